This is an optimization exercise on Yosys and OpenROAD, whose aim is small area, not a production implementation.
At most, simulation tests tie the RTL to the original design; equivalence was not proved.
The runs stand in the order in which they began. Some may have run side by side, so a run need not build on the results above it, and the first need not be the original design.
Not every run is shown, and edits may drop behaviour that the tests do not exercise.
For runs 4 and 5, only the layout was checked, not whether the RTL still works.
The clock port is modelled as an ideal driver; clocking choices that lean on that would not hold on a real chip.
Power figures rest on the tool's default switching activity, not on a simulated workload.

==> design/flow/run.sh <==
#!/bin/bash
# synth_recipe.tcl (not shown) runs the flow's synth.tcl, then flattens the netlist and writes it again
# the make line also repeats each setting of config.mk as NAME=value (left out here)
make -C /OpenROAD-flow-scripts/flow DESIGN_CONFIG=/design/flow/config.mk WORK_HOME=/design/flow/orfs CLKGATE_MAP_FILE= SYNTH_SCRIPT=/design/flow/synth_recipe.tcl finish
==> design/flow/config.mk <==
export PLATFORM = sky130hd
export DESIGN_NAME = pong_top
export DESIGN_NICKNAME = pong_top
export VERILOG_FILES = /design/flow/design.v
export SDC_FILE = /design/flow/constraint.sdc
export NUM_CORES = 4
export LEC_CHECK = 0
export CAP_MARGIN = 20
export CORE_MARGIN = 2
export CORE_UTILIZATION = 40
export PLACE_DENSITY = 0.6
export SLEW_MARGIN = 20
==> design/flow/constraint.sdc <==
create_clock -name core_clock -period 10.0 [get_ports {clk}]
set_input_delay 2.0000 -clock core_clock [delete_from_list [all_inputs] [get_ports {clk}]]
set_output_delay 2.0000 -clock core_clock [all_outputs]
set_load 0.01 [all_outputs]
==> design/flow/design.v <==
module debounce(
    input clk, rst,
    input in,
	output reg out
    );
parameter delay_max = 20'd5000;
reg [31:0] delay_cnt;
reg        key_reg;
always @(posedge clk,posedge rst) begin 
    if (rst) begin 
        key_reg   <= 1'b0;
        delay_cnt <= 20'd0;
    end
    else begin
        key_reg <= in;
        if(key_reg != in)
            delay_cnt <= 20'd0; 
        else if(key_reg == in) begin
                 if(delay_cnt < delay_max)
                     delay_cnt <= delay_cnt + 1'b1;
                 else
                     delay_cnt <= delay_cnt;
             end           
    end   
end
always @(posedge clk, posedge rst) begin 
    if (rst) begin 
        out <= 1'b0;          
    end
    else begin
        if(delay_cnt == delay_max - 1'b1) begin
            out <= in;
        end
        else begin
            out <= out; 
        end  
    end   
end
endmodule 
module vga_drive(
    input vga_clk, rst,
    input [2:0] rgb_data,
    output hsync, vsync,
    output [2:0] vga_rgb,
    output [9:0] posx,
    output [9:0] posy
);                             
wire in_disp_area;
reg  [9:0] h_cnt;
reg  [9:0] v_cnt;
always @(posedge vga_clk, posedge rst) begin         
    if (rst)
        h_cnt <= 10'd0;                                  
    else begin
        if(h_cnt < 799)                                               
            h_cnt <= h_cnt + 1'b1;                               
        else 
            h_cnt <= 10'd0;  
    end
end
always @(posedge vga_clk, posedge rst) begin         
    if (rst)
        v_cnt <= 10'd0;                                  
    else if(h_cnt == 799) begin
        if(v_cnt < 524)                                               
            v_cnt <= v_cnt + 1'b1;                               
        else 
            v_cnt <= 10'd0;  
    end
end                                 
assign hsync  = (h_cnt <= 10'd95)? 1'b0 : 1'b1;
assign vsync  = (v_cnt <= 10'd1)? 1'b0 : 1'b1;
assign in_disp_area = (((h_cnt >= 10'd144) && (h_cnt < 10'd784)) && ((v_cnt >= 10'd35) && (v_cnt < 10'd525)))? 1'b1 : 1'b0;
assign vga_rgb = in_disp_area? rgb_data : 3'd0;
assign posx = in_disp_area? (h_cnt - 10'd143) : 10'd0;
assign posy = in_disp_area? (v_cnt -10'd34) : 10'd0;
endmodule 
module pong(
    input vga_clk, rst,
    input [9:0] posx, posy,
    input btn_up, btn_down,
    output reg [2:0] rgb_data
);    
parameter paddle_width  = 10'd20;
parameter paddle_length = 10'd120;
parameter ball_width = 10'd20;
reg [9:0] ball_x;
reg [9:0] ball_y;
reg [21:0] div_cnt;
reg x_direction;
reg y_direction;
reg [9:0] paddle_y;
reg [7:0] score;
wire [1:0] key_state;
debounce key_debounce_up(   .clk(vga_clk),
                                .rst(rst),
                                .in(btn_up),
                                .out(key_state[0]));
debounce key_debounce_down( .clk(vga_clk),
                                .rst(rst),
                                .in(btn_down),
                                .out(key_state[1]));
wire updatable;
assign updatable = (div_cnt == 22'd2500 - 1'b1) ? 1'b1: 1'b0;
always @(posedge vga_clk ,posedge rst) begin         
    if (rst)
        div_cnt <= 22'd0;
    else begin
        if(div_cnt < 22'd2500 - 1'b1) 
            div_cnt <= div_cnt + 1'b1;
        else
            div_cnt <= 22'd0;
    end
end
always @(posedge vga_clk ,posedge rst) begin         
    if (rst) begin
        x_direction <= 1'b1;
        y_direction <= 1'b1;
        score <= 8'd0;
    end
    else begin
        if (((ball_x == paddle_width) || (ball_x == 10'd640 - paddle_width - ball_width)) &&
            ((ball_y > paddle_y + paddle_length) || (ball_y + ball_width < paddle_y)))
            score <= 8'd0;
        else if (ball_x == paddle_width)begin
            x_direction <= 1'b1;
            score <= score + 1'b1;
        end               
        else if (ball_x == 10'd640 - paddle_width - ball_width) begin
            x_direction <= 1'b0;
            score <= score + 1'b1;
            end              
        else
            x_direction <= x_direction;
        if (ball_y == 1'b0)
            y_direction <= 1'b1;                
        else
        if (ball_y + ball_width == 10'd480)
            y_direction <= 1'b0;               
        else
            y_direction <= y_direction;
    end
end
always @(posedge vga_clk, posedge rst) begin         
    if (rst) begin
        ball_x <= 22'd320;
        ball_y <= 22'd240;
    end
    else if(updatable) begin
        if(x_direction) 
            ball_x <= ball_x + 1'b1;
        else
            ball_x <= ball_x - 1'b1;
        if(y_direction) 
            ball_y <= ball_y + 1'b1;
        else
            ball_y <= ball_y - 1'b1;
    end
    else begin
        ball_x <= ball_x;
        ball_y <= ball_y;
    end
end
always @(posedge vga_clk, posedge rst) begin         
    if (rst) begin
        paddle_y <= 10'd100;
    end
    else if(updatable) begin
        case (key_state)
            2'b00: paddle_y <= paddle_y;
            2'b01: begin
                if (paddle_y == 1'b0)
                    paddle_y <= paddle_y;
                else
                    paddle_y <= paddle_y - 1'b1;
            end
            2'b10: begin
                if (paddle_y + paddle_length == 10'd480)
                    paddle_y <= paddle_y;
                else
                    paddle_y <= paddle_y + 1'b1; 
            end
            2'b11: paddle_y <= paddle_y;
            default: paddle_y <= paddle_y;
        endcase
    end
    else begin
        paddle_y <= paddle_y;
    end
end
always @(posedge vga_clk, posedge rst) begin         
    if (rst) 
        rgb_data <= 3'b000;
    else begin
        if((posx >= ball_x) && (posx < ball_x + ball_width) &&
           (posy >= ball_y) && (posy < ball_y + ball_width))
            rgb_data <= 3'b111;
        else if (posx < paddle_width && posy >= paddle_y && posy <= paddle_y + paddle_length ||
                 posx >= 10'd640 - paddle_width && posy >= paddle_y && posy <= paddle_y + paddle_length) begin
            rgb_data <= 3'b111;
        end
        else
            rgb_data <= 3'b000;
    end
end
endmodule 
module pong_top(
    input clk, rst,
    input btn_up, btn_down,
    output hsync, vsync,
    output [2:0] vga_rgb
    );
wire [2:0] rgb_data_w;
wire [9:0] posx_w;
wire [9:0] posy_w;
vga_drive vga_driver_u( .vga_clk (clk),
                        .rst (rst),
                        .hsync (hsync),
                        .vsync (vsync),
                        .vga_rgb (vga_rgb),
                        .rgb_data (rgb_data_w),
                        .posx (posx_w),
                        .posy (posy_w));
pong pong_u(.vga_clk (clk),
            .rst (rst),
            .btn_up(btn_up),
            .btn_down(btn_down),
            .posx (posx_w),
            .posy (posy_w),
            .rgb_data (rgb_data_w));
endmodule
==> impl_metrics.ini, run 1 <==
[final_layout]
layout_commonest_cell = dfrtp_1
drive_above_1_share = 0.0600
nets = 1139
post-route-util = 0.447
largest_registers = pong_u.key_debounce_down.delay_cnt x32, pong_u.key_debounce_up.delay_cnt x32, pong_u.div_cnt x22
layout_common_cells = dfrtp_1, nor2_1, ha_1, nand2_1, o21ai_0
antenna_cells = 0
areaGrowthSynthToFinish_pct = 10.6

[grt]
track_usage = 0.161
antenna_found_initial = 0
grt.overflow.total = 0
grt_pass1_vias = 6797
grt_pass1_wl_um = 32300
grt_max_degree = 84

[die]
die_y_um = 157
core_region_area_mm2 = 0.0233
ios = 9
rows = 56
die_area_mm2 = 0.0247
start_util = 0.404
dieWidth_um = 157

[routing]
met3WireLength_um = 449
dr.pass1.iters = 7
via_count = 6875
wl_met2_um = 8550
post-route-drc-count = 0
wl_met1_um = 9450
dr.max_layer_used = met4
wl_um = 18800
drt-vias-per-instance = 5.08
drtIter0Drc = 370
wire_per_inst_um = 13.9
ant_nets = 0

[place]
gp_congestion = 0.855
portBuffers = 8
post-dp-hpwl_um = 13300

[cts]
clk_latency_ps = 430
clk_pin_slew_worst_paths_ps = 70
cts_max_level = 4
cts_setup_buffers = 0
clock_path_buffers = 2
hold_buffers = 0
cts_resized = 0
root_buffer = clkbuf_16
cts_buffers = 17
clock_sinks = 143
cts_tree = done

[timing]
fmax_mhz = 209
slew_violations = 0
rsz0062_at_grt = false
finalCritPeriodShare = 0.479
min_period_ps = 4790
relSlewSlack = 0.365
hold_viol = 0
fin_setup_tns_ps = 0
tightestPinTransition_ps = 949
skew_ps = 9.68
setup_viol = 0

[synth]
synth-seq-cells = 143
yosys.area.top_type = dfrtp_1
ys_warn_count = 3
ys_seq_area_frac = 0.383
muxShareOfSynthArea = 0.00613
syn_inst = 1010
synthAdderAreaFrac = 0.157
synth_flop_cell = dfrtp_1
synth_top_family_by_area = simple AND/OR/NAND/NOR gates
synth_top_area_share = 0.352
ys_async_sr_fraction = 1.00
synth_area_mm2 = 0.00939
synthSimpleGateAreaFrac = 0.186
synth_cell_type_count = 67
synth-edff-count = 0
syn_avg_cell_area_um2 = 9.30
synth.area.top_cells = dfrtp_1, ha_1, xnor2_1
synth-compound-area-share = 0.136
synth_xor_area_frac = 0.0932

[critical_path]
cp.required_ps = 8000
crit_fanout = 22
crit_type = flip-flop to output pin
crit_arrival_ps = 2790
worst_setup_path_start_kind = flip-flop
crit_path_start = vga_driver_u.v_cnt[1]
worst_r2r_startpoint = vga_driver_u.v_cnt[1]
cp-end-kind = output pin

[power]
ir_worst_vdd_mv = 0.0902
p_leak_nw = 4.82
p_per_area_mw_per_mm2 = 120

[hold_path]
min_from = pong_u.key_debounce_down.delay_cnt[13]
hp-class = flip-flop to flip-flop

[run]
maxCapViolCount = 0

[run_status]
status = complete, no violations
-- Yosys cell counts, types with 20 or more instances --
cell / number
and2_1: 31
ha_1: 110
a21o_1: 24
nor4_1: 20
inv_1: 60
xor2_1: 43
xnor2_1: 55
nor2_1: 113
nand3_1: 32
dfrtp_1: 132
nor3_1: 20
a21oi_1: 47
o21ai_0: 60
nand2_1: 68
-- kinds of logic (layout without fill, tap and decap cells) --
kind of cell | after synthesis | after routing
and+or+nand+nor | 356 | 356
AOI/OAI and AO/OA | 202 | 202
DFF | 143 | 143
adders and majority gates | 117 | 117
xor gates and xnor gates | 99 | 99
buffers and inverters | 87 | 102
muxes | 5 | 5
other | 1 | 10
-- final cells by class --
cell class	count	area [um^2]
fillers	2321	12900
multi-input cells	789	5480
flip-flops and latches	143	3590
clock buffers	17	425
well taps	319	399
inverters	60	230
clock inverters	14	153
repair buffers	11	106
-- stage by stage --
stage               cell area, um^2  instances  hold slack, ps  worst slack (ps)  total power, mW
floorplan                      9420       1019             445              4180            0.623
global placement               9800       1322             464              5720            0.634
detailed placement             9800       1322             463              5660            0.635
CTS                           10400       1353             484              5210             1.27
global route                  10400       1353             506              5030             1.30
finish                        10400       1353             480              5210             1.25
-- metal layers --
layer | vias to the layer above | global-route usage
li1 | 3563 | -
met1 | 3212 | 0.221
met2 | 79 | 0.257
met3 | 21 | 0.0286
met4 | 0 | 0.0537
met5 | - | 0
-- power by group --
| part | switching, mW | total [mW] | internal, mW |
|---|---|---|---|
| clock | 0.277 | 0.627 | 0.350 |
| sequential | 0.00544 | 0.591 | 0.585 |
| combinational | 0.0239 | 0.0322 | 0.00827 |
-- critical path, cell delays in order (launching register included) --
cell and delay (ps):
dfrtp_1 440, ha_1 250, o41ai_1 250, a21o_1 200
a21o_1 560, nor2_1 150, clkdlybuf4s50_1 520
-- final timing paths --
path / end / slack, ps / cells past startpoint
min: pong_u.key_debounce_down.delay_cnt[13] / 480 / 1
max: vga_rgb[1] / 5210 / 6
max reg2reg: pong_u.rgb_data[1] / 6300 / 13
max in group asynchronous: pong_u.key_debounce_up.delay_cnt[24] / 6820 / 3
min reg2reg: pong_u.key_debounce_down.delay_cnt[13] / 480 / 1
min in group asynchronous: pong_u.key_debounce_down.delay_cnt[9] / 2020 / 2
==> run 2, diff against run 1 <==
==> design/flow/design.v (replaced) <==
module debounce(
    input clk, rst,
    input in,
    output reg out
    );
localparam [12:0] CNT0 = 13'd3184;    
reg [12:0] cnt;
reg        key_reg;
wire low_zero = ~|cnt[11:0];
wire fb       = (cnt[12] ^ cnt[3] ^ cnt[2] ^ cnt[0]) & ~low_zero;
wire at_4999  = cnt[12] & low_zero;
always @(posedge clk, posedge rst) begin
    if (rst) begin
        key_reg <= 1'b0;
        cnt     <= CNT0;
    end else begin
        key_reg <= in;
        if (key_reg != in)
            cnt <= CNT0;
        else
            cnt <= {cnt[11:0], fb};
    end
end
always @(posedge clk, posedge rst) begin
    if (rst)
        out <= 1'b0;
    else if (at_4999)
        out <= in;
end
endmodule
module vga_drive(
    input clk, rst,
    input rgb_data,
    output hsync, vsync,
    output [2:0] vga_rgb,
    output [9:0] hpos,
    output [9:0] vpos,
    output line_end
);
reg [9:0] h;
reg [9:0] v;
reg [9:0] h_inc, v_inc;
reg       hc, vc;
integer   i;
always @* begin
    hc = 1'b1;
    vc = 1'b1;
    for (i = 0; i < 10; i = i + 1) begin
        h_inc[i] = h[i] ^ hc;
        hc       = hc & h[i];
        v_inc[i] = v[i] ^ vc;
        vc       = vc & v[i];
    end
end
assign line_end = hc;    
wire v_wrap = ~v[9] & (&v[8:5]) & v[3] & v[1];
always @(posedge clk, posedge rst) begin
    if (rst)
        h <= 10'd224;
    else
        h <= h_inc | {2'b00, {3{line_end}}, 5'b00000};
end
always @(posedge clk, posedge rst) begin
    if (rst)
        v <= 10'd990;
    else if (line_end)
        v <= v_wrap ? 10'd990 : v_inc;
end
assign hsync = h[9] | (h[8] & (h[7] | h[6]));
assign vsync = ~(&v[9:6] & ~v[5] & (&v[4:1]));
wire disp = (h[9] | (h[8] & (h[7] | (h[6] & h[5] & h[4])))) & ~(&h[9:4]) &
            ~v[9] & (|v[8:0]);
assign vga_rgb = {3{disp & rgb_data}};
assign hpos = h;
assign vpos = v;
endmodule
module pong(
    input clk, rst,
    input [9:0] hpos, vpos,
    input line_end,
    input btn_up, btn_down,
    output reg rgb_data
);
reg [9:0] bx;        
reg [8:0] by;        
reg [8:0] py;        
reg       x_dir, y_dir;
reg [1:0] lines;     
reg [2:0] tick_n;    
wire up, down;
debounce deb_up  (.clk(clk), .rst(rst), .in(btn_up),   .out(up));
debounce deb_down(.clk(clk), .rst(rst), .in(btn_down), .out(down));
function [10:0] sub10;
    input [9:0] a, b;
    integer k;
    reg c;
    begin
        c = 1'b1;
        for (k = 0; k < 10; k = k + 1) begin
            sub10[k] = a[k] ^ ~b[k] ^ c;
            c = (a[k] & ~b[k]) | (a[k] & c) | (~b[k] & c);
        end
        sub10[10] = ~c;
    end
endfunction
function ltc;
    input [9:0] a, c;
    integer k;
    begin
        ltc = 1'b0;
        for (k = 0; k < 10; k = k + 1)
            ltc = c[k] ? (~a[k] | ltc) : (~a[k] & ltc);
    end
endfunction
function [9:0] step10;
    input [9:0] a;
    input dn, en;
    integer k;
    reg t;
    begin
        t = en;
        for (k = 0; k < 10; k = k + 1) begin
            step10[k] = a[k] ^ t;
            t = t & (a[k] ^ dn);
        end
    end
endfunction
reg [9:0] tick_h;
always @* begin
    case (tick_n)
        3'd0: tick_h = 10'd323;
        3'd1: tick_h = 10'd423;
        3'd2: tick_h = 10'd523;
        3'd3: tick_h = 10'd623;
        3'd4: tick_h = 10'd723;
        3'd5: tick_h = 10'd823;
        3'd6: tick_h = 10'd923;
        default: tick_h = 10'd1023;
    endcase
end
wire tick = (&lines) && (hpos == tick_h);
always @(posedge clk, posedge rst) begin
    if (rst) begin
        lines  <= 2'd0;
        tick_n <= 3'd0;
    end else begin
        if (tick) begin
            tick_n <= step10({7'd0, tick_n}, 1'b0, 1'b1);
            lines  <= 2'd0;
        end else if (line_end && !(&lines))
            lines <= {lines[1] | lines[0], ~lines[0] | lines[1]};
    end
end
wire at_left  = (bx == 10'd387);
wire at_right = (bx == 10'd967);
wire [10:0] rel = sub10({1'b0, by}, {1'b0, py});
wire hit = (~rel[9] & ~rel[8] & ~rel[7] & ltc({3'd0, rel[6:0]}, 10'd121)) |
           (rel[9] & (&rel[8:5]) & ~ltc({5'd0, rel[4:0]}, 10'd12));
always @(posedge clk, posedge rst) begin
    if (rst) begin
        x_dir <= 1'b1;
        y_dir <= 1'b1;
    end else begin
        if (hit) begin
            if (at_left)
                x_dir <= 1'b1;
            else if (at_right)
                x_dir <= 1'b0;
        end
        if (~|by)
            y_dir <= 1'b1;
        else if (by[8] & by[7] & by[6] & by[3] & by[2])    
            y_dir <= 1'b0;
    end
end
wire py_top = ~|py;
wire py_bot = py[8] & py[6] & py[5] & py[3];
wire p_up = tick & up & ~down & ~py_top;
wire p_dn = tick & down & ~up & ~py_bot;
always @(posedge clk, posedge rst) begin
    if (rst) begin
        bx <= 10'd687;
        by <= 9'd240;
        py <= 9'd100;
    end else begin
        bx <= step10(bx, ~x_dir, tick);
        by <= step10({1'b0, by}, ~y_dir, tick);
        py <= step10({1'b0, py}, p_up, p_up | p_dn);
    end
end
wire x0 = (hpos == 10'd367);
wire [8:0] y = vpos[8:0] & {9{~x0}};
wire [10:0] dx = sub10(hpos, bx);
wire bx_wrap = ~ltc(bx, 10'd347) & ltc(bx, 10'd367);
wire in_ball_x = ~|dx[9:5] & ltc({5'd0, dx[4:0]}, 10'd20) & ~bx_wrap;
wire [10:0] dy = sub10({1'b0, y}, {1'b0, by});
wire in_ball_y = ~dy[10] & ~|dy[9:5] & ltc({5'd0, dy[4:0]}, 10'd20);
wire [10:0] dp = sub10({1'b0, y}, {1'b0, py});
wire in_pad_y = ~dp[10] & ~|dp[9:7] & ltc({3'd0, dp[6:0]}, 10'd121);
wire in_pad_x = ltc(hpos, 10'd387) | ~ltc(hpos, 10'd987);
always @(posedge clk)
    rgb_data <= (in_ball_x & in_ball_y) | (in_pad_x & in_pad_y);
endmodule
module pong_top(
    input clk, rst,
    input btn_up, btn_down,
    output hsync, vsync,
    output [2:0] vga_rgb
    );
wire       rgb_data_w;
wire [9:0] hpos_w;
wire [9:0] vpos_w;
wire       line_end_w;
vga_drive vga_driver_u(.clk (clk),
                       .rst (rst),
                       .rgb_data (rgb_data_w),
                       .hsync (hsync),
                       .vsync (vsync),
                       .vga_rgb (vga_rgb),
                       .hpos (hpos_w),
                       .vpos (vpos_w),
                       .line_end (line_end_w));
pong pong_u(.clk (clk),
            .rst (rst),
            .hpos (hpos_w),
            .vpos (vpos_w),
            .line_end (line_end_w),
            .btn_up (btn_up),
            .btn_down (btn_down),
            .rgb_data (rgb_data_w));
endmodule
==> impl_metrics.ini, run 2 <==
[synth]
syn_inst = 505
ys_warn_count = 3
synth_cell_type_count = 63
synth_flop_cell = dfrtp_1
syn_avg_cell_area_um2 = 10.5
yosys.area.top_type = dfrtp_1
yosysMostFrequentCell = xnor2_1
synth_area_mm2 = 0.00530
synth-seq-cells = 86
ys_async_sr_fraction = 0.988
synth.area.top_cells = dfrtp_1, dfstp_2, fa_1
ys_seq_area_frac = 0.414
synth-edff-count = 0
synth_top_area_share = 0.227
synth_common_cells = xnor2_1, dfrtp_1, inv_1, nand2_1, dfstp_2

[power]
ir_worst_vdd_mv = 0.133
sequentialPowerShare = 0.502
swShare = 0.252
switching_power_uw = 189
pwr-share-clk = 0.449
p_int_uw = 562
p_per_area_mw_per_mm2 = 129
share_comb_of_total_power = 0.049
p_leak_nw = 2.46

[routing]
met3WireLength_um = 301
dr.max_layer_used = met4
via_count = 3507
drtIter0Drc = 300
drt-vias-per-instance = 5.10
ant_nets = 0
wire_per_inst_um = 14.6
wl_um = 10000
wl_met1_um = 4900
wl_met2_um = 4630
post-route-drc-count = 0
dr.pass1.iters = 4

[final_layout]
finalNonFillerCells = 688
layout_commonest_cell = xnor2_1
drive_above_1_share = 0.135
nets = 565
ff_latch_area_mm2 = 0.00219
largest_registers = pong_u.deb_down.cnt x13, pong_u.deb_up.cnt x13
areaGrowthSynthToFinish_pct = 9.71
multi_input_area_mm2 = 0.00284
layout_common_cells = xnor2_1, dfrtp_1, inv_1, nand2_1, dfstp_2
antenna_cells = 0
final.fill_count = 1212

[cts]
hold_buffers = 0
cts_tree = done
clock_sinks = 86
cts_resized = 0
clk_pin_slew_worst_paths_ps = 70
clock_path_buffers = 2
cts_max_level = 3
cts_buffers = 9
clk_latency_ps = 360
cts_setup_buffers = 0
root_buffer = clkbuf_16

[critical_path]
slowest_stage = or4_1
path_cells = nand4b_1, or4_1, nand2_1, ha_1, maj3_1, inv_1, fa_1, fa_1, fa_1, fa_1, inv_1, fa_1, fa_1, fa_1, and4b_1, o21ai_0, o21ai_0
cp.required_ps = 10220
crit_fanout = 10
slowest_delay_ps = 680
ff2ff_setup_slack_ps = 4810
crit_arrival_ps = 5410
worst_setup_path_start_kind = flip-flop
cpMostUsedCell = fa_1
crit_type = flip-flop to flip-flop
cp-end-kind = flip-flop

[die]
start_util = 0.405
ios = 9
die_area_mm2 = 0.0142
rows = 42
die_y_um = 119
core_region_area_mm2 = 0.0131
dieWidth_um = 119

[hold_path]
hp-class = flip-flop to flip-flop

[run_status]
status = complete, no violations

[timing]
finalCritPeriodShare = 0.519
slew_violations = 0
skew_ps = 6.05
fin_setup_tns_ps = 0
setup_viol = 0
fmax_mhz = 193
hold_viol = 0
rsz0062_at_grt = false
min_period_ps = 5190
relSlewSlack = 0.441
tightestPinTransition_ps = 838

[place]
post-dp-hpwl_um = 7090
gp_congestion = 0.809
dpl.cell_count = 672
portBuffers = 8

[grt]
track_usage = 0.161
grt_pass1_wl_um = 17900
grt_max_degree = 86
antenna_found_initial = 0
grt.overflow.total = 0
grt_pass1_vias = 3571

[run]
maxCapViolCount = 0
-- run 2: kinds of logic (layout without fill, tap and decap cells) --
logic type | Yosys count | in the layout | share of synthesized area
xor gates and xnor gates | 55 | 55 | 0.0909
DFF | 86 | 86 | 0.414
adders and majority gates | 55 | 55 | 0.171
buffers and inverters | 61 | 68 | 0.0494
AOI/OAI and AO/OA | 62 | 62 | 0.0777
and+or+nand+nor | 181 | 181 | 0.187
muxes | 5 | 5 | 0.0102
-- run 2: per-layer routing --
layer  up-vias  GRT usage
met2        47      0.246
met3        14     0.0354
met5         -          0
li1       1718          -
met1      1728      0.221
met4         0     0.0729
-- run 2: path summary, 6_finish.rpt --
path | start | cells after the start | end
min in group asynchronous | rst | 3 | pong_u.deb_up.cnt[8]
worst min-delay path | vga_driver_u.h[0] | 1 | vga_driver_u.h[0]
worst min register to register | vga_driver_u.h[0] | 1 | vga_driver_u.h[0]
worst max-delay path | vga_driver_u.h[5] | 17 | pong_u.rgb_data
max in group asynchronous | rst | 3 | vga_driver_u.v[0]
worst max register to register | vga_driver_u.h[5] | 17 | pong_u.rgb_data
-- run 2: layout make-up --
cell class	count	area share
clock buffers	9	0.0388
clock inverters	7	0.0131
inverters	43	0.0280
multi-input cells	358	0.489
flip-flops and latches	86	0.377
well taps	176	0.0379
repair buffers	9	0.0157
-- run 2: power by group through the flow --
| stage | Clock [mW] | Combinational (mW) | Sequential, mW |
|---|---|---|---|
| CTS | 0.347 | 0.0374 | 0.377 |
| detailed placement | 0 | 0.0371 | 0.383 |
| global route | 0.363 | 0.0425 | 0.379 |
| finish | 0.337 | 0.0364 | 0.377 |
| floorplan | 0 | 0.0301 | 0.380 |
| global placement | 0 | 0.0363 | 0.383 |
-- run 2: stage by stage --
| step | setup slack [ps] | cell area [um^2] | hold slack, ps | power (mW) | utilization |
|---|---|---|---|---|---|
| global route | 4420 | 5810 | 475 | 0.785 | 0.444 |
| finish | 4810 | 5810 | 454 | 0.751 | 0.444 |
| floorplan | 5150 | 5300 | 414 | 0.410 | - |
| CTS | 4790 | 5810 | 457 | 0.762 | 0.444 |
| global placement | 5000 | 5510 | 425 | 0.419 | 0.421 |
| detailed placement | 4830 | 5510 | 447 | 0.420 | 0.421 |
-- run 2: worst max-delay path: cells and delay by family, from the launching register on --
kind	cells	cell delay [ps]
AO/OA/AOI/OAI	2	170
adder cells (fa/ha/maj)	9	2970
flip-flops	1	630
buffers and inverters	2	140
AND/OR/NAND/NOR	4	1140
==> run 3, diff against run 2 <==
--- a/design/flow/config.mk
+++ b/design/flow/config.mk
@@ -7,6 +7,8 @@
 export LEC_CHECK = 0
 export CAP_MARGIN = 20
 export CORE_MARGIN = 2
-export CORE_UTILIZATION = 40
-export PLACE_DENSITY = 0.6
+export CORE_UTILIZATION = 60
+export CTS_BUF_LIST = sky130_fd_sc_hd__clkbuf_8
+export CTS_CLUSTER_SIZE = 50
+export PLACE_DENSITY = 0.8
 export SLEW_MARGIN = 20
==> impl_metrics.ini, run 3 <==
[hold_path]
hp-class = flip-flop to flip-flop
whs_path_depth = 1

[final_layout]
layout_commonest_cell = xnor2_1
layout_common_cells = xnor2_1, dfrtp_1, inv_1, nand2_1, dfstp_2
areaGrowthSynthToFinish_pct = 6.09
antenna_cells = 0
multi_input_area_mm2 = 0.00284
nets = 565
final.fill_count = 677
ff_latch_area_mm2 = 0.00219
largest_registers = pong_u.deb_down.cnt x13, pong_u.deb_up.cnt x13
drive_above_1_share = 0.135
finalNonFillerCells = 620

[critical_path]
cp.required_ps = 10290
r2r_cells = 17
crit_path_end = pong_u.x_dir
worst_setup_path_start_kind = flip-flop
ff2ff_setup_slack_ps = 4850
crit_fanout = 5
timing.rr.end = pong_u.x_dir
cp-end-kind = flip-flop
worst_r2r_startpoint = pong_u.by[0]
crit_path_start = pong_u.by[0]
crit_arrival_ps = 5440
crit_type = flip-flop to flip-flop

[cts]
clock_sinks = 86
cts_setup_buffers = 0
root_buffer = clkbuf_8
cts_buffers = 9
cts_max_level = 3
cts_resized = 0
cts_tree = done
clock_path_buffers = 2
clk_pin_slew_worst_paths_ps = 100
clk_latency_ps = 370
hold_buffers = 0

[routing]
via_count = 3593
wire_per_inst_um = 16.2
post-route-drc-count = 0
dr.pass1.iters = 4
ant_nets = 0
drtIter0Drc = 166
wl_um = 10000
drt-vias-per-instance = 5.80

[die]
core_region_area_mm2 = 0.00864
ios = 9
start_util = 0.613
die_area_mm2 = 0.00960
die_y_um = 98.0
rows = 34
dieWidth_um = 98.0

[synth]
synth_cell_type_count = 63
yosys.area.top_type = dfrtp_1
synth_area_mm2 = 0.00530
synth-edff-count = 0
synth_top_family_by_area = simple AND/OR/NAND/NOR gates
synthAdderAreaFrac = 0.171
synth.area.top_cells = dfrtp_1, dfstp_2, fa_1
synth_flop_cell = dfrtp_1
muxShareOfSynthArea = 0.0102
synth-compound-area-share = 0.0777
synth_xor_area_frac = 0.0909
syn_inst = 505
ys_warn_count = 3
ys_seq_area_frac = 0.414
synth_common_cells = xnor2_1, dfrtp_1, inv_1, nand2_1, dfstp_2
synth_top_area_share = 0.227
syn_avg_cell_area_um2 = 10.5
synth-seq-cells = 86
yosysMostFrequentCell = xnor2_1
synthSimpleGateAreaFrac = 0.187
ys_async_sr_fraction = 0.988

[timing]
finalCritPeriodShare = 0.515
relSlewSlack = 0.450
fin_setup_tns_ps = 0
rsz0062_at_grt = false
min_period_ps = 5150
fmax_mhz = 194
hold_viol = 0
skew_ps = 13.0
setup_viol = 0
slew_violations = 0
tightestPinTransition_ps = 819

[place]
post-dp-hpwl_um = 7140
portBuffers = 8
gp_congestion = 0.822
dpl.cell_count = 604

[grt]
grt_pass1_vias = 3773
grt_pass1_wl_um = 17700
grt_max_degree = 86
antenna_found_initial = 0
track_usage = 0.229
grt.overflow.total = 0

[run]
maxCapViolCount = 0

[power]
ir_worst_vdd_mv = 0.119
p_leak_nw = 2.41
p_per_area_mw_per_mm2 = 118

[run_status]
status = complete, no violations
run 3: cell counts after synthesis:
No cell type changed its count.
run 3: final cells by class:
class                   count  area share
clock buffers               9      0.0220
well taps                 108      0.0240
clock inverters             7      0.0127
multi-input cells         358       0.506
flip-flops and latches     86       0.390
repair buffers              9      0.0163
inverters                  43      0.0289
run 3: through the flow:
stage / hold slack [ps] / util / power [mW] / area (um^2) / setup WS [ps]
6_report: 445 / 0.651 / 0.661 / 5620 / 4850
4_1_cts: 451 / 0.650 / 0.670 / 5620 / 4820
3_5_place_dp: 437 / 0.628 / 0.420 / 5420 / 4840
3_3_place_gp: 424 / 0.628 / 0.419 / 5420 / 5030
2_1_floorplan: 414 / - / 0.410 / 5300 / 5150
5_1_grt: 485 / 0.651 / 0.689 / 5620 / 4490
run 3: how the worst min path moves through the flow:
stage | startpoint | to | slack [ps]
5_1_grt | vga_driver_u.h[0] | vga_driver_u.h[0] | 480
6_report | vga_driver_u.h[0] | vga_driver_u.h[0] | 450
4_1_cts | vga_driver_u.h[0] | vga_driver_u.h[0] | 450
3_5_place_dp | vga_driver_u.h[0] | vga_driver_u.h[0] | 440
3_3_place_gp | vga_driver_u.h[0] | vga_driver_u.h[0] | 420
2_1_floorplan | vga_driver_u.h[0] | vga_driver_u.h[0] | 410
run 3: critical path, stage by stage (launching register included):
cell and delay [ps]:
dfrtp_1 430, inv_1 130, ha_1 190, fa_1 170, inv_1 50, fa_1 440
fa_1 460, fa_1 480, fa_1 470, fa_1 460, fa_1 460, fa_1 470
nor4b_1 330, nand2_1 90, a21oi_1 190, nand3_1 100, nand2_1 80, o21ai_0 70
run 3: kinds of logic after synthesis:
logic type / Yosys count
simple gates: 181
mux: 5
compound gates: 62
flops: 86
buf+inv: 61
xor+xnor: 55
fa+ha+maj: 55
run 3: power by group:
group | switching [mW] | internal [mW]
sequential | 0.0106 | 0.367
clock | 0.148 | 0.0987
combinational | 0.0195 | 0.0173
run 3: layer usage:
layer  global-route usage  vias to the layer above  part of all wire
met4               0.0844                        0             0.022
li1                     -                     1721                 -
met1                0.303                     1794              0.45
met5                    0                        -                 0
met3               0.0494                       14             0.033
met2                0.375                       64              0.50
==> run 4, diff against run 3 <==
--- a/design/flow/design.v
+++ b/design/flow/design.v
@@ -4,21 +4,23 @@
     output reg out
     );
 localparam [12:0] CNT0 = 13'd3184;    
-reg [12:0] cnt;
+localparam [12:0] INV  = 13'b0101010101010;
+reg [12:0] cnt_q;
 reg        key_reg;
+wire [12:0] cnt = cnt_q ^ INV;
 wire low_zero = ~|cnt[11:0];
 wire fb       = (cnt[12] ^ cnt[3] ^ cnt[2] ^ cnt[0]) & ~low_zero;
 wire at_4999  = cnt[12] & low_zero;
 always @(posedge clk, posedge rst) begin
     if (rst) begin
         key_reg <= 1'b0;
-        cnt     <= CNT0;
+        cnt_q   <= CNT0 ^ INV;
     end else begin
         key_reg <= in;
         if (key_reg != in)
-            cnt <= CNT0;
+            cnt_q <= CNT0 ^ INV;
         else
-            cnt <= {cnt[11:0], fb};
+            cnt_q <= {cnt[11:0], fb} ^ INV;
     end
 end
 always @(posedge clk, posedge rst) begin
@@ -138,7 +140,7 @@
         default: tick_h = 10'd1023;
     endcase
 end
-wire tick = (&lines) && (hpos == tick_h);
+wire tick = (&lines) && (&(hpos | ~tick_h));
 always @(posedge clk, posedge rst) begin
     if (rst) begin
         lines  <= 2'd0;
@@ -189,14 +191,13 @@
     end
 end
 wire x0 = (hpos == 10'd367);
-wire [8:0] y = vpos[8:0] & {9{~x0}};
 wire [10:0] dx = sub10(hpos, bx);
 wire bx_wrap = ~ltc(bx, 10'd347) & ltc(bx, 10'd367);
 wire in_ball_x = ~|dx[9:5] & ltc({5'd0, dx[4:0]}, 10'd20) & ~bx_wrap;
-wire [10:0] dy = sub10({1'b0, y}, {1'b0, by});
-wire in_ball_y = ~dy[10] & ~|dy[9:5] & ltc({5'd0, dy[4:0]}, 10'd20);
-wire [10:0] dp = sub10({1'b0, y}, {1'b0, py});
-wire in_pad_y = ~dp[10] & ~|dp[9:7] & ltc({3'd0, dp[6:0]}, 10'd121);
+wire [10:0] dy = sub10({1'b0, vpos[8:0]}, {1'b0, by});
+wire in_ball_y = x0 ? ~|by : (~dy[10] & ~|dy[9:5] & ltc({5'd0, dy[4:0]}, 10'd20));
+wire [10:0] dp = sub10({1'b0, vpos[8:0]}, {1'b0, py});
+wire in_pad_y = x0 ? py_top : (~dp[10] & ~|dp[9:7] & ltc({3'd0, dp[6:0]}, 10'd121));
 wire in_pad_x = ltc(hpos, 10'd387) | ~ltc(hpos, 10'd987);
 always @(posedge clk)
     rgb_data <= (in_ball_x & in_ball_y) | (in_pad_x & in_pad_y);
==> impl_metrics.ini, run 4 <==
[routing]
wl_um = 9960
dr.pass1.iters = 4
wire_per_inst_um = 16.1
drt-vias-per-instance = 5.89
via_count = 3654
ant_nets = 0
drtIter0Drc = 180
post-route-drc-count = 0

[die]
start_util = 0.612
die_y_um = 97.8
rows = 34
core_region_area_mm2 = 0.00864
dieWidth_um = 97.8
die_area_mm2 = 0.00957
ios = 9

[cts]
cts_tree = done
cts_buffers = 9
clock_path_buffers = 2
clock_sinks = 86
clk_latency_ps = 370
hold_buffers = 0
cts_max_level = 3
clk_pin_slew_worst_paths_ps = 90
root_buffer = clkbuf_8
cts_setup_buffers = 0
cts_resized = 0

[power]
pwr-share-clk = 0.362
p_int_uw = 482
share_comb_of_total_power = 0.056
swShare = 0.261
ir_worst_vdd_mv = 0.0918
p_leak_nw = 2.43
sequentialPowerShare = 0.582
switching_power_uw = 170
p_per_area_mw_per_mm2 = 116

[final_layout]
finalNonFillerCells = 620
final.fill_count = 701
antenna_cells = 0
layout_common_cells = inv_1, dfrtp_1, dfstp_2, nand2_1, nor2_1
drive_above_1_share = 0.152
areaGrowthSynthToFinish_pct = 6.61
nets = 566
layout_commonest_cell = inv_1
largest_registers = pong_u.deb_down.cnt_q x13, pong_u.deb_up.cnt_q x13
final_area_mm2 = 0.00563

[timing]
relSlewSlack = 0.457
rsz0062_at_grt = false
skew_ps = 10.4
min_period_ps = 5340
tightestPinTransition_ps = 807
hold_viol = 0
worst_hold_slack_ps = 402
fin_setup_tns_ps = 0
slew_violations = 0
setup_viol = 0
fmax_mhz = 187
finalCritPeriodShare = 0.534

[critical_path]
crit_arrival_ps = 5640
critical_path_buf_inv_count = 1
critPathTopFamily = adder cells
cpMostUsedCell = fa_1
worst_setup_path_start_kind = flip-flop
cp-end-kind = flip-flop
crit_fanout = 9
cp.required_ps = 10300
path_cells = ha_1, fa_1, inv_1, fa_1, fa_1, fa_1, fa_1, fa_1, fa_1, fa_1, nand3b_1, nor3_1, a31oi_1, nor4_1, nand3_1, o2bb2ai_1
slowest_delay_ps = 570
crit_type = flip-flop to flip-flop
slowest_stage = fa_1

[synth]
synth_flop_cell = dfrtp_1
yosys.area.top_type = dfrtp_1
synth-seq-cells = 86
ys_seq_area_frac = 0.416
synth_area_mm2 = 0.00528
ys_async_sr_fraction = 0.988
synth_common_cells = inv_1, dfrtp_1, dfstp_2, nand2_1, nor2_1
ys_warn_count = 3
synth.area.top_cells = dfrtp_1, dfstp_2, fa_1
syn_inst = 500
syn_avg_cell_area_um2 = 10.6
synth_cell_type_count = 56
synth-edff-count = 0
yosysMostFrequentCell = inv_1
synth_top_area_share = 0.208

[place]
place_area_mm2 = 0.00544
post-dp-hpwl_um = 7350
dpl.cell_count = 604
gp_congestion = 0.829
portBuffers = 8

[grt]
grt.overflow.total = 0
grt_pass1_vias = 3703
grt_pass1_wl_um = 17700
grt_max_degree = 86
track_usage = 0.228
antenna_found_initial = 0

[hold_path]
hp-class = flip-flop to flip-flop

[run]
maxCapViolCount = 0

[run_status]
status = complete, no violations
==> run 4: layout make-up <==
class | instances | area [um^2] | share of cell area
multi-input combinational | 352 | 2830 | 0.503
sequential | 86 | 2200 | 0.390
inverter | 49 | 185 | 0.0329
tap | 108 | 135 | 0.0240
clock buffer | 9 | 124 | 0.0220
timing repair buffer | 9 | 91.3 | 0.0162
clock inverter | 7 | 62.6 | 0.0111
==> run 4: kinds of logic after synthesis <==
| group | Yosys count | synth area share |
|---|---|---|
| AO/OA/AOI/OAI | 63 | 0.0853 |
| multiplexers | 8 | 0.0159 |
| adder cells (fa/ha/maj) | 56 | 0.175 |
| XOR/XNOR | 47 | 0.0779 |
| AND/OR/NAND/NOR | 178 | 0.183 |
| flip-flops | 86 | 0.416 |
| buffers and inverters | 62 | 0.0471 |
==> run 4: power groups by stage <==
stage	Sequential, mW	Combinational [mW]	Clock (mW)
final	0.380	0.0366	0.236
after global placement	0.385	0.0358	0
after floorplan	0.383	0.0292	0
after CTS	0.380	0.0373	0.243
after global routing	0.382	0.0427	0.257
after detailed placement	0.386	0.0374	0
==> run 4: through the flow <==
step                 util  setup slack [ps]  power (mW)
finish              0.652              4660       0.652
global route        0.652              4300       0.682
CTS                 0.652              4640       0.661
detailed placement  0.630              4670       0.423
global placement    0.630              4810       0.421
floorplan               -              4940       0.412
==> run 4: worst paths after layout <==
kind                                         from                 endpoint  slack, ps  cells past startpoint
min                        pong_u.deb_up.cnt_q[8]   pong_u.deb_up.cnt_q[9]        400                      1
max                                  pong_u.py[0]             pong_u.x_dir       4660                     16
max reg2reg                          pong_u.py[0]             pong_u.x_dir       4660                     16
min in group asynchronous                     rst        vga_driver_u.h[0]       2160                      3
max in group asynchronous                     rst  pong_u.deb_up.cnt_q[12]       7340                      3
min reg2reg                pong_u.deb_up.cnt_q[8]   pong_u.deb_up.cnt_q[9]        400                      1
==> run 4: metal layers <==
layer | track usage | wire [um] | up-vias
li1 | - | - | 1738
met1 | 0.328 | 4620 | 1809
met2 | 0.350 | 4770 | 89
met5 | 0 | 0 | -
met3 | 0.0422 | 369 | 18
met4 | 0.0876 | 191 | 0
==> run 5, diff against run 4 <==
==> design/flow/flow/run.sh (new file) <==
#!/bin/bash
# Layout: the standard flow, with a smaller clock tree (no dummy loads)
# and single-strength port buffers. Each tool's output goes to flow.log.
set -euo pipefail
export CTS_ARGS="-sink_clustering_enable -repair_clock_nets -dont_use_dummy_load -buf_list sky130_fd_sc_hd__clkbuf_8 -sink_clustering_size 30 -sink_clustering_max_diameter 100"
export BUFFER_PORTS_ARGS="-buffer_cell sky130_fd_sc_hd__buf_1"
bash standard.sh > flow.log 2>&1
==> design/flow/standard.sh (new file) <==
#!/bin/bash
# synth_recipe.tcl (not shown) runs the flow's synth.tcl, then flattens the netlist and writes it again
# the make line also repeats each setting of config.mk as NAME=value (left out here)
make -C /OpenROAD-flow-scripts/flow DESIGN_CONFIG=/design/flow/config.mk WORK_HOME=/design/flow/orfs CLKGATE_MAP_FILE= SYNTH_SCRIPT=/design/flow/synth_recipe.tcl "${@:-finish}"
--- a/design/flow/config.mk
+++ b/design/flow/config.mk
@@ -8,7 +8,5 @@
 export CAP_MARGIN = 20
 export CORE_MARGIN = 2
 export CORE_UTILIZATION = 60
-export CTS_BUF_LIST = sky130_fd_sc_hd__clkbuf_8
-export CTS_CLUSTER_SIZE = 50
 export PLACE_DENSITY = 0.8
 export SLEW_MARGIN = 20
removed: design/flow/run.sh
==> impl_metrics.ini, run 5 <==
[run_status]
status = complete, no violations

[synth]
synthAdderAreaFrac = 0.175
synth_cell_type_count = 56
yosys.area.top_type = dfrtp_1
synth-compound-area-share = 0.0853
ys_seq_area_frac = 0.416
synth-seq-cells = 86
syn_avg_cell_area_um2 = 10.6
syn_inst = 500
synth_top_area_share = 0.208
synth-edff-count = 0
synth_top_family_by_area = simple AND/OR/NAND/NOR gates
ys_async_sr_fraction = 0.988
synth.area.top_cells = dfrtp_1, dfstp_2, fa_1
muxShareOfSynthArea = 0.0159
synthSimpleGateAreaFrac = 0.183
yosysMostFrequentCell = inv_1
ys_warn_count = 3
synth_flop_cell = dfrtp_1
synth_common_cells = inv_1, dfrtp_1, dfstp_2, nand2_1, nor2_1
synth_area_mm2 = 0.00528
synth_xor_area_frac = 0.0779

[final_layout]
drive_above_1_share = 0.141
largest_registers = pong_u.deb_down.cnt_q x13, pong_u.deb_up.cnt_q x13
areaGrowthSynthToFinish_pct = 4.48
layout_commonest_cell = inv_1
multi_input_area_mm2 = 0.00283
nets = 566
ff_latch_area_mm2 = 0.00220
antenna_cells = 0
layout_common_cells = inv_1, dfrtp_1, dfstp_2, nand2_1, nor2_1
final.fill_count = 676
final_area_mm2 = 0.00552
post-route-util = 0.639

[run]
maxCapViolCount = 0

[die]
dieWidth_um = 97.8
core_region_area_mm2 = 0.00864
ios = 9
die_y_um = 97.8
die_area_mm2 = 0.00957
start_util = 0.612
rows = 34

[cts]
cts_tree = done
clock_sinks = 86
hold_buffers = 0
cts_setup_buffers = 0
clock_path_buffers = 2
clk_latency_ps = 350
cts_buffers = 9
root_buffer = clkbuf_8
cts_resized = 0
clk_pin_slew_worst_paths_ps = 80
cts_max_level = 3

[timing]
slew_violations = 0
skew_ps = 21.2
hold_viol = 0
fmax_mhz = 187
tightestPinTransition_ps = 830
setup_viol = 0
relSlewSlack = 0.442
fin_setup_tns_ps = 0
finalCritPeriodShare = 0.534
min_period_ps = 5340
worst_hold_slack_ps = 391
rsz0062_at_grt = false

[critical_path]
crit_type = flip-flop to flip-flop
path_cells = ha_1, fa_1, inv_1, fa_1, fa_1, fa_1, fa_1, fa_1, fa_1, fa_1, nand3b_1, nor3_1, a31oi_1, nor4_1, nand3_1, o2bb2ai_1
worst_setup_path_start_kind = flip-flop
crit_arrival_ps = 5630
r2r_cells = 16
slowest_stage = fa_1
cp-end-kind = flip-flop
crit_fanout = 9
slowest_delay_ps = 570
cpMostUsedCell = fa_1
cp.required_ps = 10280

[power]
p_leak_nw = 2.37
p_per_area_mw_per_mm2 = 110
ir_worst_vdd_mv = 0.0939

[routing]
via_count = 3638
ant_nets = 0
wire_per_inst_um = 16.5
post-route-drc-count = 0
dr.pass1.iters = 5
drt-vias-per-instance = 5.93
wl_um = 10100
drtIter0Drc = 211

[grt]
antenna_found_initial = 0
grt_pass1_vias = 3596
grt_pass1_wl_um = 17300
grt_max_degree = 86
grt.overflow.total = 0
track_usage = 0.226

[place]
place_area_mm2 = 0.00539
portBuffers = 8
post-dp-hpwl_um = 7510
gp_congestion = 0.834

[hold_path]
whs_path_depth = 1
hp-class = flip-flop to flip-flop
-- run 5: cell types whose count changed in the layout (fill, tap and decap cells not counted) --
cell             delta
buf_1               +8
clkdlybuf4s50_1     -8
clkinv_2            -1
inv_6               -4
inv_8               -2
-- run 5: cell type report --
| type | instances | share of cell area |
|---|---|---|
| Timing Repair Buffer | 9 | 0.00748 |
| Clock buffer | 9 | 0.0224 |
| Multi-Input combinational cell | 352 | 0.514 |
| Tap cell | 108 | 0.0245 |
| Inverter | 49 | 0.0336 |
| Sequential cell | 86 | 0.398 |
-- run 5: where the power goes --
group / internal (mW) / switching, mW
clock: 0.0807 / 0.109
combinational: 0.0154 / 0.0201
sequential: 0.369 / 0.0107
total: 0.465 / 0.140
-- run 5: worst max-delay path, delay by kind of cell, from the launching register on --
| kind | cells | cell delay, ps |
|---|---|---|
| DFF | 1 | 530 |
| AOI/OAI and AO/OA | 2 | 220 |
| buffers and inverters | 1 | 50 |
| adders and majority gates | 9 | 3730 |
| and+or+nand+nor | 4 | 750 |
-- run 5: cell families after synthesis --
logic type,after synthesis
adders and majority gates,56
DFF,86
and+or+nand+nor,178
AOI/OAI and AO/OA,63
xor gates and xnor gates,47
muxes,8
buffers and inverters,62
-- run 5: path summary, 6_finish.rpt --
kind                                   startpoint                endpoint  slack, ps
setup / recovery                     pong_u.py[0]            pong_u.x_dir       4660
hold / removal             pong_u.deb_up.cnt_q[5]  pong_u.deb_up.cnt_q[6]        390
setup reg to reg                     pong_u.py[0]            pong_u.x_dir       4660
hold reg to reg            pong_u.deb_up.cnt_q[5]  pong_u.deb_up.cnt_q[6]        390
max in group asynchronous                     rst        pong_u.tick_n[2]       7630
min in group asynchronous                     rst            pong_u.bx[4]       1810
-- run 5: metal layers --
layer | global-route usage | routed length (um)
met3 | 0.0437 | 412
met2 | 0.354 | 4820
met4 | 0.0812 | 224
met5 | 0 | 0
met1 | 0.317 | 4630
-- run 5: metrics by stage --
step                      instances  power, mW  worst slack (ps)
after floorplan                 500      0.412              4940
final                           613      0.605              4660
after CTS                       613      0.610              4600
after detailed placement        604      0.422              4600
after global routing            613      0.632              4370
after global placement          604      0.420              4810
==> run 6, diff against run 5 <==
--- a/design/flow/design.v
+++ b/design/flow/design.v
@@ -83,8 +83,8 @@
     input btn_up, btn_down,
     output reg rgb_data
 );
-reg [9:0] bx;        
-reg [8:0] by;        
+reg [9:0] nbx;       
+reg [8:0] nby;       
 reg [8:0] py;        
 reg       x_dir, y_dir;
 reg [1:0] lines;     
@@ -103,6 +103,19 @@
             c = (a[k] & ~b[k]) | (a[k] & c) | (~b[k] & c);
         end
         sub10[10] = ~c;
+    end
+endfunction
+function [10:0] add10c;
+    input [9:0] a, b;
+    integer k;
+    reg c;
+    begin
+        c = 1'b1;
+        for (k = 0; k < 10; k = k + 1) begin
+            add10c[k] = a[k] ^ b[k] ^ c;
+            c = (a[k] & b[k]) | (a[k] & c) | (b[k] & c);
+        end
+        add10c[10] = c;
     end
 endfunction
 function ltc;
@@ -153,54 +166,57 @@
             lines <= {lines[1] | lines[0], ~lines[0] | lines[1]};
     end
 end
-wire at_left  = (bx == 10'd387);
-wire at_right = (bx == 10'd967);
-wire [10:0] rel = sub10({1'b0, by}, {1'b0, py});
-wire hit = (~rel[9] & ~rel[8] & ~rel[7] & ltc({3'd0, rel[6:0]}, 10'd121)) |
-           (rel[9] & (&rel[8:5]) & ~ltc({5'd0, rel[4:0]}, 10'd12));
+wire x0 = (hpos == 10'd367);
+wire by_zero = &nby;
+wire py_top  = ~|py;
+wire py_bot  = py[8] & py[6] & py[5] & py[3];           
+wire by_bot  = ~nby[8] & ~nby[7] & ~nby[6] & ~nby[3] & ~nby[2];    
+wire [10:0] dx = add10c(hpos, nbx);                     
+wire bx_wrap = ~ltc(nbx, 10'd657) & ltc(nbx, 10'd677);
+wire in_ball_x = ~|dx[9:5] & ltc({5'd0, dx[4:0]}, 10'd20) & ~bx_wrap;
+wire [8:0] y_op = x0 ? py : vpos[8:0];
+wire [10:0] dy = add10c({1'b0, y_op}, {1'b1, nby});     
+wire dy_lo = ~|dy[9:5];
+wire in_ball_y = x0 ? by_zero : (dy[10] & dy_lo & ltc({5'd0, dy[4:0]}, 10'd20));
+wire hit = (dy[10] & dy_lo & ltc({5'd0, dy[4:0]}, 10'd21)) |
+           (~dy[10] & (&dy[9:7]) & ~ltc({3'd0, dy[6:0]}, 10'd8));
+wire [10:0] dp = add10c({1'b0, vpos[8:0]}, {1'b1, ~py});    
+wire in_pad_y = x0 ? py_top : (dp[10] & ~|dp[9:7] & ltc({3'd0, dp[6:0]}, 10'd121));
+wire in_pad_x = ltc(hpos, 10'd387) | ~ltc(hpos, 10'd987);
+always @(posedge clk)
+    rgb_data <= (in_ball_x & in_ball_y) | (in_pad_x & in_pad_y);
+wire at_left  = (nbx == 10'd636);
+wire at_right = (nbx == 10'd56);
 always @(posedge clk, posedge rst) begin
     if (rst) begin
         x_dir <= 1'b1;
         y_dir <= 1'b1;
     end else begin
-        if (hit) begin
+        if (x0 & hit) begin
             if (at_left)
                 x_dir <= 1'b1;
             else if (at_right)
                 x_dir <= 1'b0;
         end
-        if (~|by)
+        if (by_zero)
             y_dir <= 1'b1;
-        else if (by[8] & by[7] & by[6] & by[3] & by[2])    
+        else if (by_bot)
             y_dir <= 1'b0;
     end
 end
-wire py_top = ~|py;
-wire py_bot = py[8] & py[6] & py[5] & py[3];
 wire p_up = tick & up & ~down & ~py_top;
 wire p_dn = tick & down & ~up & ~py_bot;
 always @(posedge clk, posedge rst) begin
     if (rst) begin
-        bx <= 10'd687;
-        by <= 9'd240;
-        py <= 9'd100;
-    end else begin
-        bx <= step10(bx, ~x_dir, tick);
-        by <= step10({1'b0, by}, ~y_dir, tick);
-        py <= step10({1'b0, py}, p_up, p_up | p_dn);
-    end
-end
-wire x0 = (hpos == 10'd367);
-wire [10:0] dx = sub10(hpos, bx);
-wire bx_wrap = ~ltc(bx, 10'd347) & ltc(bx, 10'd367);
-wire in_ball_x = ~|dx[9:5] & ltc({5'd0, dx[4:0]}, 10'd20) & ~bx_wrap;
-wire [10:0] dy = sub10({1'b0, vpos[8:0]}, {1'b0, by});
-wire in_ball_y = x0 ? ~|by : (~dy[10] & ~|dy[9:5] & ltc({5'd0, dy[4:0]}, 10'd20));
-wire [10:0] dp = sub10({1'b0, vpos[8:0]}, {1'b0, py});
-wire in_pad_y = x0 ? py_top : (~dp[10] & ~|dp[9:7] & ltc({3'd0, dp[6:0]}, 10'd121));
-wire in_pad_x = ltc(hpos, 10'd387) | ~ltc(hpos, 10'd987);
-always @(posedge clk)
-    rgb_data <= (in_ball_x & in_ball_y) | (in_pad_x & in_pad_y);
+        nbx <= ~10'd687;
+        nby <= ~9'd240;
+        py  <= 9'd100;
+    end else begin
+        nbx <= step10(nbx, x_dir, tick);
+        nby <= step10({1'b0, nby}, y_dir, tick);
+        py  <= step10({1'b0, py}, p_up, p_up | p_dn);
+    end
+end
 endmodule
 module pong_top(
     input clk, rst,
==> impl_metrics.ini, run 6 <==
[timing]
fin_setup_tns_ps = 0
hold_viol = 0
skew_ps = 17.6
slew_violations = 0
relSlewSlack = 0.326
fmax_mhz = 161
setup_viol = 0
rsz0062_at_grt = false
min_period_ps = 6220
tightestPinTransition_ps = 1010
worst_hold_slack_ps = 383
finalCritPeriodShare = 0.622

[final_layout]
drive_above_1_share = 0.119
nets = 559
areaGrowthSynthToFinish_pct = 4.37
final_area_mm2 = 0.00534
antenna_cells = 0
largest_registers = pong_u.deb_down.cnt_q x13, pong_u.deb_up.cnt_q x13
layout_common_cells = nand2_1, dfrtp_1, inv_1, nor2_1, dfstp_2
layout_commonest_cell = nand2_1
post-route-util = 0.647

[critical_path]
cpMostUsedCell = fa_1
crit_fanout = 18
critPathTopFamily = adder cells
slowest_stage = nor4_4
slowest_delay_ps = 740
critical_path_buf_inv_count = 5
cp-end-kind = flip-flop
crit_type = flip-flop to flip-flop
crit_arrival_ps = 6470
cp.required_ps = 10250
path_cells = or3b_1, nor4_4, mux2i_1, ha_1, inv_1, fa_1, inv_1, fa_1, inv_1, fa_1, inv_1, fa_1, fa_1, inv_1, fa_1, fa_1, fa_1, nor4b_1, nand2_1, a21oi_1, o2111ai_1, mux2i_1, nand2_1
worst_setup_path_start_kind = flip-flop

[routing]
ant_nets = 0
drt-vias-per-instance = 5.84
dr.pass1.iters = 4
wl_um = 9690
post-route-drc-count = 0
wire_per_inst_um = 15.9
via_count = 3564
drtIter0Drc = 245

[grt]
grt_pass1_vias = 3479
antenna_found_initial = 0
grt_max_degree = 86
grt_pass1_wl_um = 16300
grt.overflow.total = 0
track_usage = 0.231

[cts]
hold_buffers = 0
cts_max_level = 3
clk_pin_slew_worst_paths_ps = 80
cts_resized = 0
clock_path_buffers = 2
cts_setup_buffers = 0
cts_tree = done
cts_buffers = 9
root_buffer = clkbuf_8
clock_sinks = 86
clk_latency_ps = 340

[place]
post-dp-hpwl_um = 7050
portBuffers = 8
place_area_mm2 = 0.00522
gp_congestion = 0.867

[synth]
synth_cell_type_count = 60
synth-seq-cells = 86
synth_common_cells = nand2_1, dfrtp_1, inv_1, nor2_1, dfstp_2
synth_flop_cell = dfrtp_1
synth_top_area_share = 0.230
synth_area_mm2 = 0.00512
ys_async_sr_fraction = 0.988
synth-edff-count = 0
syn_inst = 502
yosysMostFrequentCell = nand2_1
ys_seq_area_frac = 0.429
ys_warn_count = 3
yosys.area.top_type = dfrtp_1
synth.area.top_cells = dfrtp_1, dfstp_2, fa_1
syn_avg_cell_area_um2 = 10.2

[die]
dieWidth_um = 96.4
die_y_um = 96.4
core_region_area_mm2 = 0.00826
rows = 33
ios = 9
die_area_mm2 = 0.00929
start_util = 0.620

[power]
swShare = 0.227
p_per_area_mw_per_mm2 = 112
switching_power_uw = 136
share_comb_of_total_power = 0.058
p_leak_nw = 2.36
total_power_uw = 600
ir_worst_vdd_mv = 0.101
sequentialPowerShare = 0.633
p_int_uw = 464
pwr-share-clk = 0.309

[run_status]
status = complete, no violations

[hold_path]
hp-class = flip-flop to flip-flop

[run]
maxCapViolCount = 0
run 6: cell types whose count changed after synthesis, sizes merged, moves of 5 or more:
cell and delta:
o211ai -6, a211oi -5, xnor2 +10, xor2 -11, o21ai +10, inv -6, or4 -6, o31ai +6
fa -7, or3 -5, nand2 +16
run 6: power groups by stage:
stage	registers [mW]	logic [mW]	clock network, mW
finish	0.380	0.0347	0.186
floorplan	0.382	0.0278	0
global placement	0.385	0.0331	0
CTS	0.380	0.0351	0.191
detailed placement	0.386	0.0348	0
global route	0.382	0.0394	0.207
run 6: layout make-up:
type                            instances  area, um^2
Clock buffer                            9         124
Fill cell                             676        2910
Inverter                               43         163
Multi-Input combinational cell        358        2690
Sequential cell                        86        2190
Tap cell                              105         131
Timing Repair Buffer                    9        41.3
run 6: logic make-up after synthesis:
family / after synthesis / synth area share
xor+xnor: 46 / 0.0787
fa+ha+maj: 48 / 0.151
mux: 11 / 0.0225
simple gates: 180 / 0.183
compound gates: 73 / 0.0902
flops: 86 / 0.429
buf+inv: 58 / 0.0459
run 6: stage by stage:
| stage | cells | setup WS, ps |
|---|---|---|
| after floorplan | 502 | 4510 |
| after global placement | 601 | 4130 |
| after detailed placement | 601 | 3800 |
| after CTS | 610 | 3760 |
| after global routing | 610 | 3330 |
| final | 610 | 3780 |
run 6: final timing paths:
check,startpoint,end,slack [ps],cells after the start
max,vga_driver_u.h[4],pong_u.x_dir,3780,23
min,pong_u.deb_down.cnt_q[5],pong_u.deb_down.cnt_q[6],380,1
max reg2reg,vga_driver_u.h[4],pong_u.x_dir,3780,23
min reg2reg,pong_u.deb_down.cnt_q[5],pong_u.deb_down.cnt_q[6],380,1
max in group asynchronous,rst,vga_driver_u.h[9],7650,3
min in group asynchronous,rst,pong_u.deb_up.cnt_q[8],1840,3
run 6: layer usage:
metal	share of wire	global-route usage	wire length, um	vias to the layer above
met3	0.032	0.0411	306	14
met5	0	0	0	-
met1	0.47	0.321	4550	1769
li1	-	-	-	1715
met2	0.48	0.376	4690	66
met4	0.014	0.0669	138	0
==> run 7, diff against run 6 <==
--- a/design/flow/design.v
+++ b/design/flow/design.v
@@ -3,13 +3,13 @@
     input in,
     output reg out
     );
-localparam [12:0] CNT0 = 13'd3184;    
-localparam [12:0] INV  = 13'b0101010101010;
+localparam [12:0] CNT0 = 13'd7232;    
+localparam [12:0] INV  = 13'b1010101010101;
 reg [12:0] cnt_q;
 reg        key_reg;
 wire [12:0] cnt = cnt_q ^ INV;
 wire low_zero = ~|cnt[11:0];
-wire fb       = (cnt[12] ^ cnt[3] ^ cnt[2] ^ cnt[0]) & ~low_zero;
+wire fb       = (cnt[12] ^ cnt[2]) & ~low_zero;
 wire at_4999  = cnt[12] & low_zero;
 always @(posedge clk, posedge rst) begin
     if (rst) begin
@@ -43,15 +43,19 @@
 reg [9:0] v;
 reg [9:0] h_inc, v_inc;
 reg       hc, vc;
-integer   i;
+integer   i, j;
 always @* begin
     hc = 1'b1;
-    vc = 1'b1;
     for (i = 0; i < 10; i = i + 1) begin
         h_inc[i] = h[i] ^ hc;
         hc       = hc & h[i];
-        v_inc[i] = v[i] ^ vc;
-        vc       = vc & v[i];
+    end
+end
+always @* begin
+    vc = &h;
+    for (j = 0; j < 10; j = j + 1) begin
+        v_inc[j] = v[j] ^ vc;
+        vc       = vc & v[j];
     end
 end
 assign line_end = hc;    
@@ -62,11 +66,14 @@
     else
         h <= h_inc | {2'b00, {3{line_end}}, 5'b00000};
 end
+wire v_load = line_end & v_wrap;
+wire [9:0] v_next = (v_inc | {v_load, 4'b0000, v_load, 1'b0, v_load, 2'b00}) &
+                    ~{4'b0000, v_load, 4'b0000, v_load};
 always @(posedge clk, posedge rst) begin
     if (rst)
         v <= 10'd990;
-    else if (line_end)
-        v <= v_wrap ? 10'd990 : v_inc;
+    else
+        v <= v_next;
 end
 assign hsync = h[9] | (h[8] & (h[7] | h[6]));
 assign vsync = ~(&v[9:6] & ~v[5] & (&v[4:1]));
==> impl_metrics.ini, run 7 <==
[cts]
root_buffer = clkbuf_8
cts_buffers = 9
clk_latency_ps = 350
cts_setup_buffers = 0
clock_path_buffers = 2
clk_pin_slew_worst_paths_ps = 80
cts_tree = done
hold_buffers = 0
cts_resized = 0
cts_max_level = 3
clock_sinks = 86

[synth]
ys_warn_count = 3
synth_area_mm2 = 0.00508
synth_top_area_share = 0.251
syn_inst = 489
yosysMostFrequentCell = nand2_1
ys_seq_area_frac = 0.431
yosys.area.top_type = dfrtp_1
synth_common_cells = nand2_1, dfrtp_1, nor2_1, inv_1
synth_flop_cell = dfrtp_1
synth-seq-cells = 86
synth.area.top_cells = dfrtp_1, dfstp_2, fa_1
ys_async_sr_fraction = 0.988
syn_avg_cell_area_um2 = 10.4
synth_cell_type_count = 56
synth-edff-count = 0

[critical_path]
crit_type = flip-flop to flip-flop
critical_path_buf_inv_count = 5
r2r_cells = 22
cp-end-kind = flip-flop
cp.required_ps = 10260
slowest_delay_ps = 610
worst-path-stages = 22
cpMostUsedCell = fa_1
slowest_stage = or4b_1
crit_arrival_ps = 6260
worst_setup_path_start_kind = flip-flop
crit_fanout = 17
critPathTopFamily = adder cells
path_cells = or4b_1, nor3_4, mux2i_1, ha_1, inv_1, fa_1, inv_1, fa_1, inv_1, fa_1, inv_1, fa_1, fa_1, inv_1, fa_1, fa_1, fa_1, nor2_1, nand3_1, o22a_1, o41ai_1, nand2b_1

[place]
place_area_mm2 = 0.00514
dpl.cell_count = 584
post-dp-hpwl_um = 6520
pre_cts_ws_ps = 3980
portBuffers = 8
gp_congestion = 0.953

[final_layout]
areaGrowthSynthToFinish_pct = 3.62
finalNonFillerCells = 593
post-route-util = 0.641
layout_commonest_cell = nand2_1
largest_registers = pong_u.deb_down.cnt_q x13, pong_u.deb_up.cnt_q x13
drive_above_1_share = 0.127
nets = 542
antenna_cells = 0
layout_common_cells = nand2_1, dfrtp_1, nor2_1, inv_1
final_area_mm2 = 0.00527

[routing]
via_count = 3396
dr.pass1.iters = 4
wire_per_inst_um = 14.9
drtIter0Drc = 230
ant_nets = 0
drt-vias-per-instance = 5.73
wl_um = 8860
post-route-drc-count = 0

[grt]
grt.overflow.total = 0
grt_pass1_vias = 3404
grt_pass1_wl_um = 15700
antenna_found_initial = 0
track_usage = 0.220
grt_max_degree = 86

[timing]
layout_setup_ws_ps = 3990
fmax_mhz = 166
setup_viol = 0
hold_viol = 0
relSlewSlack = 0.512
finalCritPeriodShare = 0.601
fin_setup_tns_ps = 0
rsz0062_at_grt = false
worst_hold_slack_ps = 392
slew_violations = 0
tightestPinTransition_ps = 731
min_period_ps = 6010
skew_ps = 23.1

[power]
p_per_area_mw_per_mm2 = 113
ir_worst_vdd_mv = 0.0984
total_power_uw = 593
p_leak_nw = 2.32

[run_status]
status = complete, no violations

[die]
ios = 9
core_region_area_mm2 = 0.00822
die_area_mm2 = 0.00922
dieWidth_um = 96.0
rows = 33
die_y_um = 96.0
start_util = 0.619

[hold_path]
whs_path_depth = 1
hp-class = flip-flop to flip-flop

[run]
maxCapViolCount = 0
==> run 7: changes by cell type after synthesis, moves of 5 or more <==
cell,change
nor4_1,+5
o21ai_0,+7
a31oi_1,-6
nand3_1,+15
a21oi_1,-11
nor3_1,-11
==> run 7: worst paths after layout <==
path	from	slack, ps	endpoint
max	vga_driver_u.h[4]	3990	pong_u.x_dir
min	pong_u.deb_down.cnt_q[10]	390	pong_u.deb_down.cnt_q[11]
max reg2reg	vga_driver_u.h[4]	3990	pong_u.x_dir
min in group asynchronous	rst	1830	pong_u.tick_n[0]
max in group asynchronous	rst	7680	pong_u.py[7]
min reg2reg	pong_u.deb_down.cnt_q[10]	390	pong_u.deb_down.cnt_q[11]
==> run 7: cell families (layout without fill, tap and decap cells) <==
| logic type | after synthesis | in the layout | share of synthesized area |
|---|---|---|---|
| adder cells (fa/ha/maj) | 48 | 48 | 0.152 |
| multiplexers | 10 | 10 | 0.0204 |
| AND/OR/NAND/NOR | 188 | 188 | 0.197 |
| buffers and inverters | 59 | 58 | 0.0527 |
| AO/OA/AOI/OAI | 52 | 52 | 0.0677 |
| XOR/XNOR | 46 | 46 | 0.0793 |
| flip-flops | 86 | 86 | 0.431 |
==> run 7: power by group <==
group	total, mW	internal (mW)	switching (mW)
clock	0.186	0.0806	0.105
sequential	0.375	0.364	0.0106
combinational	0.0326	0.0133	0.0193
==> run 7: layout make-up <==
cell class	count	area, um^2
well taps	105	131
inverters	39	148
multi-input cells	344	2630
repair buffers	10	48.8
clock buffers	9	124
flip-flops and latches	86	2190
fillers	650	2950
==> run 7: metal layers <==
metal  part of all wire  GRT usage  routed length (um)  up-vias
met2               0.48      0.359                4290       67
li1                   -          -                   -     1645
met1               0.45      0.292                4020     1666
met4              0.025     0.0702                 218        0
met5                  0          0                   0        -
met3              0.038     0.0525                 337       18
==> run 8, diff against run 7 <==
--- a/design/flow/design.v
+++ b/design/flow/design.v
@@ -76,7 +76,7 @@
         v <= v_next;
 end
 assign hsync = h[9] | (h[8] & (h[7] | h[6]));
-assign vsync = ~(&v[9:6] & ~v[5] & (&v[4:1]));
+assign vsync = ~v[9] | v[5];
 wire disp = (h[9] | (h[8] & (h[7] | (h[6] & h[5] & h[4])))) & ~(&h[9:4]) &
             ~v[9] & (|v[8:0]);
 assign vga_rgb = {3{disp & rgb_data}};
@@ -93,7 +93,7 @@
 reg [9:0] nbx;       
 reg [8:0] nby;       
 reg [8:0] py;        
-reg       x_dir, y_dir;
+reg       nx_dir, ny_dir;    
 reg [1:0] lines;     
 reg [2:0] tick_n;    
 wire up, down;
@@ -179,7 +179,7 @@
 wire py_bot  = py[8] & py[6] & py[5] & py[3];           
 wire by_bot  = ~nby[8] & ~nby[7] & ~nby[6] & ~nby[3] & ~nby[2];    
 wire [10:0] dx = add10c(hpos, nbx);                     
-wire bx_wrap = ~ltc(nbx, 10'd657) & ltc(nbx, 10'd677);
+wire bx_wrap = ~ltc(nbx, 10'd657);
 wire in_ball_x = ~|dx[9:5] & ltc({5'd0, dx[4:0]}, 10'd20) & ~bx_wrap;
 wire [8:0] y_op = x0 ? py : vpos[8:0];
 wire [10:0] dy = add10c({1'b0, y_op}, {1'b1, nby});     
@@ -196,19 +196,19 @@
 wire at_right = (nbx == 10'd56);
 always @(posedge clk, posedge rst) begin
     if (rst) begin
-        x_dir <= 1'b1;
-        y_dir <= 1'b1;
+        nx_dir <= 1'b0;
+        ny_dir <= 1'b0;
     end else begin
         if (x0 & hit) begin
             if (at_left)
-                x_dir <= 1'b1;
+                nx_dir <= 1'b0;
             else if (at_right)
-                x_dir <= 1'b0;
+                nx_dir <= 1'b1;
         end
         if (by_zero)
-            y_dir <= 1'b1;
+            ny_dir <= 1'b0;
         else if (by_bot)
-            y_dir <= 1'b0;
+            ny_dir <= 1'b1;
     end
 end
 wire p_up = tick & up & ~down & ~py_top;
@@ -219,8 +219,8 @@
         nby <= ~9'd240;
         py  <= 9'd100;
     end else begin
-        nbx <= step10(nbx, x_dir, tick);
-        nby <= step10({1'b0, nby}, y_dir, tick);
+        nbx <= step10(nbx, ~nx_dir, tick);
+        nby <= step10({1'b0, nby}, ~ny_dir, tick);
         py  <= step10({1'b0, py}, p_up, p_up | p_dn);
     end
 end
==> impl_metrics.ini, run 8 <==
[run_status]
status = complete, no violations

[cts]
clock_sinks = 86
cts_setup_buffers = 0
hold_buffers = 0
cts_resized = 0
cts_max_level = 3
cts_tree = done
clock_path_buffers = 2
clk_pin_slew_worst_paths_ps = 80
root_buffer = clkbuf_8
cts_buffers = 9
clk_latency_ps = 350

[final_layout]
layout_common_cells = dfrtp_1, inv_1, nor2_1, nand2_1, xnor2_1
antenna_cells = 0
drive_above_1_share = 0.134
largest_registers = pong_u.deb_down.cnt_q x13, pong_u.deb_up.cnt_q x13
final_area_mm2 = 0.00521
layout_commonest_cell = dfrtp_1
areaGrowthSynthToFinish_pct = 4.20
nets = 533

[synth]
synth_common_cells = dfrtp_1, inv_1, nor2_1, nand2_1, xnor2_1
synth_flop_cell = dfrtp_1
yosysMostFrequentCell = dfrtp_1
synth_cell_type_count = 56
synth_top_area_share = 0.265
syn_inst = 476
synth-seq-cells = 86
yosys.area.top_type = dfrtp_1
synth-edff-count = 0
ys_seq_area_frac = 0.437
synth_area_mm2 = 0.00500
synth.area.top_cells = dfrtp_1, dfstp_2, fa_1
syn_avg_cell_area_um2 = 10.5
ys_async_sr_fraction = 0.988
ys_warn_count = 3

[critical_path]
r2r_cells = 23
cp-end-kind = flip-flop
crit_arrival_ps = 6110
crit_type = flip-flop to flip-flop
timing.rr.end = pong_u.nx_dir
crit_fanout = 15
cp.required_ps = 10220
worst_setup_path_start_kind = flip-flop
worst_r2r_startpoint = vga_driver_u.h[0]
ff2ff_setup_slack_ps = 4110

[grt]
grt_max_degree = 86
grt_pass1_wl_um = 15600
grt_pass1_vias = 3376
antenna_found_initial = 0
track_usage = 0.223
grt.overflow.total = 0

[place]
place_area_mm2 = 0.00508
portBuffers = 8
gp_congestion = 0.916
post-dp-hpwl_um = 6670

[power]
p_per_area_mw_per_mm2 = 113
ir_worst_vdd_mv = 0.0649
p_leak_nw = 2.30
total_power_uw = 589

[timing]
relSlewSlack = 0.503
worst_hold_slack_ps = 400
setup_viol = 0
finalCritPeriodShare = 0.589
fin_setup_tns_ps = 0
fmax_mhz = 170
skew_ps = 25.1
rsz0062_at_grt = false
tightestPinTransition_ps = 740
hold_viol = 0
min_period_ps = 5890
slew_violations = 0

[run]
maxCapViolCount = 0

[routing]
dr.pass1.iters = 5
post-route-drc-count = 0
drt-vias-per-instance = 5.79
drtIter0Drc = 146
wire_per_inst_um = 15.5
ant_nets = 0
via_count = 3384
wl_um = 9030

[die]
ios = 9
rows = 33
die_y_um = 95.3
die_area_mm2 = 0.00908
core_region_area_mm2 = 0.00813
dieWidth_um = 95.3
start_util = 0.615

[hold_path]
min_from = pong_u.deb_up.cnt_q[10]
hp-class = flip-flop to flip-flop
hold_end = pong_u.deb_up.cnt_q[11]
whs_path_depth = 1
-- run 8: cell types whose count changed in the layout (fill, tap and decap cells not counted), moves of 4 or more --
cell / delta
nand2_1: -17
o21ai_1: +4
and3_1: +4
mux2_2: +4
or3_1: +5
nor3_1: +4
xor2_1: -6
a21oi_1: +5
nand2b_1: -4
or2_2: +4
nor4_1: -5
o21ai_0: -9
-- run 8: final cells by class --
| type | instances | area [um^2] |
|---|---|---|
| fill | 611 | 2920 |
| multi-input combinational | 333 | 2560 |
| sequential | 86 | 2190 |
| inverter | 41 | 155 |
| tap | 105 | 131 |
| clock buffer | 9 | 124 |
| timing repair buffer | 10 | 48.8 |
-- run 8: per-layer routing --
layer,share of wire,routed length (um),vias up,GRT usage
met5,0,0,-,0
met4,0.012,108,0,0.0749
met3,0.043,385,10,0.0704
met2,0.50,4510,58,0.356
met1,0.45,4030,1696,0.288
li1,-,-,1620,-
-- run 8: kinds of logic (layout without fill, tap and decap cells) --
logic type | after synthesis | count (layout) | synth area share
flops | 86 | 86 | 0.437
buf+inv | 57 | 60 | 0.0498
mux | 13 | 13 | 0.0278
xor+xnor | 43 | 43 | 0.0753
simple gates | 173 | 173 | 0.180
compound gates | 56 | 56 | 0.0753
fa+ha+maj | 48 | 48 | 0.155
-- run 8: worst max path at each step --
stage / startpoint / endpoint / slack [ps] / cells after the start
3_5_place_dp: vga_driver_u.h[0] / pong_u.nx_dir / 4090 / 23
5_1_grt: vga_driver_u.h[0] / pong_u.nx_dir / 3650 / 23
4_1_cts: vga_driver_u.h[0] / pong_u.nx_dir / 4090 / 23
2_1_floorplan: vga_driver_u.h[0] / pong_u.nx_dir / 4400 / 24
6_report: vga_driver_u.h[0] / pong_u.nx_dir / 4110 / 23
3_3_place_gp: vga_driver_u.h[0] / pong_u.nx_dir / 4340 / 23
-- run 8: critical path: stages (launching register included) --
cell       delay [ps]
dfrtp_1           410
ha_1              260
and3_1            230
nand3_1           500
mux2i_1           260
ha_1              170
inv_1              50
fa_1              390
inv_1              90
fa_1              160
inv_1              50
fa_1              370
inv_1              80
fa_1              200
fa_1              170
inv_1              50
fa_1              410
fa_1              430
fa_1              500
nor4b_1           310
nand2_1           110
a21oi_1           170
o2111ai_1         120
a211o_1           300
-- run 8: stage by stage --
step | std cells | setup slack, ps | utilization
detailed placement | 575 | 4090 | 0.625
global route | 584 | 3650 | 0.641
global placement | 575 | 4340 | 0.625
finish | 584 | 4110 | 0.641
floorplan | 476 | 4400 | -
CTS | 584 | 4090 | 0.640
-- run 8: power breakdown --
group          switching (mW)  internal (mW)  leakage, nW
clock network           0.105         0.0806       0.0647
registers             0.00897          0.364         1.05
logic                  0.0202         0.0105         1.19
==> run 9, diff against run 8 <==
==> design/flow/flow/run.sh (replaced) <==
#!/bin/bash
# Layout: the standard flow, with a smaller clock tree (no dummy loads),
# single-strength port buffers, and gates downsized where timing allows
# after clock tree synthesis. Each tool's output goes to flow.log.
set -euo pipefail
export CTS_ARGS="-sink_clustering_enable -repair_clock_nets -dont_use_dummy_load -buf_list sky130_fd_sc_hd__clkbuf_8 -sink_clustering_size 30 -sink_clustering_max_diameter 100"
export BUFFER_PORTS_ARGS="-buffer_cell sky130_fd_sc_hd__buf_1"
export POST_CTS_TCL="$PWD/flow/post_cts.tcl"
bash standard.sh > flow.log 2>&1
==> design/flow/flow/post_cts.tcl (new file) <==
# After clock tree synthesis and its timing repair: give back the drive
# strength that synthesis added on paths with timing slack to spare.
repair_timing -recover_power 100
==> impl_metrics.ini, run 9 <==
[run_status]
status = complete, no violations

[final_layout]
layout_common_cells = dfrtp_1, inv_1, nor2_1, nand2_1, xnor2_1
multi_input_area_mm2 = 0.00255
drive_above_1_share = 0.133
areaGrowthSynthToFinish_pct = 4.60
final.fill_count = 608
largest_registers = pong_u.deb_down.cnt_q x13, pong_u.deb_up.cnt_q x13
ff_latch_area_mm2 = 0.00219
nets = 535
post-route-util = 0.643
antenna_cells = 0
layout_commonest_cell = dfrtp_1

[synth]
synth_top_area_share = 0.265
synth.area.top_cells = dfrtp_1, dfstp_2, fa_1
yosys.area.top_type = dfrtp_1
syn_inst = 476
syn_avg_cell_area_um2 = 10.5
synth-seq-cells = 86
synth_area_mm2 = 0.00500
synth_flop_cell = dfrtp_1
ys_warn_count = 3
ys_async_sr_fraction = 0.988
synth-edff-count = 0
yosysMostFrequentCell = dfrtp_1
ys_seq_area_frac = 0.437
synth_cell_type_count = 56
synth_common_cells = dfrtp_1, inv_1, nor2_1, nand2_1, xnor2_1

[critical_path]
cpMostUsedCell = fa_1
slowest_stage = dfstp_1
critical_path_buf_inv_count = 5
cp-end-kind = flip-flop
critPathTopFamily = adder cells
path_cells = and3_1, nand3_1, mux2i_1, ha_1, inv_1, fa_1, inv_1, fa_1, inv_1, fa_1, inv_1, fa_1, fa_1, inv_1, fa_1, fa_1, fa_1, nor4b_1, nand2_1, a21oi_1, o2111ai_1, a211o_1
crit_arrival_ps = 6180
worst_setup_path_start_kind = flip-flop
crit_fanout = 15
crit_type = flip-flop to flip-flop
cp.required_ps = 10220
slowest_delay_ps = 660

[cts]
clock_sinks = 86
clk_latency_ps = 360
cts_tree = done
clk_pin_slew_worst_paths_ps = 90

[timing]
worst_hold_slack_ps = 399
relSlewSlack = 0.574
setup_viol = 0
skew_ps = 23.9
min_period_ps = 5950
fmax_mhz = 168
finalCritPeriodShare = 0.595
hold_viol = 0
rsz0062_at_grt = false
tightestPinTransition_ps = 637
slew_violations = 0
fin_setup_tns_ps = 0

[grt]
grt.overflow.total = 0
antenna_found_initial = 0
grt_pass1_wl_um = 15600
grt_max_degree = 86
track_usage = 0.222
grt_pass1_vias = 3371

[die]
die_y_um = 95.3
dieWidth_um = 95.3
rows = 33
start_util = 0.615
die_area_mm2 = 0.00908
ios = 9
core_region_area_mm2 = 0.00813

[power]
p_leak_nw = 2.31
p_per_area_mw_per_mm2 = 113
ir_worst_vdd_mv = 0.0651

[routing]
wl_um = 9010
ant_nets = 0
post-route-drc-count = 0
wire_per_inst_um = 15.4
drtIter0Drc = 123
via_count = 3386
dr.pass1.iters = 5
drt-vias-per-instance = 5.78

[place]
portBuffers = 8
gp_congestion = 0.916
post-dp-hpwl_um = 6670

[hold_path]
hp-class = flip-flop to flip-flop

[run]
maxCapViolCount = 0
[run 9: cell types whose count changed in the layout (fill, tap and decap cells not counted), sizes merged]
| cell | change |
|---|---|
| clkinv | -1 |
| buf | -1 |
| clkinvlp | +1 |
| clkbuf | +3 |
[run 9: cell families (layout without fill, tap and decap cells)]
family,count (synthesis),after routing,share of synthesized area
compound gates,56,56,0.0753
xor+xnor,43,43,0.0753
fa+ha+maj,48,48,0.155
buf+inv,57,62,0.0498
flops,86,86,0.437
mux,13,13,0.0278
simple gates,173,173,0.180
[run 9: worst reg2reg max path: cells and delay by family (launching register included)]
kind | cells | cell delay, ps
flops | 1 | 660
simple gates | 4 | 1160
mux | 1 | 320
buf+inv | 5 | 320
compound gates | 3 | 590
fa+ha+maj | 9 | 2800
[run 9: metrics by stage]
step	cell area, um^2	total power, mW	setup slack (ps)	std cells
after detailed placement	5080	0.411	4090	575
after global routing	5230	0.618	3600	586
after floorplan	5000	0.401	4400	476
final	5230	0.590	4050	586
after global placement	5080	0.409	4340	575
[run 9: power breakdown]
part           leakage [nW]  switching (mW)  internal [mW]
clock                0.0647           0.105         0.0806
combinational          1.20          0.0202         0.0115
sequential             1.05         0.00896          0.364
total                  2.31           0.134          0.456
[run 9: cell type report]
cell class	instances	area share
clock buffers	9	0.0237
well taps	105	0.0251
multi-input cells	333	0.489
inverters	41	0.0297
repair buffers	12	0.0148
flip-flops and latches	86	0.418
[run 9: path summary, 6_finish.rpt]
path                                           from                  endpoint  slack, ps  depth (start not counted)
setup / recovery                  vga_driver_u.h[6]             pong_u.nx_dir       4050                         22
hold / removal             pong_u.deb_down.cnt_q[3]  pong_u.deb_down.cnt_q[4]        400                          1
setup reg to reg                  vga_driver_u.h[6]             pong_u.nx_dir       4050                         22
hold reg to reg            pong_u.deb_down.cnt_q[3]  pong_u.deb_down.cnt_q[4]        400                          1
max in group asynchronous                       rst              pong_u.py[2]       7550                          4
min in group asynchronous                       rst             pong_u.nbx[3]       1790                          3
[run 9: per-layer routing]
metal | wire length [um] | track usage | part of all wire | up-vias
met5 | 0 | 0 | 0 | -
met4 | 145 | 0.0749 | 0.016 | 0
met3 | 298 | 0.0704 | 0.033 | 12
met2 | 4470 | 0.356 | 0.50 | 49
met1 | 4100 | 0.287 | 0.45 | 1702
li1 | - | - | - | 1623
==> run 10, diff against run 9 <==
==> design/flow/flow/run.sh (replaced) <==
#!/bin/bash
# Layout: the standard flow, with a smaller clock tree (no dummy loads,
# and clkbuf_4 in place of clkbuf_8 where the clock slews stay low; see
# post_cts.tcl) and single-strength port buffers. Each tool's output goes
# to flow.log.
set -euo pipefail
export CTS_ARGS="-sink_clustering_enable -repair_clock_nets -dont_use_dummy_load -buf_list sky130_fd_sc_hd__clkbuf_8 -sink_clustering_size 30 -sink_clustering_max_diameter 100"
export BUFFER_PORTS_ARGS="-buffer_cell sky130_fd_sc_hd__buf_1"
export POST_CTS_TCL="$PWD/flow/post_cts.tcl"
bash standard.sh > flow.log 2>&1
==> design/flow/flow/post_cts.tcl (replaced) <==
proc clk_pin_slew_worst {} {
  set w 0
  foreach pin [get_pins -hierarchical */CLK] {
    set s [get_property $pin slew_max]
    if {$s > $w} { set w $s }
  }
  return $w
}
estimate_parasitics -placement
set small sky130_fd_sc_hd__clkbuf_4
foreach inst [[ord::get_db_block] getInsts] {
  set master [[$inst getMaster] getName]
  if {$master ne "sky130_fd_sc_hd__clkbuf_8"} { continue }
  set name [$inst getName]
  replace_cell [get_cells $name] $small
  estimate_parasitics -placement
  set w [clk_pin_slew_worst]
  set h [sta::worst_slack_cmd min]
  if {$w > 0.105 || $h < 0.2e-9} {
    replace_cell [get_cells $name] $master
    estimate_parasitics -placement
    puts "clock buffer $name: kept $master (slew $w, hold slack $h)"
  } else {
    puts "clock buffer $name: now $small (slew $w, hold slack $h)"
  }
}
==> impl_metrics.ini, run 10 <==
[place]
gp_congestion = 0.916
post-dp-hpwl_um = 6670
dpl.cell_count = 575
portBuffers = 8

[cts]
clk_latency_ps = 420
cts_tree = done
clock_sinks = 86
clk_pin_slew_worst_paths_ps = 90

[routing]
wl_um = 9040
drt-vias-per-instance = 5.78
wire_per_inst_um = 15.5
via_count = 3376
dr.pass1.iters = 4
post-route-drc-count = 0
drtIter0Drc = 154
ant_nets = 0

[hold_path]
hp-class = flip-flop to flip-flop

[critical_path]
crit_arrival_ps = 6220
slowest_stage = nand3_1
critical_path_buf_inv_count = 5
crit_fanout = 15
crit_type = flip-flop to flip-flop
critPathTopFamily = adder cells
path_cells = ha_1, and3_1, nand3_1, mux2i_1, ha_1, inv_1, fa_1, inv_1, fa_1, inv_1, fa_1, inv_1, fa_1, fa_1, inv_1, fa_1, fa_1, fa_1, nor4b_1, nand2_1, a21oi_1, o2111ai_1, a211o_1
cp-end-kind = flip-flop
cp.required_ps = 10310
cpMostUsedCell = fa_1
slowest_delay_ps = 510
worst_setup_path_start_kind = flip-flop

[synth]
yosysMostFrequentCell = dfrtp_1
synth_top_family_by_area = simple AND/OR/NAND/NOR gates
muxShareOfSynthArea = 0.0278
synth_cell_type_count = 56
yosys.area.top_type = dfrtp_1
synth_top_area_share = 0.265
syn_inst = 476
synth_area_mm2 = 0.00500
ys_seq_area_frac = 0.437
synth-seq-cells = 86
syn_avg_cell_area_um2 = 10.5
synth_common_cells = dfrtp_1, inv_1, nor2_1, nand2_1, xnor2_1
synthAdderAreaFrac = 0.155
ys_async_sr_fraction = 0.988
synthSimpleGateAreaFrac = 0.180
synth-compound-area-share = 0.0753
synth.area.top_cells = dfrtp_1, dfstp_2, fa_1
synth-edff-count = 0
ys_warn_count = 3
synth_flop_cell = dfrtp_1
synth_xor_area_frac = 0.0753

[timing]
fmax_mhz = 169
min_period_ps = 5910
slew_violations = 0
finalCritPeriodShare = 0.591
setup_viol = 0
tightestPinTransition_ps = 752
relSlewSlack = 0.495
rsz0062_at_grt = false
hold_viol = 0
skew_ps = 26.6
fin_setup_tns_ps = 0

[die]
die_y_um = 95.3
die_area_mm2 = 0.00908
core_region_area_mm2 = 0.00813
rows = 33
start_util = 0.615
ios = 9
dieWidth_um = 95.3

[grt]
grt_pass1_vias = 3376
grt_pass1_wl_um = 15600
track_usage = 0.222
grt_max_degree = 86
antenna_found_initial = 0
grt.overflow.total = 0

[run]
maxCapViolCount = 0

[run_status]
status = complete, no violations

[final_layout]
drive_above_1_share = 0.134
ff_latch_area_mm2 = 0.00219
layout_commonest_cell = dfrtp_1
nets = 533
finalNonFillerCells = 584
antenna_cells = 0
multi_input_area_mm2 = 0.00256
areaGrowthSynthToFinish_pct = 3.58
layout_common_cells = dfrtp_1, inv_1, nor2_1, nand2_1, xnor2_1
largest_registers = pong_u.deb_down.cnt_q x13, pong_u.deb_up.cnt_q x13
post-route-util = 0.637
final.fill_count = 619

[power]
p_leak_nw = 2.29
p_per_area_mw_per_mm2 = 109
ir_worst_vdd_mv = 0.0584
-- run 10: cell types whose count changed in the layout (fill, tap and decap cells not counted), sizes merged --
cell      previous run  this run
clkbuf              12         9
buf                  9        10
clkinv               0         1
clkinvlp             1         0
-- run 10: worst register-to-register path, delay by kind of cell, from the launching register on --
family / cells / cell delay [ps]
AO/OA/AOI/OAI: 3 / 590
multiplexers: 1 / 260
AND/OR/NAND/NOR: 4 / 1150
buffers and inverters: 5 / 320
adder cells (fa/ha/maj): 10 / 3060
flip-flops: 1 / 420
-- run 10: per-stage QoR --
step                      area (um^2)  setup slack (ps)  power (mW)  hold slack, ps
after floorplan                  5000              4400       0.401             363
after global placement           5080              4340       0.409             380
after detailed placement         5080              4090       0.411             391
after global routing             5180              3650       0.592             417
final                            5180              4090       0.564             400
-- run 10: final timing paths --
path	to	start	depth (start not counted)	slack, ps
worst min-delay path	pong_u.deb_down.cnt_q[4]	pong_u.deb_down.cnt_q[3]	1	400
worst max register to register	pong_u.nx_dir	vga_driver_u.h[0]	23	4090
max in group asynchronous	pong_u.py[1]	rst	3	7740
worst min register to register	pong_u.deb_down.cnt_q[4]	pong_u.deb_down.cnt_q[3]	1	400
worst max-delay path	pong_u.nx_dir	vga_driver_u.h[0]	23	4090
min in group asynchronous	pong_u.nbx[3]	rst	3	1750
-- run 10: metal layers --
metal  routed length, um  vias up  global-route usage
li1                    -     1622                   -
met1                4150     1698               0.288
met2                4470       47               0.356
met3                 304        9              0.0680
met4                 110        0              0.0749
met5                   0        -                   0
-- run 10: area by class of cell --
class	instances	share of cell area
flip-flops and latches	86	0.422
well taps	105	0.0254
repair buffers	10	0.00942
multi-input cells	333	0.495
inverters	41	0.0300
clock buffers	9	0.0179
-- run 10: power breakdown --
part,internal (mW),switching [mW]
registers,0.364,0.00896
logic,0.0105,0.0203
clock network,0.0588,0.102
total,0.433,0.131
-- run 10: logic make-up (layout without fill, tap and decap cells) --
| kind of cell | count (synthesis) | count (layout) |
|---|---|---|
| AO/OA/AOI/OAI | 56 | 56 |
| buffers and inverters | 57 | 60 |
| multiplexers | 13 | 13 |
| flip-flops | 86 | 86 |
| AND/OR/NAND/NOR | 173 | 173 |
| XOR/XNOR | 43 | 43 |
| adder cells (fa/ha/maj) | 48 | 48 |
==> run 11, diff against run 10 <==
--- a/design/flow/config.mk
+++ b/design/flow/config.mk
@@ -7,6 +7,6 @@
 export LEC_CHECK = 0
 export CAP_MARGIN = 20
 export CORE_MARGIN = 2
-export CORE_UTILIZATION = 60
-export PLACE_DENSITY = 0.8
+export CORE_UTILIZATION = 75
+export PLACE_DENSITY = 0.9
 export SLEW_MARGIN = 20
==> impl_metrics.ini, run 11 <==
[power]
switching_power_uw = 134
p_leak_nw = 2.29
p_per_area_mw_per_mm2 = 110
ir_worst_vdd_mv = 0.127
sequentialPowerShare = 0.656
pwr-share-clk = 0.288
p_int_uw = 433
swShare = 0.237
share_comb_of_total_power = 0.055

[synth]
synth_top_area_share = 0.265
ys_seq_area_frac = 0.437
yosysMostFrequentCell = dfrtp_1
syn_avg_cell_area_um2 = 10.5
ys_async_sr_fraction = 0.988
synth-edff-count = 0
synth_area_mm2 = 0.00500
syn_inst = 476
synth.area.top_cells = dfrtp_1, dfstp_2, fa_1
synth_cell_type_count = 56
yosys.area.top_type = dfrtp_1
ys_warn_count = 3
synth_flop_cell = dfrtp_1
synth-seq-cells = 86
synth_common_cells = dfrtp_1, inv_1, nor2_1, nand2_1, xnor2_1

[hold_path]
min_from = pong_u.deb_up.cnt_q[1]
hp-class = flip-flop to flip-flop

[critical_path]
worst_r2r_startpoint = vga_driver_u.h[4]
critPathTopFamily = adder cells
worst_setup_path_start_kind = flip-flop
cp.required_ps = 10330
worst-path-stages = 22
crit_fanout = 15
slowest_delay_ps = 520
ff2ff_setup_slack_ps = 3930
cp-end-kind = flip-flop
crit_path_start = vga_driver_u.h[4]
crit_type = flip-flop to flip-flop
crit_path_end = pong_u.nx_dir
critical_path_buf_inv_count = 5
timing.rr.end = pong_u.nx_dir
r2r_cells = 22
cpMostUsedCell = fa_1
path_cells = nor3_1, nand3_1, mux2i_1, ha_1, inv_1, fa_1, inv_1, fa_1, inv_1, fa_1, inv_1, fa_1, fa_1, inv_1, fa_1, fa_1, fa_1, nor4b_1, nand2_1, a21oi_1, o2111ai_1, a211o_1
slowest_stage = fa_1
crit_arrival_ps = 6400

[grt]
grt_pass1_vias = 3661
grt_pass1_wl_um = 17200
track_usage = 0.301
grt.overflow.total = 0
antenna_found_initial = 0
grt_max_degree = 86

[die]
core_region_area_mm2 = 0.00639
rows = 29
die_y_um = 85.6
dieWidth_um = 85.6
ios = 9
die_area_mm2 = 0.00734
start_util = 0.783

[timing]
rsz0062_at_grt = false
hold_viol = 0
fmax_mhz = 165
skew_ps = 23.8
slew_violations = 0
tightestPinTransition_ps = 824
relSlewSlack = 0.447
worst_hold_slack_ps = 396
min_period_ps = 6070
finalCritPeriodShare = 0.607
fin_setup_tns_ps = 0
setup_viol = 0

[final_layout]
layout_common_cells = dfrtp_1, inv_1, nor2_1, nand2_1, xnor2_1
antenna_cells = 0
largest_registers = pong_u.deb_down.cnt_q x13, pong_u.deb_up.cnt_q x13
layout_commonest_cell = dfrtp_1
nets = 533
post-route-util = 0.805
drive_above_1_share = 0.134
areaGrowthSynthToFinish_pct = 2.88
final.fill_count = 360

[routing]
drtIter0Drc = 329
via_count = 3542
drt-vias-per-instance = 6.37
ant_nets = 0
wl_um = 9810
dr.pass1.iters = 5
wire_per_inst_um = 17.6
post-route-drc-count = 0

[place]
gp_congestion = 0.896
post-dp-hpwl_um = 7020
portBuffers = 8

[run]
maxCapViolCount = 0

[cts]
cts_tree = done
clock_sinks = 86
clk_pin_slew_worst_paths_ps = 100
clk_latency_ps = 440

[run_status]
status = complete, no violations
run 11: cell counts after synthesis:
No cell type changed its count.
run 11: worst min-delay path by stage:
stage,slack [ps],depth (start not counted),endpoint
detailed placement,390,1,pong_u.deb_up.cnt_q[2]
global placement,380,1,pong_u.deb_up.cnt_q[11]
global route,420,1,pong_u.deb_up.cnt_q[11]
floorplan,360,1,pong_u.deb_down.cnt_q[4]
finish,400,1,pong_u.deb_up.cnt_q[2]
run 11: power groups by stage:
stage / clock network, mW / registers (mW) / logic (mW)
floorplan: 0 / 0.376 / 0.0250
global placement: 0 / 0.379 / 0.0303
detailed placement: 0 / 0.379 / 0.0315
global route: 0.178 / 0.374 / 0.0354
finish: 0.164 / 0.373 / 0.0312
run 11: cells by family after synthesis:
family / count (synthesis) / synth area share
and+or+nand+nor: 173 / 0.180
DFF: 86 / 0.437
buffers and inverters: 57 / 0.0498
AOI/OAI and AO/OA: 56 / 0.0753
adders and majority gates: 48 / 0.155
xor gates and xnor gates: 43 / 0.0753
muxes: 13 / 0.0278
run 11: metrics by stage:
stage | power [mW] | cell area (um^2) | instances | worst slack (ps)
3_3_place_gp | 0.409 | 5050 | 547 | 4350
2_1_floorplan | 0.401 | 5000 | 476 | 4400
5_1_grt | 0.587 | 5140 | 556 | 3400
3_5_place_dp | 0.410 | 5050 | 547 | 4000
6_report | 0.568 | 5140 | 556 | 3930
run 11: layer usage:
metal | track usage | part of all wire
met1 | 0.394 | 0.42
met2 | 0.506 | 0.52
met3 | 0.0645 | 0.045
met4 | 0.0967 | 0.020
met5 | 0 | 0
run 11: layout make-up:
class	count	area (um^2)	share of cell area
clock buffers	9	92.6	0.0180
multi-input cells	333	2560	0.498
repair buffers	10	48.8	0.00949
inverters	41	155	0.0302
well taps	77	96.3	0.0187
flip-flops and latches	86	2190	0.425
==> run 12, diff against run 11 <==
==> design/flow/config.mk (replaced) <==
export PLATFORM = sky130hd
export DESIGN_NAME = pong_top
export DESIGN_NICKNAME = pong_top
export VERILOG_FILES = /design/flow/design.v
export SDC_FILE = /design/flow/constraint.sdc
export NUM_CORES = 4
export LEC_CHECK = 0
export CAP_MARGIN = 0
export CORE_MARGIN = 2
export CORE_UTILIZATION = 60
export PLACE_DENSITY = 0.8
export SLEW_MARGIN = 0
==> impl_metrics.ini, run 12 <==
[routing]
dr.pass1.iters = 4
ant_nets = 0
post-route-drc-count = 0
via_count = 3379
wire_per_inst_um = 15.5
drt-vias-per-instance = 5.79
wl_um = 9040
drtIter0Drc = 154

[cts]
clock_sinks = 86
clk_pin_slew_worst_paths_ps = 90
cts_tree = done
clk_latency_ps = 420

[final_layout]
largest_registers = pong_u.deb_down.cnt_q x13, pong_u.deb_up.cnt_q x13
layout_commonest_cell = dfrtp_1
final.fill_count = 619
nets = 533
layout_common_cells = dfrtp_1, inv_1, nor2_1, nand2_1, xnor2_1
areaGrowthSynthToFinish_pct = 3.50
post-route-util = 0.636
finalNonFillerCells = 584
antenna_cells = 0
drive_above_1_share = 0.134

[synth]
ys_async_sr_fraction = 0.988
synth-edff-count = 0
synth_cell_type_count = 56
synth_top_area_share = 0.265
synth_common_cells = dfrtp_1, inv_1, nor2_1, nand2_1, xnor2_1
yosysMostFrequentCell = dfrtp_1
ys_seq_area_frac = 0.437
synth-seq-cells = 86
synth_area_mm2 = 0.00500
syn_inst = 476
ys_warn_count = 3
syn_avg_cell_area_um2 = 10.5
synth_flop_cell = dfrtp_1
yosys.area.top_type = dfrtp_1
synth.area.top_cells = dfrtp_1, dfstp_2, fa_1

[die]
core_region_area_mm2 = 0.00813
die_y_um = 95.3
dieWidth_um = 95.3
ios = 9
die_area_mm2 = 0.00908
start_util = 0.615
rows = 33

[timing]
tightestPinTransition_ps = 1030
hold_viol = 0
skew_ps = 26.6
slew_violations = 0
min_period_ps = 5910
finalCritPeriodShare = 0.591
fmax_mhz = 169
relSlewSlack = 0.316
setup_viol = 0
fin_setup_tns_ps = 0
rsz0062_at_grt = false
worst_hold_slack_ps = 400

[grt]
track_usage = 0.222
grt_pass1_vias = 3376
antenna_found_initial = 0
grt_pass1_wl_um = 15600
grt.overflow.total = 0
grt_max_degree = 86

[power]
p_leak_nw = 2.29
swShare = 0.232
share_comb_of_total_power = 0.054
switching_power_uw = 131
p_per_area_mw_per_mm2 = 109
ir_worst_vdd_mv = 0.0599
p_int_uw = 433
pwr-share-clk = 0.285
sequentialPowerShare = 0.661

[place]
gp_congestion = 0.916
dpl.cell_count = 575
portBuffers = 8
post-dp-hpwl_um = 6670

[hold_path]
whs_path_depth = 1
hp-class = flip-flop to flip-flop

[critical_path]
cp-end-kind = flip-flop
worst_setup_path_start_kind = flip-flop
crit_fanout = 15
crit_arrival_ps = 6220
r2r_cells = 23
crit_type = flip-flop to flip-flop
cp.required_ps = 10310

[run]
maxCapViolCount = 0

[run_status]
status = complete, no violations
-- run 12: cell type report --
| cell class | instances | area [um^2] | area share |
|---|---|---|---|
| tap | 105 | 131 | 0.0254 |
| sequential | 86 | 2190 | 0.423 |
| timing repair buffer | 10 | 45.0 | 0.00870 |
| multi-input combinational | 333 | 2560 | 0.495 |
| inverter | 41 | 155 | 0.0300 |
| clock buffer | 9 | 92.6 | 0.0179 |
-- run 12: worst max-delay path: stages (launching register included) --
cell and delay (ps):
dfrtp_1 420, ha_1 260, and3_1 230, nand3_1 510
mux2i_1 260, ha_1 170, inv_1 50, fa_1 390
inv_1 90, fa_1 160, inv_1 50, fa_1 370
inv_1 80, fa_1 200, fa_1 170, inv_1 50
fa_1 410, fa_1 430, fa_1 500, nor4b_1 310
nand2_1 110, a21oi_1 170, o2111ai_1 120, a211o_1 300
-- run 12: power groups by stage --
stage / clock (mW) / sequential (mW) / combinational, mW
floorplan: 0 / 0.376 / 0.0250
global placement: 0 / 0.379 / 0.0307
detailed placement: 0 / 0.379 / 0.0315
global route: 0.182 / 0.375 / 0.0350
finish: 0.161 / 0.373 / 0.0307
-- run 12: worst paths after layout --
path	startpoint	endpoint	slack, ps
max	vga_driver_u.h[0]	pong_u.nx_dir	4090
min	pong_u.deb_down.cnt_q[3]	pong_u.deb_down.cnt_q[4]	400
max reg2reg	vga_driver_u.h[0]	pong_u.nx_dir	4090
min reg2reg	pong_u.deb_down.cnt_q[3]	pong_u.deb_down.cnt_q[4]	400
max in group asynchronous	rst	pong_u.py[1]	7450
min in group asynchronous	rst	pong_u.nbx[3]	1880
-- run 12: metal layers --
layer,routed length (um),share of wire,GRT usage
met2,4460,0.49,0.356
met3,305,0.034,0.0680
met4,108,0.012,0.0749
met5,0,0,0
met1,4170,0.46,0.288
-- run 12: cells by family (layout without fill, tap and decap cells) --
kind of cell,count (synthesis),in the layout,share of synthesized area
buf+inv,57,60,0.0498
flops,86,86,0.437
mux,13,13,0.0278
xor+xnor,43,43,0.0753
simple gates,173,173,0.180
fa+ha+maj,48,48,0.155
compound gates,56,56,0.0753
-- run 12: per-stage QoR --
step,cell area [um^2],power (mW),setup slack (ps)
global route,5170,0.592,3650
finish,5170,0.564,4090
global placement,5080,0.409,4340
floorplan,5000,0.401,4400
detailed placement,5080,0.411,4090
==> run 13, diff against run 12 <==
--- a/design/flow/config.mk
+++ b/design/flow/config.mk
@@ -5,8 +5,9 @@
 export SDC_FILE = /design/flow/constraint.sdc
 export NUM_CORES = 4
 export LEC_CHECK = 0
-export CAP_MARGIN = 0
+export CAP_MARGIN = 20
 export CORE_MARGIN = 2
 export CORE_UTILIZATION = 60
 export PLACE_DENSITY = 0.8
-export SLEW_MARGIN = 0
+export SLEW_MARGIN = 20
+export SYNTH_HIERARCHICAL = 1
==> impl_metrics.ini, run 13 <==
[run_status]
status = complete, no violations

[synth]
synth_cell_type_count = 55
synth_flop_cell = dfrtp_1
synth_top_area_share = 0.267
yosysMostFrequentCell = dfrtp_1
synth_area_mm2 = 0.00497
synth_common_cells = dfrtp_1, nor2_1, inv_1, dfstp_2, xor2_1
ys_warn_count = 9
synth.area.top_cells = dfrtp_1, dfstp_2, fa_1
ys_seq_area_frac = 0.440
ys_async_sr_fraction = 0.988
synth-edff-count = 0
yosys.area.top_type = dfrtp_1
syn_avg_cell_area_um2 = 10.6
syn_inst = 471
synth-seq-cells = 86

[final_layout]
drive_above_1_share = 0.122
finalNonFillerCells = 580
layout_commonest_cell = dfrtp_1
largest_registers = pong_u.deb_down.cnt_q x13, pong_u.deb_up.cnt_q x13
final_area_mm2 = 0.00517
layout_common_cells = dfrtp_1, nor2_1, inv_1, dfstp_2, xor2_1
post-route-util = 0.635
areaGrowthSynthToFinish_pct = 3.95
nets = 527
final.fill_count = 655

[grt]
grt_pass1_wl_um = 15600
track_usage = 0.228
grt_max_degree = 36
grt_pass1_vias = 3276
grt.overflow.total = 0
antenna_found_initial = 1

[timing]
hold_viol = 0
min_period_ps = 6220
fmax_mhz = 161
skew_ps = 31.8
finalCritPeriodShare = 0.622
layout_setup_ws_ps = 3780
relSlewSlack = 0.395
rsz0062_at_grt = false
slew_violations = 0
fin_setup_tns_ps = 0
worst_hold_slack_ps = 363
tightestPinTransition_ps = 901
setup_viol = 0

[critical_path]
slowest_stage = or4b_2
crit_fanout = 12
cp-end-kind = flip-flop
cpMostUsedCell = fa_1
cp.required_ps = 10390
crit_type = flip-flop to flip-flop
crit_arrival_ps = 6620
path_cells = or4b_2, nor3_2, buf_4, mux2i_1, ha_1, inv_1, fa_1, inv_1, fa_1, inv_1, fa_1, fa_1, fa_1, fa_1, fa_1, fa_1, nor4_1, nand2_1, a211oi_1, a21oi_1, a211oi_1, a21o_1
r2r_cells = 22
slowest_delay_ps = 710
worst_setup_path_start_kind = flip-flop

[power]
p_per_area_mw_per_mm2 = 111
sequentialPowerShare = 0.652
share_comb_of_total_power = 0.062
ir_worst_vdd_mv = 0.106
p_int_uw = 436
p_leak_nw = 2.37
total_power_uw = 573
switching_power_uw = 137
pwr-share-clk = 0.286
swShare = 0.239

[die]
die_y_um = 95.0
ios = 9
dieWidth_um = 95.0
core_region_area_mm2 = 0.00813
rows = 33
start_util = 0.611
die_area_mm2 = 0.00903

[place]
portBuffers = 8
pre_cts_ws_ps = 3410
gp_congestion = 0.962
post-dp-hpwl_um = 6710
place_area_mm2 = 0.00507
dpl.cell_count = 569

[cts]
cts_tree = done
clock_sinks = 86
clk_latency_ps = 440
clk_pin_slew_worst_paths_ps = 100

[routing]
wire_per_inst_um = 15.7
dr.pass1.iters = 4
wl_um = 9090
drt-vias-per-instance = 5.83
post-route-drc-count = 0
ant_nets = 0
drtIter0Drc = 218
via_count = 3380

[hold_path]
hp-class = flip-flop to flip-flop
whs_path_depth = 1

[run]
maxCapViolCount = 0
[run 13: changes by cell type in the layout (fill, tap and decap cells not counted), moves of 4 or more]
cell	delta
xor2_1	+23
nor2_1	+8
nand4_1	-4
xnor2_1	-24
nand2_1	-13
nor4_1	+10
a211oi_1	+6
a21oi_1	+4
inv_1	-4
nor3_1	+15
nand3_1	-14
o21ai_1	-4
and4bb_1	+6
[run 13: worst paths after layout]
path / start / to / slack [ps]
worst max-delay path: vga_driver_u.h[4] / pong_u.rgb_data / 3780
worst min-delay path: pong_u.deb_up.cnt_q[3] / pong_u.deb_up.cnt_q[4] / 360
worst max register to register: vga_driver_u.h[4] / pong_u.rgb_data / 3780
worst min register to register: pong_u.deb_up.cnt_q[3] / pong_u.deb_up.cnt_q[4] / 360
max in group asynchronous: rst / vga_driver_u.v[5] / 7810
min in group asynchronous: rst / pong_u.deb_down.cnt_q[12] / 1630
[run 13: final cells by class]
| type | count | area (um^2) | share of cell area |
|---|---|---|---|
| Multi-Input combinational cell | 333 | 2570 | 0.498 |
| Sequential cell | 86 | 2190 | 0.423 |
| Inverter | 36 | 135 | 0.0261 |
| Tap cell | 105 | 131 | 0.0254 |
| Clock buffer | 9 | 92.6 | 0.0179 |
| Timing Repair Buffer | 10 | 45.0 | 0.00871 |
| Antenna cell | 1 | 2.50 | 0.000484 |
[run 13: worst max-delay path: cells and delay by family (launching register included)]
kind | cells | cell delay, ps
compound gates | 4 | 610
fa+ha+maj | 9 | 3070
buf+inv | 4 | 440
flops | 1 | 500
mux | 1 | 220
simple gates | 4 | 1360
[run 13: cell families (layout without fill, tap and decap cells)]
family	count (synthesis)	in the layout	share of synthesized area
other cells	0	1	0
buf+inv	52	55	0.0423
mux	11	11	0.0237
fa+ha+maj	47	47	0.153
compound gates	59	59	0.0778
simple gates	174	174	0.189
flops	86	86	0.440
xor+xnor	42	42	0.0740
[run 13: metal layers]
| metal | track usage | routed length, um | vias up |
|---|---|---|---|
| met4 | 0.0725 | 135 | 0 |
| met5 | 0 | 0 | - |
| met3 | 0.0553 | 294 | 11 |
| met2 | 0.363 | 4420 | 56 |
| met1 | 0.313 | 4240 | 1685 |
| li1 | - | - | 1628 |
[run 13: per-module statistics from Yosys (local to each module, per instance), a selection]
module | times used | area [um^2]
pong | 1 | 2990
debounce | 2 | 524
vga_drive | 1 | 931
[run 13: power groups by stage]
stage / combinational (mW) / clock (mW) / sequential, mW
global route: 0.0409 / 0.185 / 0.376
floorplan: 0.0285 / 0 / 0.376
detailed placement: 0.0363 / 0 / 0.380
finish: 0.0353 / 0.164 / 0.374
global placement: 0.0352 / 0 / 0.379
==> run 14, diff against run 13 <==
--- a/design/flow/flow/run.sh
+++ b/design/flow/flow/run.sh
@@ -1,6 +1,7 @@
 #!/bin/bash
 # Layout: the standard flow, with a smaller clock tree (no dummy loads,
 # and clkbuf_4 in place of clkbuf_8 where the clock slews stay low; see
+# post_cts.tcl), logic gates at drive strength 1 where timing allows (also
 # post_cts.tcl) and single-strength port buffers. Each tool's output goes
 # to flow.log.
 set -euo pipefail
--- a/design/flow/flow/post_cts.tcl
+++ b/design/flow/flow/post_cts.tcl
@@ -24,3 +24,30 @@
     puts "clock buffer $name: now $small (slew $w, hold slack $h)"
   }
 }
+proc ds_ok {} {
+  if {[sta::worst_slack_cmd max] < 2e-9} { return 0 }
+  if {[sta::max_slew_check_slack_limit] < 0.2} { return 0 }
+  if {[sta::max_capacitance_check_slack_limit] < 0.2} { return 0 }
+  return 1
+}
+estimate_parasitics -placement
+puts "downsize: start slew ratio [sta::max_slew_check_slack_limit] cap ratio [sta::max_capacitance_check_slack_limit] slack [sta::worst_slack_cmd max]"
+set lib_cells {}
+foreach inst [[ord::get_db_block] getInsts] {
+  set master [[$inst getMaster] getName]
+  if {![regexp {^(sky130_fd_sc_hd__)([a-z0-9]+)_([0-9]+)$} $master -> pre base drive]} { continue }
+  if {$drive <= 1} { continue }
+  if {[string match df* $base] || [string match sdf* $base] || [string match *buf* $base] || [string match *inv* $base] || [string match *dly* $base] || [string match conb* $base] || [string match tap* $base] || [string match fill* $base] || [string match decap* $base]} { continue }
+  set small "${pre}${base}_1"
+  if {[[ord::get_db] findMaster $small] eq "NULL"} { continue }
+  set name [$inst getName]
+  replace_cell [get_cells $name] $small
+  estimate_parasitics -placement
+  if {[ds_ok]} {
+    puts "downsize: $name $master -> $small"
+  } else {
+    replace_cell [get_cells $name] $master
+    estimate_parasitics -placement
+    puts "downsize: $name kept $master"
+  }
+}
--- a/design/flow/config.mk
+++ b/design/flow/config.mk
@@ -10,4 +10,3 @@
 export CORE_UTILIZATION = 60
 export PLACE_DENSITY = 0.8
 export SLEW_MARGIN = 20
-export SYNTH_HIERARCHICAL = 1
==> impl_metrics.ini, run 14 <==
[critical_path]
slowest_stage = dfstp_2
cp.required_ps = 10310
path_cells = and3_1, nand3_1, mux2_1, fa_1, inv_1, fa_1, inv_1, fa_1, inv_1, fa_1, fa_1, inv_1, fa_1, fa_1, fa_1, nor4b_1, nand2_1, a21oi_1, o2111ai_1, a211o_1
cp-end-kind = flip-flop
crit_fanout = 15
critical_path_buf_inv_count = 4
crit_type = flip-flop to flip-flop
critPathTopFamily = adder cells
crit_arrival_ps = 6250
ff2ff_setup_slack_ps = 4060
worst_setup_path_start_kind = flip-flop
slowest_delay_ps = 610
cpMostUsedCell = fa_1

[hold_path]
hp-class = flip-flop to flip-flop

[synth]
synth-seq-cells = 86
yosysMostFrequentCell = dfrtp_1
ys_seq_area_frac = 0.437
synth_common_cells = dfrtp_1, inv_1, nor2_1, nand2_1, xnor2_1
synth_cell_type_count = 56
yosys.area.top_type = dfrtp_1
syn_avg_cell_area_um2 = 10.5
syn_inst = 476
ys_warn_count = 3
synth_flop_cell = dfrtp_1
synth.area.top_cells = dfrtp_1, dfstp_2, fa_1
synth_top_area_share = 0.265
synth-edff-count = 0
synth_area_mm2 = 0.00500
ys_async_sr_fraction = 0.988

[final_layout]
finalNonFillerCells = 584
layout_common_cells = dfrtp_1, inv_1, nor2_1, nand2_1, xnor2_1
areaGrowthSynthToFinish_pct = 3.10
layout_commonest_cell = dfrtp_1
final.fill_count = 624
largest_registers = pong_u.deb_down.cnt_q x13, pong_u.deb_up.cnt_q x13
drive_above_1_share = 0.0939
nets = 533
final_area_mm2 = 0.00515
antenna_cells = 0

[power]
pwr-share-clk = 0.285
p_int_uw = 432
switching_power_uw = 131
share_comb_of_total_power = 0.053
ir_worst_vdd_mv = 0.0581
p_leak_nw = 2.27
total_power_uw = 563
p_per_area_mw_per_mm2 = 109
swShare = 0.232
sequentialPowerShare = 0.662

[cts]
cts_tree = done
clock_sinks = 86
clk_latency_ps = 420
clk_pin_slew_worst_paths_ps = 90

[die]
die_y_um = 95.3
dieWidth_um = 95.3
rows = 33
die_area_mm2 = 0.00908
ios = 9
core_region_area_mm2 = 0.00813
start_util = 0.615

[routing]
dr.pass1.iters = 5
wl_um = 8980
drtIter0Drc = 142
wire_per_inst_um = 15.4
via_count = 3363
drt-vias-per-instance = 5.76
ant_nets = 0
post-route-drc-count = 0

[grt]
grt_max_degree = 86
grt_pass1_vias = 3358
antenna_found_initial = 0
track_usage = 0.221
grt_pass1_wl_um = 15500
grt.overflow.total = 0

[timing]
slew_violations = 0
min_period_ps = 5940
hold_viol = 0
tightestPinTransition_ps = 770
setup_viol = 0
fin_setup_tns_ps = 0
skew_ps = 27.2
relSlewSlack = 0.482
layout_setup_ws_ps = 4060
rsz0062_at_grt = false
fmax_mhz = 168
finalCritPeriodShare = 0.594

[run_status]
status = complete, no violations

[run]
maxCapViolCount = 0

[place]
post-dp-hpwl_um = 6670
place_area_mm2 = 0.00508
pre_cts_ws_ps = 4090
portBuffers = 8
dpl.cell_count = 575
gp_congestion = 0.916
run 14: cell count changes in the layout (fill, tap and decap cells not counted), sizes merged, moves of 4 or more:
cell | before | now
o21ai | 13 | 18
a21oi | 15 | 11
xnor2 | 13 | 37
a211oi | 7 | 1
nand2 | 24 | 37
inv | 36 | 40
nor2 | 48 | 40
nand3 | 11 | 25
nor3 | 28 | 11
and4bb | 6 | 0
nor4 | 14 | 5
xor2 | 29 | 6
nand4 | 4 | 9
run 14: path summary, 6_finish.rpt:
| path | startpoint | end | depth (start not counted) |
|---|---|---|---|
| max | vga_driver_u.h[6] | pong_u.nx_dir | 20 |
| min | pong_u.deb_down.cnt_q[3] | pong_u.deb_down.cnt_q[4] | 1 |
| max reg2reg | vga_driver_u.h[6] | pong_u.nx_dir | 20 |
| min reg2reg | pong_u.deb_down.cnt_q[3] | pong_u.deb_down.cnt_q[4] | 1 |
| max in group asynchronous | rst | vga_driver_u.v[0] | 3 |
| min in group asynchronous | rst | pong_u.nbx[3] | 3 |
run 14: area by class of cell:
| class | count | area (um^2) | area share |
|---|---|---|---|
| sequential | 86 | 2190 | 0.424 |
| tap | 105 | 131 | 0.0255 |
| timing repair buffer | 10 | 48.8 | 0.00947 |
| clock buffer | 9 | 92.6 | 0.0180 |
| multi-input combinational | 333 | 2540 | 0.493 |
| inverter | 41 | 155 | 0.0301 |
run 14: logic make-up after synthesis:
logic type	Yosys count	synth area share
buf+inv	57	0.0498
mux	13	0.0278
fa+ha+maj	48	0.155
xor+xnor	43	0.0753
flops	86	0.437
simple gates	173	0.180
compound gates	56	0.0753
run 14: metal layers:
layer	wire length (um)	up-vias	part of all wire	GRT usage
li1	-	1618	-	-
met1	4040	1689	0.45	0.287
met2	4460	49	0.50	0.355
met3	365	7	0.041	0.0680
met4	109	0	0.012	0.0737
met5	0	-	0	0
run 14: power by group through the flow:
stage	clock network [mW]	logic, mW	registers, mW
floorplan	0	0.0250	0.376
global placement	0	0.0307	0.379
detailed placement	0	0.0315	0.379
global route	0.182	0.0340	0.374
finish	0.160	0.0297	0.373
run 14: per-stage QoR:
step / hold WS (ps) / utilization
2_1_floorplan: 363 / -
3_3_place_gp: 380 / 0.625
3_5_place_dp: 391 / 0.625
5_1_grt: 417 / 0.634
6_report: 399 / 0.634
run 14: worst reg2reg max path: stages, from the launching register on:
cell and delay, ps:
dfstp_2 610, and3_1 250, nand3_1 490, mux2_1 530, fa_1 430, inv_1 90, fa_1 160, inv_1 50
fa_1 370, inv_1 80, fa_1 200, fa_1 170, inv_1 50, fa_1 410, fa_1 430, fa_1 500
nor4b_1 310, nand2_1 110, a21oi_1 170, o2111ai_1 120, a211o_1 300

-- port drivers added, routing unchanged --
The results above use ideal ports. As a check the final layouts listed here were re-extracted and re-timed, cells and wires unchanged. Step 1: set_driving_cell puts a clkbuf_16 on clk and a buf_2 on each other input, an assumption about the parent block. Step 2 times the ports against the registers' clock, not the clock port: input delays grow and output delays shrink by t, the midpoint of the rising clock arrivals with the driver on. Three values: ideal ports, drivers, drivers and shift; two values: the first two.
| run | shift t [ns] | setup WS [ns] | latest minus earliest clock arrival (ns) | worst data-port slew with drivers (ns) |
|---|---|---|---|---|
| run 1 | 0.466 | 5.211 / 5.168 / 5.633 | 0.011 / 0.011 | 0.03 |
| run 2 | 0.391 | 4.808 / 4.808 / 4.808 | 0.006 / 0.006 | 0.03 |
| run 3 | 0.398 | 4.848 / 4.848 / 4.848 | 0.014 / 0.014 | 0.03 |
| run 4 | 0.393 | 4.660 / 4.660 / 4.660 | 0.011 / 0.011 | 0.03 |
| run 5 | 0.374 | 4.657 / 4.657 / 4.657 | 0.022 / 0.023 | 0.03 |
| run 6 | 0.359 | 3.779 / 3.779 / 3.779 | 0.017 / 0.017 | 0.03 |
| run 7 | 0.374 | 3.991 / 3.991 / 3.991 | 0.024 / 0.024 | 0.03 |
| run 8 | 0.379 | 4.111 / 4.111 / 4.111 | 0.027 / 0.026 | 0.03 |
| run 9 | 0.383 | 4.049 / 4.049 / 4.049 | 0.026 / 0.025 | 0.03 |
| run 10 | 0.443 | 4.089 / 4.089 / 4.089 | 0.028 / 0.028 | 0.03 |
| run 11 | 0.455 | 3.932 / 3.932 / 3.932 | 0.024 / 0.024 | 0.03 |
| run 12 | 0.445 | 4.092 / 4.092 / 4.092 | 0.028 / 0.028 | 0.03 |
| run 13 | 0.457 | 3.777 / 3.777 / 3.777 | 0.032 / 0.032 | 0.03 |
| run 14 | 0.445 | 4.062 / 4.062 / 4.062 | 0.028 / 0.029 | 0.03 |
After both steps every run listed still meets setup and hold.
